This design comes from an exercise in tuning for small area on the open sky130 flow, not from production work. Where RTL was checked, it was by simulation tests only, not by an equivalence proof against the original. Runs are listed by start time; runs that overlapped did not see each other's results, and the first one shown may already differ from the original design. Not every run is shown, and edits may drop behaviour that the tests do not exercise. Function not checked in runs 4 and 5: the RTL went through the layout flow alone. Power is estimated from default activity; no workload was simulated.

==> design.v <==
`timescale 1ns / 1ps
module router_fifo(
    input clock,resetn,write_enb,soft_reset,read_enb,lfd_state,
    input [7:0]data_in,
    output empty,full,
    output reg[7:0]data_out);
    reg [8:0] mem[15:0];
    reg [4:0] rd_ptr,wr_ptr;      
    reg[6:0] count;    
    reg temp;  
    always@(posedge clock) begin
        if(!resetn) temp<=0;
        else temp<=lfd_state;
    end
    integer i;
    always@(posedge clock)  begin
    if(!resetn) begin
        for(i=0;i<16;i=i+1) begin
            mem[i]<=0;
            wr_ptr<=0;
        end
    end
    else if(soft_reset) begin
        for(i=0;i<16;i=i+1) begin
                mem[i]<=0;
                wr_ptr<=0;
            end
        end
    else if(write_enb && !full)begin
        mem[wr_ptr[3:0]]<={temp,data_in};
        wr_ptr<=wr_ptr+1;
    end
    end
   always@(posedge clock) begin
   if(!resetn) begin
      data_out<=0;
      rd_ptr=0;
    end
    else if(soft_reset) begin
        data_out<=8'b0;
    end
    else if(count==0)
         data_out <= 8'b0;
    else if(read_enb && !empty) begin
          data_out <= mem[rd_ptr[3:0]][7:0];
          rd_ptr <= rd_ptr + 1'b1;
   end
   else
      data_out <= 8'b0;
    end
       always@(posedge clock) begin
         if(!resetn)
             count <= 7'b000_0000;
         else if(soft_reset)
             count <= 7'b000_0000;
         else if(mem[rd_ptr[3:0]][8] == 1'b1)
             count <= mem[rd_ptr[3:0]][7:2] + 1'b1;
         else if(read_enb && !empty)
             count <= count - 1'b1;
         else
             count <= count;
     end
     assign full = ((wr_ptr[4] != rd_ptr[4]) && (wr_ptr[3:0] == rd_ptr[3:0])) ? 1'b1 : 1'b0;
     assign empty = (wr_ptr == rd_ptr) ? 1'b1 : 1'b0;
endmodule
`timescale 1ns / 1ps
module router_fsm(
    input        clock,
    input        resetn,
    input        pkt_valid,
    input        parity_done,
    input  [1:0] data_in,
    input        soft_reset_0,
    input        soft_reset_1,
    input        soft_reset_2,
    input        fifo_full,
    input      low_pkt_valid,
    input fifo_empty_0,
    input fifo_empty_1,
    input fifo_empty_2, 
    output        busy,
    output       detect_add,
    output       ld_state,
    output       laf_state,
    output       full_state,
    output       write_enb_reg,
    output       rst_int_reg,
    output       lfd_state
  );
  reg [1:0] addr;
  reg [2:0] state,next_state;
  parameter DECODE_ADDRESS=         3'b000,
            LOAD_FIRST_DATA=        3'b001,
            LOAD_DATA=              3'b010,
            LOAD_PARITY=            3'b011,
            FIFO_FULL_STATE=        3'b100,
            LOAD_AFTER_FULL=        3'b101,
            WAIT_TILL_EMPTY=        3'b110,
            CHECK_PARITY_ERROR=     3'b111;
   always@(posedge clock) begin
   if(!resetn) state<=DECODE_ADDRESS;
   else if(soft_reset_0 | soft_reset_1 | soft_reset_2) state<=DECODE_ADDRESS;
   else state<=next_state;
   end
   always@(posedge clock) begin
   if(!resetn) addr<=0;
   else addr<=data_in;
   end
    always @(*) begin
          case (state)
              DECODE_ADDRESS: if((pkt_valid & (data_in[1:0]==0) & fifo_empty_0)|
                                 (pkt_valid & (data_in[1:0]==1) & fifo_empty_1)|
                                 (pkt_valid & (data_in[1:0]==2) & fifo_empty_2)) begin
                                      next_state = LOAD_FIRST_DATA;
                               end
                               else if((pkt_valid & (data_in[1:0]==0) & !fifo_empty_0)|
                                 (pkt_valid & (data_in[1:0]==1) & !fifo_empty_1)|
                                 (pkt_valid & (data_in[1:0]==2) & !fifo_empty_2)) begin
                                     next_state = WAIT_TILL_EMPTY;
                               end
                               else begin
                                  next_state = DECODE_ADDRESS;
                               end
              LOAD_FIRST_DATA: next_state = LOAD_DATA;
              LOAD_DATA: if(fifo_full) begin
                              next_state = FIFO_FULL_STATE;
                          end
                          else if(!fifo_full && !pkt_valid) begin
                              next_state = LOAD_PARITY;
                          end
                          else begin
                              next_state = LOAD_DATA;
                          end
           LOAD_PARITY: next_state = CHECK_PARITY_ERROR;
                           FIFO_FULL_STATE: if (!fifo_full) begin
                                               next_state = LOAD_AFTER_FULL;
                                            end
                                            else begin
                                               next_state = FIFO_FULL_STATE;
                                            end
                           LOAD_AFTER_FULL: if(parity_done) begin
                                               next_state = DECODE_ADDRESS;
                                            end
                                            else if (!parity_done && !low_pkt_valid) begin
                                               next_state = LOAD_DATA;
                                            end
                                            else if (!parity_done && low_pkt_valid) begin
                                               next_state = LOAD_PARITY;
                                            end
                                            else begin
                                               next_state = LOAD_AFTER_FULL;
                                            end
                           WAIT_TILL_EMPTY: if ((fifo_empty_0 && (addr == 0)) || (fifo_empty_1 && (addr == 1)) || (fifo_empty_2 &&(addr == 2))) begin
                                               next_state = LOAD_FIRST_DATA;
                                            end
                                            else begin
                                               next_state = WAIT_TILL_EMPTY;
                                            end
                           CHECK_PARITY_ERROR: 
                                            if (!fifo_full) begin
                                                next_state = DECODE_ADDRESS;
                                            end
                                            else if (fifo_full) begin
                                                next_state = FIFO_FULL_STATE;
                                             end
                                             else begin
                                                next_state = CHECK_PARITY_ERROR;
                                             end
                                       endcase
                                     end
                                      assign detect_add = (state == DECODE_ADDRESS) ? 1'b1 : 1'b0;
                                      assign lfd_state  = (state == LOAD_FIRST_DATA) ? 1'b1 : 1'b0;
                                      assign busy       = ((state == LOAD_FIRST_DATA)||(state == LOAD_PARITY)||(state == FIFO_FULL_STATE) || (state == LOAD_AFTER_FULL) ||(state == WAIT_TILL_EMPTY) || (state == CHECK_PARITY_ERROR)) ? 1'b1 : 1'b0;
                                      assign ld_state   = (state == LOAD_DATA) ? 1'b1 : 1'b0;
                                      assign write_enb_reg = ((state == LOAD_DATA) || (state == LOAD_PARITY) ||(state == LOAD_AFTER_FULL)) ? 1'b1 : 1'b0;
                                      assign full_state = (state == FIFO_FULL_STATE) ? 1'b1 : 1'b0;
                                      assign laf_state = (state == LOAD_AFTER_FULL) ? 1'b1 : 1'b0;
                                      assign rst_int_reg = (state == CHECK_PARITY_ERROR) ? 1'b1 : 1'b0;
endmodule
`timescale 1ns / 1ps
module router_reg(input clock,
                  input resetn,
                  input pkt_valid,
                  input[7:0] data_in,
                  input fifo_full,
                  input rst_int_reg,
                  input detect_add,
                  input ld_state,
                  input laf_state,
                  input full_state,
                  input lfd_state,
                  output reg parity_done,
                  output reg low_pkt_valid,
                  output reg err,
                  output reg[7:0] dout
                  );
    reg[7:0] fifo_full_state;
    reg[7:0] internal_parity;
    reg[7:0] header_byte;
    reg[7:0] packet_parity; 
    always@(posedge clock) begin
        if(!resetn)
            dout <= 0;
        else if(lfd_state)
            dout <= header_byte;
        else if(ld_state && !fifo_full)
            dout <= data_in;
        else if(laf_state)
            dout <= fifo_full_state;
        else
            dout <= dout;
    end
    always@(posedge clock) begin
        if(!resetn)
            parity_done <= 1'b0;
        else if(ld_state && !fifo_full && !pkt_valid)
            parity_done <= 1'b1;
        else if(laf_state && !parity_done && low_pkt_valid)
            parity_done <= 1'b1;
        else if(detect_add)
            parity_done <= 1'b0;
    end
    always@(posedge clock) begin
        if(!resetn) 
            low_pkt_valid <= 1'b0;
        else if(rst_int_reg)
            low_pkt_valid <= 1'b0;
        else if(~pkt_valid && ld_state)
            low_pkt_valid <= 1'b1;
    end
    always@(posedge clock) begin
        if(!resetn)
            err <= 1'b0;
        else if(parity_done == 1 && internal_parity != packet_parity)
            err <= 1'b1;
        else
            err <= 1'b0;
    end
    always@(posedge clock) begin
        if(!resetn)
            packet_parity <= 8'b0000_0000;
        else if((ld_state && !pkt_valid && !fifo_full)||(laf_state && low_pkt_valid && parity_done))
            packet_parity <= data_in;
        else if(!pkt_valid && rst_int_reg)
            packet_parity <= 8'b0000_0000;
        else if(detect_add)
            packet_parity <= 8'b0000_0000;
    end
       always@(posedge clock) begin
           if(!resetn)
               {header_byte, fifo_full_state} = 2'b00;
           else if(detect_add && pkt_valid && data_in[1:0]!=2'b11)
               header_byte <= data_in;
           else if(ld_state && fifo_full)
               fifo_full_state <= data_in;
       end
    always@(posedge clock) begin
        if(!resetn)
            internal_parity <= 8'b0000_0000;
        else if(detect_add)
            internal_parity <= 8'b0000_0000;
        else if(lfd_state)
            internal_parity <= header_byte;
        else if(ld_state && pkt_valid && !full_state)
            internal_parity <= internal_parity ^ data_in;
        else if(!pkt_valid && rst_int_reg)
            internal_parity <= 8'b0000_0000;
    end
endmodule
`timescale 1ns / 1ps
module router_sync(
    input [1:0]data_in,
    input detect_add, write_enb_reg,clock,resetn,read_enb_0,read_enb_1,read_enb_2,empty_0,empty_1,empty_2,full_0,full_1,full_2,
    output reg [2:0] write_enb,
    output vld_out_0,vld_out_1,vld_out_2,
    output reg fifo_full,soft_reset_0,soft_reset_1,soft_reset_2
);
    reg[1:0] temp;
    always@(posedge clock) begin
    if(!resetn) temp<=0;
    else if(detect_add)temp<=data_in;
    end
    always@(*) begin
    case(temp)
        2'b00:fifo_full=full_0;
        2'b01:fifo_full=full_1;
        2'b10:fifo_full=full_2;
        default:fifo_full=0;
     endcase
     end
     assign vld_out_0=~empty_0;
     assign vld_out_1=~empty_1;
     assign vld_out_2=~empty_2;
     always@(*) begin
       if(write_enb_reg) begin
         case(temp)
            2'b00: write_enb={2'b00,write_enb_reg};        
            2'b01: write_enb={1'b0,write_enb_reg,1'b0};    
            2'b10: write_enb={write_enb_reg,2'b00};        
            default:write_enb=3'b000;
         endcase
       end
       else write_enb=3'b000;
     end
     reg [4:0] count0;
     always@(posedge clock) begin
     if(!resetn) begin
        soft_reset_0<=0;
        count0<=5'b00000;
     end
     else if(vld_out_0 && !read_enb_0) begin
        if(count0==5'd29) begin
               soft_reset_0<=1;
               count0<=0;
        end
        else begin
                soft_reset_0<=0;
                count0<=count0+1'b1;
        end
     end
     else begin
        soft_reset_0<=0;
        count0<=0;
     end
     end
     reg [4:0] count1;
          always@(posedge clock) begin
          if(!resetn) begin
             soft_reset_1<=0;
             count1<=5'b00000;
          end
          else if(vld_out_1 && !read_enb_1) begin
             if(count1==5'd29) begin
                    soft_reset_1<=1;
                    count1<=0;
             end
             else begin
                     soft_reset_1<=0;
                     count1<=count1+1'b1;
             end
          end
          else begin
             soft_reset_1<=0;
             count1<=0;
          end
      end
      reg [4:0] count2;
           always@(posedge clock) begin
           if(!resetn) begin
              soft_reset_2<=0;
              count2<=5'b00000;
           end
           else if(vld_out_2 && !read_enb_2) begin
              if(count2==5'd29) begin
                     soft_reset_2<=1;
                     count2<=0;
              end
              else begin
                      soft_reset_2<=0;
                      count2<=count2+1'b1;
              end
           end
           else begin
              soft_reset_2<=0;
              count2<=0;
           end
           end
endmodule
module router_top(
    input        clock,
    input        resetn,
    input        read_enb_0,
    input        read_enb_1,
    input        read_enb_2,
    input  [7:0] data_in,
    input        pkt_valid,
    output [7:0] data_out_0,
    output [7:0] data_out_1,
    output [7:0] data_out_2,
    output       valid_out_0,
    output       valid_out_1,
    output       valid_out_2,
    output       error,
    output       busy
);
    wire [2:0] write_enb;
    wire [7:0] dout;
    wire empty_0, empty_1, empty_2, full_0, full_1, full_2;
    wire soft_reset_0, soft_reset_1, soft_reset_2;
    wire fifo_full, parity_done, low_pkt_valid;
    wire detect_add, ld_state, laf_state, full_state, write_enb_reg, rst_int_reg, lfd_state;
    router_fsm fsm(.clock(clock), .resetn(resetn), .pkt_valid(pkt_valid),
                   .parity_done(parity_done), .data_in(data_in[1:0]),
                   .soft_reset_0(soft_reset_0), .soft_reset_1(soft_reset_1), .soft_reset_2(soft_reset_2),
                   .fifo_full(fifo_full), .low_pkt_valid(low_pkt_valid),
                   .fifo_empty_0(empty_0), .fifo_empty_1(empty_1), .fifo_empty_2(empty_2),
                   .busy(busy), .detect_add(detect_add), .ld_state(ld_state), .laf_state(laf_state),
                   .full_state(full_state), .write_enb_reg(write_enb_reg), .rst_int_reg(rst_int_reg),
                   .lfd_state(lfd_state));
    router_sync sync(.data_in(data_in[1:0]), .detect_add(detect_add), .write_enb_reg(write_enb_reg),
                     .clock(clock), .resetn(resetn),
                     .read_enb_0(read_enb_0), .read_enb_1(read_enb_1), .read_enb_2(read_enb_2),
                     .empty_0(empty_0), .empty_1(empty_1), .empty_2(empty_2),
                     .full_0(full_0), .full_1(full_1), .full_2(full_2),
                     .write_enb(write_enb),
                     .vld_out_0(valid_out_0), .vld_out_1(valid_out_1), .vld_out_2(valid_out_2),
                     .fifo_full(fifo_full),
                     .soft_reset_0(soft_reset_0), .soft_reset_1(soft_reset_1), .soft_reset_2(soft_reset_2));
    router_reg regs(.clock(clock), .resetn(resetn), .pkt_valid(pkt_valid), .data_in(data_in),
                    .fifo_full(fifo_full), .rst_int_reg(rst_int_reg), .detect_add(detect_add),
                    .ld_state(ld_state), .laf_state(laf_state), .full_state(full_state),
                    .lfd_state(lfd_state), .parity_done(parity_done), .low_pkt_valid(low_pkt_valid),
                    .err(error), .dout(dout));
    router_fifo fifo_0(.clock(clock), .resetn(resetn), .write_enb(write_enb[0]), .soft_reset(soft_reset_0),
                       .read_enb(read_enb_0), .lfd_state(lfd_state), .data_in(dout),
                       .empty(empty_0), .full(full_0), .data_out(data_out_0));
    router_fifo fifo_1(.clock(clock), .resetn(resetn), .write_enb(write_enb[1]), .soft_reset(soft_reset_1),
                       .read_enb(read_enb_1), .lfd_state(lfd_state), .data_in(dout),
                       .empty(empty_1), .full(full_1), .data_out(data_out_1));
    router_fifo fifo_2(.clock(clock), .resetn(resetn), .write_enb(write_enb[2]), .soft_reset(soft_reset_2),
                       .read_enb(read_enb_2), .lfd_state(lfd_state), .data_in(dout),
                       .empty(empty_2), .full(full_2), .data_out(data_out_2));
endmodule
==> run.sh <==
#!/bin/bash
# synth_recipe.tcl (not shown) runs the flow's synth.tcl, then flattens the netlist and writes it again
# the make line also repeats each setting of config.mk as NAME=value (left out here)
make -C /OpenROAD-flow-scripts/flow DESIGN_CONFIG=/design/flow/config.mk WORK_HOME=/design/flow/orfs CLKGATE_MAP_FILE= SYNTH_SCRIPT=/design/flow/synth_recipe.tcl finish
==> config.mk <==
export PLATFORM = sky130hd
export DESIGN_NAME = router_top
export DESIGN_NICKNAME = router_top
export VERILOG_FILES = /design/flow/design.v
export SDC_FILE = /design/flow/constraint.sdc
export NUM_CORES = 4
export LEC_CHECK = 0
export CAP_MARGIN = 20
export CORE_MARGIN = 2
export CORE_UTILIZATION = 40
export SLEW_MARGIN = 20
==> constraint.sdc <==
create_clock -name core_clock -period 5.0 [get_ports {clock}]
set_input_delay 1.0000 -clock core_clock [delete_from_list [all_inputs] [get_ports {clock}]]
set_output_delay 1.0000 -clock core_clock [all_outputs]
set_load 0.01 [all_outputs]
==> summary.md, run 1 <==
| Metric | Value |
|---|---|
| Setup Skew | `0.02605 ns` |
| Initial DRC count | `1810` |
| Ant diodes | `0` |
| Postcts setup bufs | `0` |
| CP most frequent cell | `buf_4` |
| Post-CTS resize count | `0` |
| Slew margin rel. | `26.93%` |
| Cell Area, Placed | `27930 sq um` |
| Crit-path cells | `nor2b_1 > a21oi_1 > a2111oi_4 > nand3_1 > buf_4 > o21ai_0 > buf_4` |
| CTS Root Cell | `clkbuf_16` |
| Syn-to-layout area delta | `12.78%` |
| Die W | `261.9 um` |
| Total Routing Usage GR | `19.80%` |
| LEAKAGE | `0.01042 uW` |
| Setup violators final | `0` |
| DR pass1 iterations | `5` |
| Most frequent cells in the layout | `edfxtp_1, nor3_1, dfxtp_1` |
| H-tree levels | `2` |
| Async S/R FF share, synth | `0%` |
| WP data required | `5.33 ns` |
| Worst hold path class | `register to register` |
| Die H | `261.9 um` |
| Number of flops mapped to enable cells by yosys | `432` |
| Top Ports | `43` |
| Slowest stage cell, crit path | `a2111oi_4` |
| Max Fanout on Critical Path | `14` |
| Via density | `5.755` |
| Setup ws final | `1.130 ns` |
| DRC violation count after routing | `0` |
| CTS buffer count | `61` |
| Status | `no timing/DRC/antenna violations` |
| Synth Warn # | `4` |
| Final Cycle Share | `77.39%` |
| Antenna violations before repair | `0` |
| Fin. Hold Viols | `0` |
| RSZ-0062 raised after global routing | `false` |
| Final nets | `2100` |
| Clock sink total | `588` |
| CTS tree | `built` |
| Mapped cell area | `26610 sq um` |
| Post-synthesis sequential area ratio | `60.48%` |
| Cell count after synthesis | `2067` |
| Yosys cell types | `66` |
| Max cap viols | `0` |
| GP Congestion | `0.8395` |
| Syn Nets | `2111` |
| Reg clk slew, reported paths | `0.06 ns` |
| First-pass GRT wire length | `103600 um` |
| Die area | `68610 sq um` |
| Insertion delay to the later sink of the worst-skew pair | `0.64 ns` |
| Initial Util | `40.41%` |
| Slowest stage delay, CP | `0.71 ns` |
| Max VDD drop | `0.2919 mV` |
| Core Util, Final | `45.57%` |
| Critical path startpoint category | `register` |
| Vias | `17110` |
| Final worst path period need | `3.870 ns` |
| Largest net degree at the start of global routing | `46` |
| DR WL/cell | `22.69 um` |
| Top_reg_cell synth | `edfxtp_1` |
| Worst EP arrival | `4.20 ns` |
| HPWL after detailed placement | `43320 um` |
| Final slew viol count | `0` |
| IO buf count | `42` |
| CTS Hold Bufs | `0` |
| Final Cell Area | `30010 sq um` |
| CTS Buffer Depth | `3` |
| DRT antenna net count | `0` |
| WS Path Type | `register to register` |
| Number of global-route vias before repair | `16960` |
| Worst Tran Pin Value | `1.096 ns` |
| Most common cell after layout, fill and taps aside | `edfxtp_1` |
| Share of cells above drive strength 1 | `15.69%` |
| Place WS | `1.133 ns` |
| Fmax | `0.2584 GHz` |
| Crit. End Element | `register` |
| PwrDens | `416.6 nW/um^2` |
| Core area | `65860 sq um` |
| #FFs+latches synth | `588` |
| FP Rows | `94` |
| Post-Route Setup TNS | `0 ns` |
| GRT overflow | `0` |
| Avg Inst Size Synth | `12.88 sq um` |
| DRT Wirelength | `67440 um` |
[Yosys cell counts, types with 9 or more instances]
cell type  number  area (sq um)
edfxtp_1      432         12970
nor3_1        214          1071
dfxtp_1       156          3123
clkbuf_1      155         581.8
nor2_1        138         518.0
mux4_2        116          2613
and3_1        111         694.4
nand2_1        85         319.1
nor4_1         81         506.7
xor2_1         56         490.5
o21ai_0        50         250.2
nand3_1        41         205.2
a21oi_1        34         170.2
and2_1         33         206.5
ha_1           30         375.4
xnor2_1        29         254.0
a22oi_1        28         210.2
inv_1          24         90.09
mux2i_1        23         230.2
buf_2          22         110.1
a211oi_1       18         135.1
nor2b_1        17         106.4
nand2b_1       15         93.84
nand4_1        14         87.58
a221oi_1       11         96.34
a22o_1         11         96.34
buf_1          11         41.29
clkinv_1        9         33.78
o31ai_1         9         67.56
[worst max-delay path: cells and delay by family, from the launching register on]
kind,cells,cell delay (ns)
buffers and inverters,2,0.64
AOI/OAI and AO/OA,3,1.40
and+or+nand+nor,2,0.99
DFF,1,0.53
[final cells by class]
class | count | area, sq um
Clock buffer | 84 | 1758
Inverter | 35 | 131.4
Sequential cell | 588 | 16100
Tap cell | 864 | 1081
Clock inverter | 32 | 314.1
Multi-Input combinational cell | 1244 | 9565
Timing Repair Buffer | 126 | 1064
Fill cell | 5815 | 35850
[through the flow]
stage / total power, uW / instances / hold WS [ns]
final: 12500 / 2973 / 0.4602
after global routing: 12980 / 2973 / 0.4783
after CTS: 12580 / 2973 / 0.4614
after detailed placement: 7940 / 2857 / 0.4520
after global placement: 7902 / 2856 / 0.4437
after floorplan: 7165 / 2067 / 0.4334
[where the power goes]
| part | switching [uW] | internal [uW] |
|---|---|---|
| sequential | 344 | 5480 |
| clock | 1970 | 2680 |
| combinational | 1290 | 731 |
[path summary, 6_finish.rpt]
kind | from | end | slack [ns] | cells after the start
worst max register to register | fsm.state[0]$_SDFF_PP0_ | fifo_1.mem[9][5]$_SDFFCE_PN0P_ | 1.13 | 7
worst min register to register | regs.fifo_full_state[7]$_SDFFE_PN0P_ | regs.fifo_full_state[7]$_SDFFE_PN0P_ | 0.46 | 2
worst max-delay path | fsm.state[0]$_SDFF_PP0_ | fifo_1.mem[9][5]$_SDFFCE_PN0P_ | 1.13 | 7
worst min-delay path | regs.fifo_full_state[7]$_SDFFE_PN0P_ | regs.fifo_full_state[7]$_SDFFE_PN0P_ | 0.46 | 2
[cell families after synthesis]
| family | count (synthesis) | share of synthesized area (%) |
|---|---|---|
| AO/OA/AOI/OAI | 194 | 5.106 |
| XOR/XNOR | 85 | 2.797 |
| adder cells (fa/ha/maj) | 30 | 1.410 |
| buffers and inverters | 235 | 3.630 |
| flip-flops | 588 | 60.48 |
| multiplexers | 141 | 10.77 |
| AND/OR/NAND/NOR | 794 | 15.81 |
[state kept, by name (all words and copies together), names as in the netlist, 7 cells and up, named ones only]
name                  cells
fifo_0.mem              144
fifo_1.mem              144
fifo_2.mem              144
fifo_0.data_out           8
fifo_1.data_out           8
fifo_2.data_out           8
regs.dout                 8
regs.fifo_full_state      8
regs.header_byte          8
regs.internal_parity      8
regs.packet_parity        8
fifo_0.count              7
fifo_1.count              7
fifo_2.count              7
[metal layers]
metal  global-route usage [%]  share of wire [%]  up-vias  wire, um
met5                        0                  0        -         0
met4                    5.979                2.6        0      1720
met3                    2.932                6.4      109      4317
met2                    33.27                 49      635     32890
met1                    26.65                 42     8516     28520
li1                         -                  -     7850         -
==> run 2: changes to the inputs <==
==> design.v (replaced) <==
module router_fifo(
    input            clock,
    input            resetn,
    input            write_enb,
    input            soft_reset,
    input            read_enb,
    input            hdr_in,         
    input      [7:0] data_in,
    output           empty,
    output           full,
    output reg [7:0] data_out);
    reg  [7:0] mem [0:15];
    reg [15:0] hdr;
    reg        wrapped;              
    reg  [4:0] rd_ptr, wr_ptr;
    reg  [6:0] cnt_m1;               
    wire eq_lo = (rd_ptr[3:0] == wr_ptr[3:0]);
    assign empty = eq_lo & (rd_ptr[4] == wr_ptr[4]);
    assign full  = eq_lo & (rd_ptr[4] != wr_ptr[4]);
    wire clr = ~resetn | soft_reset;
    wire we  = write_enb & ~full;
    wire [15:0] wsel = 16'd1 << wr_ptr[3:0];
    wire [15:0] rsel = 16'd1 << rd_ptr[3:0];
    integer i;
    always @(posedge clock) begin
        for (i = 0; i < 16; i = i + 1)
            if (we & wsel[i]) mem[i] <= data_in;
    end
    always @(posedge clock) begin
        for (i = 0; i < 16; i = i + 1)
            if (we & wsel[i]) hdr[i] <= hdr_in;
    end
    always @(posedge clock) begin
        if (clr) begin
            wr_ptr  <= 5'd0;
            wrapped <= 1'b0;
        end else if (we) begin
            wr_ptr <= wr_ptr + 5'd1;
            if (&wr_ptr[3:0]) wrapped <= 1'b1;
        end
    end
    wire rvalid = wrapped | (rd_ptr[3:0] < wr_ptr[3:0]);
    reg [7:0] rdata;
    reg       rhdr;
    always @(*) begin
        rdata = 8'd0;
        rhdr  = 1'b0;
        for (i = 0; i < 16; i = i + 1) begin
            rdata = rdata | (mem[i] & {8{rsel[i]}});
            rhdr  = rhdr | (hdr[i] & rsel[i]);
        end
    end
    wire cnt_zero = &cnt_m1;
    wire rd_ok    = read_enb & ~empty;
    wire do_read  = rd_ok & ~cnt_zero & ~soft_reset;
    wire rd_data  = do_read & rvalid;
    always @(posedge clock) begin
        if (!resetn) begin
            data_out <= 8'd0;
            rd_ptr   <= 5'd0;
        end else begin
            data_out <= rd_data ? rdata : 8'd0;
            if (do_read) rd_ptr <= rd_ptr + 5'd1;
        end
    end
    always @(posedge clock) begin
        if (clr) cnt_m1 <= 7'h7f;
        else if (rhdr & rvalid) cnt_m1 <= {1'b0, rdata[7:2]};
        else if (rd_ok) cnt_m1 <= cnt_m1 - 7'd1;
    end
endmodule
module router_fsm(
    input        clock,
    input        resetn,
    input        pkt_valid,
    input        parity_done,
    input  [1:0] data_in,
    input        soft_reset,
    input        fifo_full,
    input        low_pkt_valid,
    input        fifo_empty_0,
    input        fifo_empty_1,
    input        fifo_empty_2,
    output       busy,
    output       detect_add,
    output       ld_state,
    output       laf_state,
    output       full_state,
    output       write_enb_reg,
    output       rst_int_reg,
    output       lfd_state);
    localparam DECODE_ADDRESS     = 3'b000,
               LOAD_FIRST_DATA    = 3'b001,
               LOAD_DATA          = 3'b010,
               LOAD_PARITY        = 3'b011,
               FIFO_FULL_STATE    = 3'b100,
               LOAD_AFTER_FULL    = 3'b101,
               WAIT_TILL_EMPTY    = 3'b110,
               CHECK_PARITY_ERROR = 3'b111;
    reg [2:0] state, next_state;
    reg [1:0] addr;
    always @(posedge clock) begin
        if (!resetn) addr <= 2'd0;
        else addr <= data_in;
    end
    always @(posedge clock) begin
        if (!resetn | soft_reset) state <= DECODE_ADDRESS;
        else state <= next_state;
    end
    reg empty_in, empty_addr;
    always @(*) begin
        case (data_in)
            2'd0: empty_in = fifo_empty_0;
            2'd1: empty_in = fifo_empty_1;
            default: empty_in = fifo_empty_2;
        endcase
        case (addr)
            2'd0: empty_addr = fifo_empty_0;
            2'd1: empty_addr = fifo_empty_1;
            2'd2: empty_addr = fifo_empty_2;
            default: empty_addr = 1'b0;
        endcase
    end
    wire take_hdr = pkt_valid & (data_in != 2'd3);
    always @(*) begin
        case (state)
            DECODE_ADDRESS:     next_state = !take_hdr ? DECODE_ADDRESS :
                                             empty_in ? LOAD_FIRST_DATA : WAIT_TILL_EMPTY;
            LOAD_FIRST_DATA:    next_state = LOAD_DATA;
            LOAD_DATA:          next_state = fifo_full ? FIFO_FULL_STATE :
                                             !pkt_valid ? LOAD_PARITY : LOAD_DATA;
            LOAD_PARITY:        next_state = CHECK_PARITY_ERROR;
            FIFO_FULL_STATE:    next_state = fifo_full ? FIFO_FULL_STATE : LOAD_AFTER_FULL;
            LOAD_AFTER_FULL:    next_state = parity_done ? DECODE_ADDRESS :
                                             low_pkt_valid ? LOAD_PARITY : LOAD_DATA;
            WAIT_TILL_EMPTY:    next_state = empty_addr ? LOAD_FIRST_DATA : WAIT_TILL_EMPTY;
            default:            next_state = fifo_full ? FIFO_FULL_STATE : DECODE_ADDRESS;
        endcase
    end
    assign detect_add    = (state == DECODE_ADDRESS);
    assign lfd_state     = (state == LOAD_FIRST_DATA);
    assign ld_state      = (state == LOAD_DATA);
    assign full_state    = (state == FIFO_FULL_STATE);
    assign laf_state     = (state == LOAD_AFTER_FULL);
    assign rst_int_reg   = (state == CHECK_PARITY_ERROR);
    assign busy          = ~(detect_add | ld_state);
    assign write_enb_reg = ld_state | (state == LOAD_PARITY) | laf_state;
endmodule
module router_reg(
    input            clock,
    input            resetn,
    input            pkt_valid,
    input      [7:0] data_in,
    input            fifo_full,
    input            rst_int_reg,
    input            detect_add,
    input            ld_state,
    input            laf_state,
    input            lfd_state,
    output reg       parity_done,
    output reg       low_pkt_valid,
    output reg       err,
    output reg [7:0] dout);
    reg [7:0] fifo_full_state;
    reg [7:0] internal_parity;
    reg [7:0] packet_parity;
    wire take_hdr = detect_add & pkt_valid & (data_in[1:0] != 2'b11);
    always @(posedge clock) begin
        if (!resetn) dout <= 8'd0;
        else if (take_hdr | (ld_state & ~fifo_full)) dout <= data_in;
        else if (laf_state) dout <= fifo_full_state;
    end
    always @(posedge clock) begin
        if (!resetn) fifo_full_state <= 8'd0;
        else if (ld_state & fifo_full) fifo_full_state <= data_in;
    end
    always @(posedge clock) begin
        if (!resetn) parity_done <= 1'b0;
        else if ((ld_state & ~fifo_full & ~pkt_valid) | (laf_state & low_pkt_valid)) parity_done <= 1'b1;
        else if (detect_add) parity_done <= 1'b0;
    end
    always @(posedge clock) begin
        if (!resetn | rst_int_reg) low_pkt_valid <= 1'b0;
        else if (~pkt_valid & ld_state) low_pkt_valid <= 1'b1;
    end
    always @(posedge clock) begin
        if (!resetn) err <= 1'b0;
        else err <= parity_done & (internal_parity != packet_parity);
    end
    always @(posedge clock) begin
        if (!resetn) packet_parity <= 8'd0;
        else if ((ld_state & ~pkt_valid & ~fifo_full) | (laf_state & low_pkt_valid & parity_done))
            packet_parity <= data_in;
        else if ((~pkt_valid & rst_int_reg) | detect_add)
            packet_parity <= 8'd0;
    end
    always @(posedge clock) begin
        if (!resetn) internal_parity <= 8'd0;
        else if (lfd_state) internal_parity <= dout;
        else if (ld_state & pkt_valid) internal_parity <= internal_parity ^ data_in;
        else if (~pkt_valid & rst_int_reg) internal_parity <= 8'd0;
    end
endmodule
module router_sync(
    input            clock,
    input            resetn,
    input      [1:0] data_in,
    input            detect_add,
    input            write_enb_reg,
    input            read_enb_0, read_enb_1, read_enb_2,
    input            empty_0, empty_1, empty_2,
    input            full_0, full_1, full_2,
    output     [2:0] write_enb,
    output reg       fifo_full,
    output reg       soft_reset_0, soft_reset_1, soft_reset_2);
    reg [1:0] sel;
    always @(posedge clock) begin
        if (!resetn) sel <= 2'd0;
        else if (detect_add) sel <= data_in;
    end
    always @(*) begin
        case (sel)
            2'd0: fifo_full = full_0;
            2'd1: fifo_full = full_1;
            2'd2: fifo_full = full_2;
            default: fifo_full = 1'b0;
        endcase
    end
    assign write_enb[0] = write_enb_reg & (sel == 2'd0);
    assign write_enb[1] = write_enb_reg & (sel == 2'd1);
    assign write_enb[2] = write_enb_reg & (sel == 2'd2);
    reg [4:0] count0, count1, count2;
    wire wait0 = ~empty_0 & ~read_enb_0;
    wire wait1 = ~empty_1 & ~read_enb_1;
    wire wait2 = ~empty_2 & ~read_enb_2;
    wire hit0 = (count0 == 5'd29);
    wire hit1 = (count1 == 5'd29);
    wire hit2 = (count2 == 5'd29);
    always @(posedge clock) begin
        if (!resetn | ~wait0 | hit0) count0 <= 5'd0;
        else count0 <= count0 + 5'd1;
        soft_reset_0 <= resetn & wait0 & hit0;
    end
    always @(posedge clock) begin
        if (!resetn | ~wait1 | hit1) count1 <= 5'd0;
        else count1 <= count1 + 5'd1;
        soft_reset_1 <= resetn & wait1 & hit1;
    end
    always @(posedge clock) begin
        if (!resetn | ~wait2 | hit2) count2 <= 5'd0;
        else count2 <= count2 + 5'd1;
        soft_reset_2 <= resetn & wait2 & hit2;
    end
endmodule
module router_top(
    input        clock,
    input        resetn,
    input        read_enb_0,
    input        read_enb_1,
    input        read_enb_2,
    input  [7:0] data_in,
    input        pkt_valid,
    output [7:0] data_out_0,
    output [7:0] data_out_1,
    output [7:0] data_out_2,
    output       valid_out_0,
    output       valid_out_1,
    output       valid_out_2,
    output       error,
    output       busy
);
    wire [2:0] write_enb;
    wire [7:0] dout;
    wire empty_0, empty_1, empty_2, full_0, full_1, full_2;
    wire soft_reset_0, soft_reset_1, soft_reset_2;
    wire fifo_full, parity_done, low_pkt_valid;
    wire detect_add, ld_state, laf_state, full_state, write_enb_reg, rst_int_reg, lfd_state;
    reg hdr_next;
    always @(posedge clock) begin
        if (!resetn) hdr_next <= 1'b0;
        else hdr_next <= lfd_state;
    end
    router_fsm fsm(.clock(clock), .resetn(resetn), .pkt_valid(pkt_valid),
                   .parity_done(parity_done), .data_in(data_in[1:0]),
                   .soft_reset(soft_reset_0 | soft_reset_1 | soft_reset_2),
                   .fifo_full(fifo_full), .low_pkt_valid(low_pkt_valid),
                   .fifo_empty_0(empty_0), .fifo_empty_1(empty_1), .fifo_empty_2(empty_2),
                   .busy(busy), .detect_add(detect_add), .ld_state(ld_state), .laf_state(laf_state),
                   .full_state(full_state), .write_enb_reg(write_enb_reg), .rst_int_reg(rst_int_reg),
                   .lfd_state(lfd_state));
    router_sync sync(.clock(clock), .resetn(resetn), .data_in(data_in[1:0]),
                     .detect_add(detect_add), .write_enb_reg(write_enb_reg),
                     .read_enb_0(read_enb_0), .read_enb_1(read_enb_1), .read_enb_2(read_enb_2),
                     .empty_0(empty_0), .empty_1(empty_1), .empty_2(empty_2),
                     .full_0(full_0), .full_1(full_1), .full_2(full_2),
                     .write_enb(write_enb), .fifo_full(fifo_full),
                     .soft_reset_0(soft_reset_0), .soft_reset_1(soft_reset_1), .soft_reset_2(soft_reset_2));
    router_reg regs(.clock(clock), .resetn(resetn), .pkt_valid(pkt_valid), .data_in(data_in),
                    .fifo_full(fifo_full), .rst_int_reg(rst_int_reg), .detect_add(detect_add),
                    .ld_state(ld_state), .laf_state(laf_state), .lfd_state(lfd_state),
                    .parity_done(parity_done), .low_pkt_valid(low_pkt_valid),
                    .err(error), .dout(dout));
    router_fifo fifo_0(.clock(clock), .resetn(resetn), .write_enb(write_enb[0]), .soft_reset(soft_reset_0),
                       .read_enb(read_enb_0), .hdr_in(hdr_next), .data_in(dout),
                       .empty(empty_0), .full(full_0), .data_out(data_out_0));
    router_fifo fifo_1(.clock(clock), .resetn(resetn), .write_enb(write_enb[1]), .soft_reset(soft_reset_1),
                       .read_enb(read_enb_1), .hdr_in(hdr_next), .data_in(dout),
                       .empty(empty_1), .full(full_1), .data_out(data_out_1));
    router_fifo fifo_2(.clock(clock), .resetn(resetn), .write_enb(write_enb[2]), .soft_reset(soft_reset_2),
                       .read_enb(read_enb_2), .hdr_in(hdr_next), .data_in(dout),
                       .empty(empty_2), .full(full_2), .data_out(data_out_2));
    assign valid_out_0 = ~empty_0;
    assign valid_out_1 = ~empty_1;
    assign valid_out_2 = ~empty_2;
endmodule
==> summary.md, run 2 <==
| Metric | Value |
|---|---|
| Async S/R FF share, synth | `0%` |
| Largest cells by area after synthesis | `edfxtp_1, dfxtp_1, ha_1` |
| Worst Tran Pin Value | `1.087 ns` |
| Setup Skew | `0.01507 ns` |
| DR pass1 iterations | `6` |
| Vias | `14790` |
| CTS tree | `built` |
| DRT antenna net count | `0` |
| Clock power share | `35.4%` |
| Final slew viol count | `0` |
| Biggest regs | `fifo_0.mem: 128 flops, fifo_1.mem: 128 flops, fifo_2.mem: 128 flops` |
| Final Cycle Share | `75.72%` |
| Cell count after synthesis | `1724` |
| Number of global-route vias before repair | `14590` |
| CTS Buffer Depth | `3` |
| Mapped cell area | `23360 sq um` |
| Antenna violations before repair | `0` |
| Post-synthesis sequential area ratio | `67.45%` |
| Slew margin rel. | `27.52%` |
| Max cap viols | `0` |
| Delay-heaviest family, CP | `buffers and inverters` |
| RSZ-0062 raised after global routing | `false` |
| Worst EP arrival | `2.79 ns` |
| Post-synth top area share | `55.54%` |
| Insertion delay to the later sink of the worst-skew pair | `0.61 ns` |
| Final nets | `1833` |
| Most common cell after layout, fill and taps aside | `edfxtp_1` |
| Clock sink total | `571` |
| WS Path Type | `register to output port` |
| Synth area leader | `edfxtp_1` |
| Slowest stage delay, CP | `0.51 ns` |
| Reg clk slew, reported paths | `0.06 ns` |
| Share of cells above drive strength 1 | `10.29%` |
| CTS Hold Bufs | `0` |
| Top-count cell post-synth | `edfxtp_1` |
| Die area | `60350 sq um` |
| Core area | `57700 sq um` |
| Yosys cell types | `71` |
| Power Internal | `8895 uW` |
| HPWL after detailed placement | `35900 um` |
| First-pass GRT wire length | `90470 um` |
| GRT overflow | `0` |
| DR WL/cell | `22.76 um` |
| Syn Nets | `1798` |
| Top Ports | `43` |
| Status | `no timing/DRC/antenna violations` |
| Place WS | `1.567 ns` |
| CTS buffer count | `58` |
| Net Sw Power | `3572 uW` |
| Synth Warn # | `6` |
| Ant diodes | `0` |
| Worst hold path class | `register to register` |
| Initial Util | `40.49%` |
| Post-CTS resize count | `0` |
| Initial DRC count | `1551` |
| IO buf count | `42` |
| Power Total | `12470 uW` |
| Setup ws final | `1.214 ns` |
| DRC violation count after routing | `0` |
| Via density | `5.746` |
| Crit. End Element | `output port` |
| Slowest stage cell, crit path | `dfxtp_1` |
| CP Buf/Inv Count | `2` |
| R2R setup slack | `1.55 ns` |
| Switching part of the total power | `28.65%` |
| Top_reg_cell synth | `edfxtp_1` |
| PwrDens | `469.6 nW/um^2` |
| #FFs+latches synth | `571` |
| Seq pwr share | `48.6%` |
| Max Fanout on Critical Path | `12` |
| LEAKAGE | `0.009026 uW` |
| Setup violators final | `0` |
| CTS Root Cell | `clkbuf_16` |
| WP data required | `4.00 ns` |
| Most frequent cells in the layout | `edfxtp_1, dfxtp_1, nand2_1` |
| Post-Route Setup TNS | `0 ns` |
| Die W | `245.7 um` |
| H-tree levels | `2` |
| DRT Wirelength | `58560 um` |
| Largest net degree at the start of global routing | `56` |
| Avg Inst Size Synth | `13.55 sq um` |
| GP Congestion | `0.8601` |
| Die H | `245.7 um` |
| Comb pwr share | `16.1%` |
| Post-synth top cells | `edfxtp_1, dfxtp_1, nand2_1, nor2_1, nand3_1` |
| Number of flops mapped to enable cells by yosys | `432` |
| Max VDD drop | `0.3966 mV` |
| Fin. Hold Viols | `0` |
| Total Routing Usage GR | `19.53%` |
| Critical path startpoint category | `register` |
| FP Rows | `88` |
| Final worst path period need | `3.786 ns` |
| Fmax | `0.2641 GHz` |
| Postcts setup bufs | `0` |
| Syn-to-layout area delta | `13.65%` |
| Crit-path cells | `inv_1 > ha_1 > nand4_1 > or2_2 > clkdlybuf4s50_1` |
==> run 2: cell count changes after synthesis, sizes merged, moves of 22 or more <==
cell    before  now
nor3       215   28
mux4       116    6
clkbuf     158   56
and3       115   27
nor4        84   10
nand2       85  125
ha          30   60
a22oi       28   57
a222oi       0   28
xor2        56   28
nor2       139  113
nand3       41   64
a221oi      11   33
==> run 2: power groups by stage <==
| stage | clock network, uW | registers [uW] | logic, uW |
|---|---|---|---|
| 6_report | 4410 | 6050 | 2000 |
| 5_1_grt | 4690 | 6100 | 2200 |
| 4_1_cts | 4480 | 6050 | 2010 |
| 3_5_place_dp | 0 | 6150 | 2000 |
| 3_3_place_gp | 0 | 6130 | 1970 |
| 2_1_floorplan | 0 | 5990 | 1260 |
==> run 2: logic make-up after synthesis <==
family	count (synthesis)	synth area share, %
xor+xnor	57	2.137
compound gates	370	12.05
fa+ha+maj	60	3.214
flops	571	67.45
mux	57	2.876
simple gates	472	9.883
buf+inv	137	2.394
==> run 2: final cells by class <==
cell class                      instances  area (sq um)
Clock inverter                         35         315.3
Inverter                               38         142.6
Tap cell                              765         957.2
Sequential cell                       571         15780
Clock buffer                           74          1637
Fill cell                            5121         31150
Timing Repair Buffer                   74         655.6
Multi-Input combinational cell       1016          7062
==> run 2: final timing paths <==
path,endpoint,startpoint,cells after the start
worst max-delay path,valid_out_1,fifo_1.wr_ptr[2]$_SDFFE_PP0P_,5
worst min register to register,fifo_0.wrapped$_SDFFE_PP0P_,fifo_0.wrapped$_SDFFE_PP0P_,2
worst max register to register,fifo_2.mem[6][3]$_DFFE_PP_,fsm.state[2]$_SDFF_PP0_,5
worst min-delay path,fifo_0.wrapped$_SDFFE_PP0P_,fifo_0.wrapped$_SDFFE_PP0P_,2
==> run 2: tightest hold or removal path, cell delays in order (launching register included) <==
cell and delay, ns:
dfxtp_1 0.32, a31oi_1 0.04, nor2_1 0.07
==> run 2: layer usage <==
metal  up-vias  global-route usage (%)  share of wire [%]
met4         0                   4.082                1.6
met1      7464                   27.85                 44
met3        64                   3.350                6.7
met5         -                       0                  0
met2       527                   31.38                 47
li1       6730                       -                  -
==> run 2: per-stage QoR <==
step	hold slack, ns	std cells	instance area [sq um]	utilization [%]
after detailed placement	0.4606	2464	24580	42.60
after global routing	0.4926	2573	26550	46.01
final	0.4691	2573	26550	46.01
after floorplan	0.4311	1724	23360	-
after global placement	0.4460	2464	24570	42.59
after CTS	0.4750	2573	26530	45.98
==> run 3: changes to the inputs <==
--- a/config.mk
+++ b/config.mk
@@ -8,4 +8,7 @@
 export CAP_MARGIN = 20
 export CORE_MARGIN = 2
 export CORE_UTILIZATION = 40
+export CTS_BUF_LIST = sky130_fd_sc_hd__clkbuf_4
+export CTS_CLUSTER_SIZE = 20
+export GPL_TIMING_DRIVEN = 0
 export SLEW_MARGIN = 20
==> summary.md, run 3 <==
| Metric | Value |
|---|---|
| Synth area leader | `edfxtp_1` |
| R2R Path End | `fifo_0.hdr[8]$_DFFE_PP_` |
| Mapped cell area | `23360 sq um` |
| DRT Wirelength | `62860 um` |
| CP Buf/Inv Count | `3` |
| Post-synth top cells | `edfxtp_1, dfxtp_1, nand2_1, nor2_1, nand3_1` |
| Post-synth top area share | `55.54%` |
| Number of global-route vias before repair | `16150` |
| Slowest stage delay, CP | `0.50 ns` |
| Crit-path cells | `clkbuf_1 > inv_1 > ha_1 > nand4_1 > or2_2 > clkdlybuf4s50_1` |
| Stages on worst setup path | `6` |
| Total Routing Usage GR | `21.05%` |
| Post-Route Setup TNS | `0 ns` |
| CTS tree | `built` |
| Biggest regs | `fifo_0.mem: 128 flops, fifo_1.mem: 128 flops, fifo_2.mem: 128 flops` |
| Critical path startpoint category | `register` |
| Number of flops mapped to enable cells by yosys | `432` |
| Most common cell after layout, fill and taps aside | `edfxtp_1` |
| Worst hold path class | `input port to register` |
| Slew margin rel. | `12.20%` |
| Worst Tran Pin Value | `1.284 ns` |
| First-pass GRT wire length | `94900 um` |
| IO buf count | `39` |
| Core area | `57700 sq um` |
| Reg2Reg Depth | `9` |
| Yosys cell types | `71` |
| Slowest stage cell, crit path | `clkdlybuf4s50_1` |
| WP data required | `4.00 ns` |
| Vias | `15900` |
| Max Fanout on Critical Path | `10` |
| Initial DRC count | `1582` |
| Core Util, Final | `46.74%` |
| Avg Inst Size Synth | `13.55 sq um` |
| Syn-to-layout area delta | `15.44%` |
| CTS Hold Bufs | `0` |
| GP Congestion | `0.8320` |
| Final Cycle Share | `88.08%` |
| Die H | `245.7 um` |
| DR pass1 iterations | `6` |
| Largest net degree at the start of global routing | `44` |
| Initial Util | `40.49%` |
| DRC violation count after routing | `0` |
| Cell count after synthesis | `1724` |
| CTS buffer count | `151` |
| Final nets | `2008` |
| Top-count cell post-synth | `edfxtp_1` |
| LEAKAGE | `0.009420 uW` |
| Reg-to-Reg Start | `fifo_0.wr_ptr[3]$_SDFFE_PP0P_` |
| Top_reg_cell synth | `edfxtp_1` |
| Async S/R FF share, synth | `0%` |
| Top Ports | `43` |
| Setup Skew | `0.05337 ns` |
| PwrDens | `455.7 nW/um^2` |
| WS Path Type | `register to output port` |
| GRT overflow | `0` |
| Post-synthesis sequential area ratio | `67.45%` |
| Status | `no timing/DRC/antenna violations` |
| Insertion delay to the later sink of the worst-skew pair | `0.96 ns` |
| Antenna violations before repair | `1` |
| Max cap viols | `0` |
| Via density | `5.671` |
| Largest cells by area after synthesis | `edfxtp_1, dfxtp_1, ha_1` |
| Crit. End Element | `output port` |
| Setup violators final | `0` |
| Fin. Hold Viols | `0` |
| CP startpoint | `fifo_0.wr_ptr[3]$_SDFFE_PP0P_` |
| R2R setup slack | `0.81 ns` |
| RSZ-0062 raised after global routing | `false` |
| DR WL/cell | `22.42 um` |
| Setup crit end | `valid_out_0` |
| Fmax | `0.2271 GHz` |
| Delay-heaviest family, CP | `buffers and inverters` |
| Syn Nets | `1798` |
| CTS Root Cell | `clkbuf_4` |
| Postcts setup bufs | `0` |
| Synth Warn # | `6` |
| Clock sink total | `571` |
| CTS Buffer Depth | `3` |
| Reg clk slew, reported paths | `0.07 ns` |
| Die area | `60350 sq um` |
| DRT antenna net count | `0` |
| #FFs+latches synth | `571` |
| Post-CTS resize count | `0` |
| HPWL after detailed placement | `41100 um` |
| Final worst path period need | `4.404 ns` |
| FP Rows | `88` |
| Worst EP arrival | `3.40 ns` |
| Most frequent cells in the layout | `edfxtp_1, clkbuf_4, dfxtp_1` |
| Max VDD drop | `0.2352 mV` |
| H-tree levels | `4` |
| Die W | `245.7 um` |
| Share of cells above drive strength 1 | `17.32%` |
| Final slew viol count | `0` |
## run 3: changes by cell type in the layout (fill, tap and decap cells not counted), sizes merged
cell and delta:
buf +28, clkbuf +208, bufinv -2, clkinvlp -3, clkdlybuf4s50 -2, inv +2
clkinv -1, diode +1
## run 3: worst min path at each step
stage                                           start                     endpoint  slack (ns)  depth (start not counted)
after floorplan           fifo_0.wrapped$_SDFFE_PP0P_  fifo_0.wrapped$_SDFFE_PP0P_        0.43                          2
after detailed placement    sync.count1[0]$_SDFF_PP0_    sync.count1[0]$_SDFF_PP0_        0.46                          1
after CTS                                  data_in[0]     sync.sel[0]$_SDFFE_PN0P_        0.33                          3
final                                      data_in[0]     sync.sel[0]$_SDFFE_PN0P_        0.43                          3
after global placement      sync.count1[0]$_SDFF_PP0_    sync.count1[0]$_SDFF_PP0_        0.45                          1
after global routing                       data_in[0]     sync.sel[0]$_SDFFE_PN0P_        0.34                          3
## run 3: area by class of cell
class	count	area, sq um
fillers	5236	30730
clock inverters	31	217.7
plain buffers	99	416.7
multi-input cells	1016	7104
well taps	765	957.2
clock buffers	226	1697
diodes	1	2.502
inverters	38	142.6
repair buffers	57	661.9
flip-flops and latches	571	15770
## run 3: worst register-to-register path, cell delays in order (launching register included)
cell and delay, ns:
dfxtp_1 0.31, clkbuf_1 0.38, inv_1 0.22, ha_1 0.36, nand4_1 0.26, nor2b_1 0.13
nor4_2 0.62, clkbuf_1 0.41, nand2_1 0.22, nor2_1 0.89
## run 3: power by group
| part | leakage, uW | total [uW] | switching (uW) | internal (uW) |
|---|---|---|---|---|
| combinational | 0.00317 | 2260 | 1470 | 784 |
| sequential | 0.00511 | 5940 | 323 | 5610 |
| clock | 0.00114 | 4090 | 1890 | 2210 |
| total | 0.00942 | 12300 | 3680 | 8600 |
## run 3: metal layers
layer / wire (um) / GRT usage, % / part of all wire (%)
met2: 29240 / 33.13 / 47
met5: 0 / 0 / 0
met3: 4993 / 5.653 / 7.9
met4: 1647 / 7.986 / 2.6
met1: 26980 / 27.83 / 43
## run 3: logic make-up after synthesis
group / count (synthesis) / synth area share [%]
multiplexers: 57 / 2.876
XOR/XNOR: 57 / 2.137
buffers and inverters: 137 / 2.394
AND/OR/NAND/NOR: 472 / 9.883
adder cells (fa/ha/maj): 60 / 3.214
flip-flops: 571 / 67.45
AO/OA/AOI/OAI: 370 / 12.05
## run 3: stage by stage
step,setup slack [ns],power [uW],instances,area [sq um],hold slack [ns]
5_1_grt,0.3724,12850,2804,26970,0.3408
2_1_floorplan,1.962,7255,1724,23360,0.4311
3_5_place_dp,0.8649,8257,2545,25030,0.4589
3_3_place_gp,0.4254,8093,2528,24710,0.4451
6_report,0.5961,12290,2804,26970,0.4307
4_1_cts,0.5199,12350,2802,26940,0.3331
==> run 4: changes to the inputs <==
--- a/design.v
+++ b/design.v
@@ -40,16 +40,29 @@
         end
     end
     wire rvalid = wrapped | (rd_ptr[3:0] < wr_ptr[3:0]);
-    reg [7:0] rdata;
-    reg       rhdr;
-    always @(*) begin
-        rdata = 8'd0;
-        rhdr  = 1'b0;
-        for (i = 0; i < 16; i = i + 1) begin
-            rdata = rdata | (mem[i] & {8{rsel[i]}});
-            rhdr  = rhdr | (hdr[i] & rsel[i]);
+    wire [8:0] rword [0:15];
+    wire [8:0] rbit;
+    genvar b, k;
+    generate
+        for (k = 0; k < 16; k = k + 1) begin : g_word
+            assign rword[k] = {hdr[k], mem[k]};
         end
-    end
+        for (b = 0; b < 9; b = b + 1) begin : g_bit
+            wire [5:0] t;
+            for (k = 0; k < 5; k = k + 1) begin : g_grp
+                router_aoi222 u_aoi(.a(rword[3*k][b]), .sa(rsel[3*k]),
+                                    .b(rword[3*k+1][b]), .sb(rsel[3*k+1]),
+                                    .c(rword[3*k+2][b]), .sc(rsel[3*k+2]), .y(t[k]));
+            end
+            assign t[5] = ~(rword[15][b] & rsel[15]);
+            wire h0, h1;
+            router_nand3 u_n0(.a(t[0]), .b(t[1]), .c(t[2]), .y(h0));
+            router_nand3 u_n1(.a(t[3]), .b(t[4]), .c(t[5]), .y(h1));
+            assign rbit[b] = h0 | h1;
+        end
+    endgenerate
+    wire [7:0] rdata = rbit[7:0];
+    wire       rhdr  = rbit[8];
     wire cnt_zero = &cnt_m1;
     wire rd_ok    = read_enb & ~empty;
     wire do_read  = rd_ok & ~cnt_zero & ~soft_reset;
@@ -69,6 +82,12 @@
         else if (rd_ok) cnt_m1 <= cnt_m1 - 7'd1;
     end
 endmodule
+module router_aoi222(input a, input sa, input b, input sb, input c, input sc, output y);
+    assign y = ~((a & sa) | (b & sb) | (c & sc));
+endmodule
+module router_nand3(input a, input b, input c, output y);
+    assign y = ~(a & b & c);
+endmodule
 module router_fsm(
     input        clock,
     input        resetn,
--- a/config.mk
+++ b/config.mk
@@ -8,7 +8,6 @@
 export CAP_MARGIN = 20
 export CORE_MARGIN = 2
 export CORE_UTILIZATION = 40
-export CTS_BUF_LIST = sky130_fd_sc_hd__clkbuf_4
-export CTS_CLUSTER_SIZE = 20
-export GPL_TIMING_DRIVEN = 0
 export SLEW_MARGIN = 20
+export SYNTH_HIERARCHICAL = 1
+export SYNTH_MINIMUM_KEEP_SIZE = 0
==> summary.md, run 4 <==
| Metric | Value |
|---|---|
| DR pass1 iterations | `12` |
| GRT overflow | `0` |
| Core area | `55200 sq um` |
| Synth Warn # | `13` |
| CTS Root Cell | `clkbuf_16` |
| Vias | `13740` |
| Antenna violations before repair | `0` |
| IO buf count | `42` |
| Syn-to-layout area delta | `13.95%` |
| Clock sink total | `571` |
| CTS buffer count | `57` |
| Worst Tran Pin Value | `1.078 ns` |
| Crit-path cells | `inv_1 > ha_1 > and4_1 > nand2_1 > inv_1 > inv_1 > clkdlybuf4s50_1` |
| Worst hold path class | `register to register` |
| First-pass GRT wire length | `79630 um` |
| Syn Nets | `1665` |
| GP Congestion | `0.8363` |
| Initial DRC count | `1369` |
| H-tree levels | `2` |
| Reg clk slew, reported paths | `0.06 ns` |
| Max cap viols | `0` |
| R2R setup slack | `1.87 ns` |
| Final worst path period need | `3.821 ns` |
| RSZ-0062 raised after global routing | `false` |
| Top Ports | `43` |
| DRT antenna net count | `0` |
| R2R Path End | `fifo_0.mem[6][0]$_DFFE_PP_` |
| Slowest stage cell, crit path | `dfxtp_1` |
| WS Path Type | `register to output port` |
| LEAKAGE | `0.008747 uW` |
| Via density | `5.585` |
| FP Rows | `86` |
| Max VDD drop | `0.3083 mV` |
| CTS Hold Bufs | `0` |
| Reg2Reg Depth | `7` |
| CP startpoint | `fifo_1.wr_ptr[3]$_SDFFE_PP0P_` |
| Most frequent cells in the layout | `edfxtp_1, nor2_1, a222oi_1` |
| Die W | `240.6 um` |
| CP Buf/Inv Count | `4` |
| Cell count after synthesis | `1591` |
| Die H | `240.6 um` |
| Biggest regs | `fifo_0.mem: 128 flops, fifo_1.mem: 128 flops, fifo_2.mem: 128 flops` |
| Initial Util | `40.58%` |
| Max Fanout on Critical Path | `9` |
| HPWL after detailed placement | `33020 um` |
| Cell Area, Placed | `23630 sq um` |
| PwrDens | `468.9 nW/um^2` |
| Die area | `57910 sq um` |
| Number of global-route vias before repair | `13530` |
| Final Cell Area | `25520 sq um` |
| WP data required | `4.00 ns` |
| Share of cells above drive strength 1 | `7.593%` |
| DR WL/cell | `21.27 um` |
| Delay-heaviest family, CP | `buffers and inverters` |
| Worst EP arrival | `2.82 ns` |
| CP most frequent cell | `inv_1` |
| Insertion delay to the later sink of the worst-skew pair | `0.61 ns` |
| Post-CTS resize count | `0` |
| Fin. Hold Viols | `0` |
| Total Routing Usage GR | `18.08%` |
| CTS tree | `built` |
| Setup crit end | `valid_out_1` |
| Most common cell after layout, fill and taps aside | `edfxtp_1` |
| Post-Route Setup TNS | `0 ns` |
| Final nets | `1738` |
| Status | `no timing/DRC/antenna violations` |
| Final slew viol count | `0` |
| Mapped cell area | `22400 sq um` |
| DRT Wirelength | `52320 um` |
| Reg-to-Reg Start | `fsm.state[0]$_SDFF_PP0_` |
| Final Cycle Share | `76.41%` |
| Setup violators final | `0` |
| Crit. End Element | `output port` |
| Postcts setup bufs | `0` |
| Critical path startpoint category | `register` |
| Ant diodes | `0` |
| Slew margin rel. | `27.57%` |
| DRC violation count after routing | `0` |
| CTS Buffer Depth | `3` |
| Stages on worst setup path | `7` |
| Largest net degree at the start of global routing | `52` |
| Avg Inst Size Synth | `14.08 sq um` |
| Fmax | `0.2617 GHz` |
| Setup Skew | `0.02827 ns` |
| Slowest stage delay, CP | `0.48 ns` |
==> run 4: layer usage <==
metal	track usage, %	vias to the layer above	routed length (um)
met1	24.60	6860	22920
met3	2.745	86	2979
met4	6.870	0	1603
li1	-	6359	-
met2	29.32	434	24810
met5	0	-	0
==> run 4: worst min path at each step <==
stage,start,end,slack (ns),depth (start not counted)
after floorplan,sync.count0[0]$_SDFF_PP0_,sync.count0[0]$_SDFF_PP0_,0.43,1
after global placement,sync.count0[0]$_SDFF_PP0_,sync.count0[0]$_SDFF_PP0_,0.45,1
final,sync.count2[0]$_SDFF_PP0_,sync.count2[0]$_SDFF_PP0_,0.46,1
after global routing,sync.count2[0]$_SDFF_PP0_,sync.count2[0]$_SDFF_PP0_,0.48,1
after CTS,regs.fifo_full_state[7]$_SDFFE_PN0P_,regs.fifo_full_state[7]$_SDFFE_PN0P_,0.46,2
after detailed placement,regs.fifo_full_state[7]$_SDFFE_PN0P_,regs.fifo_full_state[7]$_SDFFE_PN0P_,0.46,2
==> run 4: area by class of cell <==
class | count | area, sq um
clock inverter | 36 | 340.3
sequential | 571 | 15780
multi-input combinational | 930 | 6231
clock buffer | 71 | 1541
timing repair buffer | 55 | 513.0
inverter | 49 | 183.9
tap | 748 | 935.9
fill | 4844 | 29680
==> run 4: per-stage QoR <==
step / util (%) / power, uW / hold WS, ns / std cells / setup slack [ns]
final: 46.24 / 11970 / 0.4627 / 2460 / 1.179
after global routing: 46.24 / 12480 / 0.4823 / 2460 / 1.040
after CTS: 46.22 / 12070 / 0.4645 / 2460 / 1.176
after detailed placement: 42.81 / 7815 / 0.4563 / 2353 / 1.836
after global placement: 42.80 / 7759 / 0.4478 / 2353 / 1.917
after floorplan: - / 7098 / 0.4334 / 1591 / 2.250
==> run 4: power by group <==
group,switching [uW],leakage (uW),total [uW],internal (uW)
clock,1780,0.000925,4270,2500
combinational,833,0.00273,1350,514
sequential,640,0.00509,6350,5710
==> run 5: changes to the inputs <==
==> flow/run.sh (new file) <==
#!/bin/bash
# The standard ORFS layout (standard.sh) with two steps given their own arguments:
# - clock tree: mid-size clock buffers (clkbuf_8) in clusters of up to 17 sinks
#   and no dummy loads, instead of clkbuf_16 with dummy loads;
# - port buffers: every input and output port still gets a buffer, a buf_1.
# All output goes to standard.log here; ORFS's per-step logs are under orfs/logs.
set -euo pipefail
export CTS_ARGS="-sink_clustering_enable -repair_clock_nets -dont_use_dummy_load -buf_list sky130_fd_sc_hd__clkbuf_8 -sink_clustering_size 17 -sink_clustering_max_diameter 80"
export BUFFER_PORTS_ARGS="-buffer_cell sky130_fd_sc_hd__buf_1"
bash standard.sh > standard.log 2>&1
==> standard.sh (new file) <==
#!/bin/bash
# synth_recipe.tcl (not shown) runs the flow's synth.tcl, then flattens the netlist and writes it again
# the make line also repeats each setting of config.mk as NAME=value (left out here)
make -C /OpenROAD-flow-scripts/flow DESIGN_CONFIG=/design/flow/config.mk WORK_HOME=/design/flow/orfs CLKGATE_MAP_FILE= SYNTH_SCRIPT=/design/flow/synth_recipe.tcl "${@:-finish}"
--- a/config.mk
+++ b/config.mk
@@ -7,7 +7,8 @@
 export LEC_CHECK = 0
 export CAP_MARGIN = 20
 export CORE_MARGIN = 2
-export CORE_UTILIZATION = 40
+export CORE_UTILIZATION = 60
+export PLACE_DENSITY = 0.75
 export SLEW_MARGIN = 20
 export SYNTH_HIERARCHICAL = 1
 export SYNTH_MINIMUM_KEEP_SIZE = 0
removed: run.sh
==> summary.md, run 5 <==
| Metric | Value |
|---|---|
| Final slew viol count | `0` |
| Setup violators final | `0` |
| Ant diodes | `0` |
| Status | `no timing/DRC/antenna violations` |
| Max VDD drop | `0.3547 mV` |
| Crit-path cells | `inv_1 > ha_1 > and4_1 > nand2_1 > inv_1 > inv_1 > buf_1` |
| CTS tree | `built` |
| Insertion delay to the later sink of the worst-skew pair | `0.62 ns` |
| Biggest regs | `fifo_0.mem: 128 flops, fifo_1.mem: 128 flops, fifo_2.mem: 128 flops` |
| WS Path Type | `register to output port` |
| Vias | `13740` |
| Final Cycle Share | `70.07%` |
| Mapped cell area | `22400 sq um` |
| DRT Wirelength | `48970 um` |
| DRC violation count after routing | `0` |
| Post-CTS resize count | `0` |
| Initial Util | `61.04%` |
| Syn Nets | `1665` |
| FP Rows | `70` |
| Place WS | `1.647 ns` |
| HPWL after detailed placement | `31110 um` |
| Cell count after synthesis | `1591` |
| Synth Warn # | `13` |
| Via density | `6.509` |
| Syn-to-layout area delta | `5.324%` |
| Top Ports | `43` |
| Final worst path period need | `3.504 ns` |
| LEAKAGE | `0.008009 uW` |
| Die W | `197.2 um` |
| R2R setup slack | `1.58 ns` |
| Share of cells above drive strength 1 | `5.113%` |
| Slew margin rel. | `26.66%` |
| WHS Path Cells | `2` |
| Worst EP arrival | `2.50 ns` |
| Slowest stage delay, CP | `0.49 ns` |
| Met1 WL | `20580 um` |
| Most frequent cells in the layout | `edfxtp_1, nor2_1, a222oi_1` |
| Setup ws final | `1.496 ns` |
| Avg Inst Size Synth | `14.08 sq um` |
| CTS Root Cell | `clkbuf_8` |
| RSZ-0062 raised after global routing | `false` |
| Final nets | `1719` |
| Most common cell after layout, fill and taps aside | `edfxtp_1` |
| Crit. End Element | `output port` |
| Core area | `36700 sq um` |
| CTS Buffer Depth | `3` |
| CTS Hold Bufs | `0` |
| DRT antenna net count | `0` |
| Reg clk slew, reported paths | `0.12 ns` |
| WP data required | `4.00 ns` |
| Max Fanout on Critical Path | `9` |
| Slowest stage cell, crit path | `dfxtp_1` |
| DR pass1 iterations | `9` |
| Postcts setup bufs | `0` |
| CTS buffer count | `39` |
| IO buf count | `42` |
| Initial DRC count | `1872` |
| GRT overflow | `0` |
| WL met3 | `3287 um` |
| Reg2Reg Depth | `8` |
| PwrDens | `413.1 nW/um^2` |
| Total Routing Usage GR | `25.51%` |
| Die H | `197.2 um` |
| Highest routed metal layer | `met4` |
| First-pass GRT wire length | `76260 um` |
| Antenna violations before repair | `0` |
| Clock sink total | `571` |
| Critical path startpoint category | `register` |
| GP Congestion | `0.9034` |
| Fmax | `0.2854 GHz` |
| Worst hold path class | `register to register` |
| H-tree levels | `2` |
| Setup Skew | `0.04117 ns` |
| Number of global-route vias before repair | `13450` |
| Met2 Routed Length | `23790 um` |
| DR WL/cell | `23.20 um` |
| CP most frequent cell | `inv_1` |
| Post-Route Setup TNS | `0 ns` |
| Max cap viols | `0` |
| Die area | `38890 sq um` |
| Fin. Hold Viols | `0` |
| Worst-case hold slack | `0.4761 ns` |
| Worst Tran Pin Value | `1.100 ns` |
| Largest net degree at the start of global routing | `55` |
-- run 5: power breakdown --
part	total [uW]	internal [uW]	leakage (uW)	switching, uW
Sequential	6320	5700	0.00509	622
Combinational	1360	495	0.00264	867
Clock	2060	706	0.000280	1360
Total	9750	6900	0.00801	2850
-- run 5: path summary, 6_finish.rpt --
check | start | endpoint
max reg2reg | fsm.state[0]$_SDFF_PP0_ | fifo_0.mem[9][7]$_DFFE_PP_
min | regs.fifo_full_state[4]$_SDFFE_PN0P_ | regs.fifo_full_state[4]$_SDFFE_PN0P_
max | fifo_0.wr_ptr[3]$_SDFFE_PP0P_ | valid_out_0
min reg2reg | regs.fifo_full_state[4]$_SDFFE_PN0P_ | regs.fifo_full_state[4]$_SDFFE_PN0P_
-- run 5: cell type report --
type | instances | area [sq um]
multi-input combinational | 930 | 6240
clock buffer | 39 | 536.8
inverter | 49 | 183.9
timing repair buffer | 54 | 269.0
tap | 468 | 585.6
fill | 2683 | 13110
sequential | 571 | 15780
-- run 5: metrics by stage --
| stage | cells | utilization (%) | cell area, sq um | power (uW) |
|---|---|---|---|---|
| after CTS | 2110 | 64.15 | 23540 | 9769 |
| after global placement | 2071 | 62.69 | 23010 | 7690 |
| after detailed placement | 2071 | 62.69 | 23010 | 7771 |
| after global routing | 2111 | 64.29 | 23590 | 10150 |
| after floorplan | 1591 | - | 22400 | 7098 |
| final | 2111 | 64.29 | 23590 | 9747 |
-- run 5: metal layers --
metal  up-vias  GRT usage (%)
met5         -              0
met4         0          7.825
met3        87          3.432
met2       565          42.20
met1      6830          35.60
li1       6259              -
-- run 5: worst max-delay path: cells and delay by family, from the launching register on --
family / cells / cell delay [ns]
flops: 1 / 0.49
simple gates: 2 / 0.39
buf+inv: 4 / 0.65
fa+ha+maj: 1 / 0.37
==> run 6: changes to the inputs <==
==> design.v (replaced) <==
module router_fifo(
    input            clock,
    input            resetn,
    input            write_enb,
    input            soft_reset,
    input            read_enb,
    input            hdr_in,         
    input      [7:0] data_in,
    output           empty,
    output           full,
    output reg [7:0] data_out);
    reg  [7:0] mem [0:15];
    reg [15:0] hdr;
    reg        wrapped;              
    reg  [4:0] rd_ptr, wr_ptr;
    reg  [6:0] cnt_m1;               
    wire eq_lo = (rd_ptr[3:0] == wr_ptr[3:0]);
    assign empty = eq_lo & (rd_ptr[4] == wr_ptr[4]);
    assign full  = eq_lo & (rd_ptr[4] != wr_ptr[4]);
    wire clr = ~resetn | soft_reset;
    wire we  = write_enb & ~full;
    wire [15:0] wsel = 16'd1 << wr_ptr[3:0];
    wire [15:0] rsel = 16'd1 << rd_ptr[3:0];
    integer i;
    always @(posedge clock) begin
        for (i = 0; i < 16; i = i + 1)
            if (we & wsel[i]) mem[i] <= data_in;
    end
    always @(posedge clock) begin
        for (i = 0; i < 16; i = i + 1)
            if (we & wsel[i]) hdr[i] <= hdr_in;
    end
    always @(posedge clock) begin
        if (clr) begin
            wr_ptr  <= 5'd0;
            wrapped <= 1'b0;
        end else if (we) begin
            wr_ptr <= wr_ptr + 5'd1;
            if (&wr_ptr[3:0]) wrapped <= 1'b1;
        end
    end
    wire rvalid = wrapped | (rd_ptr[3:0] < wr_ptr[3:0]);
    wire [8:0] rword [0:15];
    wire [8:0] rbit;
    genvar b, k;
    generate
        for (k = 0; k < 16; k = k + 1) begin : g_word
            assign rword[k] = {hdr[k], mem[k]};
        end
        for (b = 0; b < 9; b = b + 1) begin : g_bit
            wire [5:0] t;
            for (k = 0; k < 5; k = k + 1) begin : g_grp
                router_aoi222 u_aoi(.a(rword[3*k][b]), .sa(rsel[3*k]),
                                    .b(rword[3*k+1][b]), .sb(rsel[3*k+1]),
                                    .c(rword[3*k+2][b]), .sc(rsel[3*k+2]), .y(t[k]));
            end
            assign t[5] = ~(rword[15][b] & rsel[15]);
            wire h0, h1;
            router_nand3 u_n0(.a(t[0]), .b(t[1]), .c(t[2]), .y(h0));
            router_nand3 u_n1(.a(t[3]), .b(t[4]), .c(t[5]), .y(h1));
            assign rbit[b] = h0 | h1;
        end
    endgenerate
    wire [7:0] rdata = rbit[7:0];
    wire       rhdr  = rbit[8];
    wire cnt_zero = &cnt_m1;
    wire rd_ok    = read_enb & ~empty;
    wire do_read  = rd_ok & ~cnt_zero & ~soft_reset;
    wire rd_data  = do_read & rvalid;
    always @(posedge clock) begin
        if (!resetn) begin
            data_out <= 8'd0;
            rd_ptr   <= 5'd0;
        end else begin
            data_out <= rd_data ? rdata : 8'd0;
            if (do_read) rd_ptr <= rd_ptr + 5'd1;
        end
    end
    always @(posedge clock) begin
        if (clr) cnt_m1 <= 7'h7f;
        else if (rhdr & rvalid) cnt_m1 <= {1'b0, rdata[7:2]};
        else if (rd_ok) cnt_m1 <= cnt_m1 - 7'd1;
    end
endmodule
module router_aoi222(input a, input sa, input b, input sb, input c, input sc, output y);
    assign y = ~((a & sa) | (b & sb) | (c & sc));
endmodule
module router_nand3(input a, input b, input c, output y);
    assign y = ~(a & b & c);
endmodule
module router_fsm(
    input            clock,
    input            resetn,
    input            pkt_valid,
    input      [7:0] data_in,
    input            soft_reset,        
    input            empty_0, empty_1, empty_2,
    input            full_0, full_1, full_2,
    output           busy,
    output reg       err,
    output reg [7:0] dout,              
    output     [2:0] write_enb,
    output reg       hdr_next);         
    localparam [2:0] DECODE_ADDRESS     = 3'b000,
                     LOAD_FIRST_DATA    = 3'b001,
                     LOAD_DATA          = 3'b010,
                     LOAD_PARITY        = 3'b011,
                     FIFO_FULL_STATE    = 3'b100,
                     LOAD_AFTER_FULL    = 3'b101,
                     WAIT_TILL_EMPTY    = 3'b110,
                     CHECK_PARITY_ERROR = 3'b111;
    reg [2:0] state, next_state;
    reg [1:0] addr;                     
    reg [1:0] sel;                      
    reg       parity_done, low_pkt_valid;
    reg [7:0] fifo_full_state, internal_parity, packet_parity;
    wire detect_add = (state == DECODE_ADDRESS);
    wire lfd_state  = (state == LOAD_FIRST_DATA);
    wire ld_state   = (state == LOAD_DATA);
    wire laf_state  = (state == LOAD_AFTER_FULL);
    wire cpe_state  = (state == CHECK_PARITY_ERROR);
    wire write_enb_reg = ld_state | (state == LOAD_PARITY) | laf_state;
    assign busy = ~(detect_add | ld_state);
    reg fifo_full, empty_in, empty_addr;
    always @(*) begin
        case (sel)
            2'd0: fifo_full = full_0;
            2'd1: fifo_full = full_1;
            2'd2: fifo_full = full_2;
            default: fifo_full = 1'b0;
        endcase
        case (data_in[1:0])
            2'd0: empty_in = empty_0;
            2'd1: empty_in = empty_1;
            default: empty_in = empty_2;
        endcase
        case (addr)
            2'd0: empty_addr = empty_0;
            2'd1: empty_addr = empty_1;
            2'd2: empty_addr = empty_2;
            default: empty_addr = 1'b0;
        endcase
    end
    assign write_enb[0] = write_enb_reg & (sel == 2'd0);
    assign write_enb[1] = write_enb_reg & (sel == 2'd1);
    assign write_enb[2] = write_enb_reg & (sel == 2'd2);
    wire take_hdr = pkt_valid & (data_in[1:0] != 2'd3);
    always @(*) begin
        case (state)
            DECODE_ADDRESS:     next_state = !take_hdr ? DECODE_ADDRESS :
                                             empty_in ? LOAD_FIRST_DATA : WAIT_TILL_EMPTY;
            LOAD_FIRST_DATA:    next_state = LOAD_DATA;
            LOAD_DATA:          next_state = fifo_full ? FIFO_FULL_STATE :
                                             !pkt_valid ? LOAD_PARITY : LOAD_DATA;
            LOAD_PARITY:        next_state = CHECK_PARITY_ERROR;
            FIFO_FULL_STATE:    next_state = fifo_full ? FIFO_FULL_STATE : LOAD_AFTER_FULL;
            LOAD_AFTER_FULL:    next_state = parity_done ? DECODE_ADDRESS :
                                             low_pkt_valid ? LOAD_PARITY : LOAD_DATA;
            WAIT_TILL_EMPTY:    next_state = empty_addr ? LOAD_FIRST_DATA : WAIT_TILL_EMPTY;
            default:            next_state = fifo_full ? FIFO_FULL_STATE : DECODE_ADDRESS;
        endcase
    end
    always @(posedge clock) begin
        if (!resetn | soft_reset) state <= DECODE_ADDRESS;
        else state <= next_state;
    end
    always @(posedge clock) begin
        addr <= data_in[1:0];
        if (detect_add) sel <= data_in[1:0];
        hdr_next <= lfd_state;
    end
    always @(posedge clock) begin
        if (detect_add | (ld_state & ~fifo_full)) dout <= data_in;
        else if (laf_state) dout <= fifo_full_state;
    end
    always @(posedge clock) begin
        if (!resetn) fifo_full_state <= 8'd0;
        else if (ld_state & fifo_full) fifo_full_state <= data_in;
    end
    always @(posedge clock) begin
        if (!resetn) parity_done <= 1'b0;
        else if ((ld_state & ~fifo_full & ~pkt_valid) | (laf_state & low_pkt_valid)) parity_done <= 1'b1;
        else if (detect_add) parity_done <= 1'b0;
    end
    always @(posedge clock) begin
        if (!resetn | cpe_state) low_pkt_valid <= 1'b0;
        else if (~pkt_valid & ld_state) low_pkt_valid <= 1'b1;
    end
    always @(posedge clock) begin
        if (!resetn) err <= 1'b0;
        else err <= parity_done & (internal_parity != packet_parity);
    end
    always @(posedge clock) begin
        if ((ld_state & ~pkt_valid & ~fifo_full) | (laf_state & low_pkt_valid & parity_done))
            packet_parity <= data_in;
        else if ((~pkt_valid & cpe_state) | detect_add)
            packet_parity <= 8'd0;
    end
    always @(posedge clock) begin
        if (lfd_state) internal_parity <= dout;
        else if (ld_state & pkt_valid) internal_parity <= internal_parity ^ data_in;
        else if (~pkt_valid & cpe_state) internal_parity <= 8'd0;
    end
endmodule
module router_sync(
    input      clock,
    input      resetn,
    input      wait_rd,             
    output reg soft_reset);
    reg [4:0] lfsr;
    wire hit = (lfsr == 5'b11000);
    always @(posedge clock) begin
        if (~wait_rd | hit) lfsr <= 5'd0;
        else lfsr <= {lfsr[3:0], ~(lfsr[4] ^ lfsr[2])};
        soft_reset <= resetn & wait_rd & hit;
    end
endmodule
module router_top(
    input        clock,
    input        resetn,
    input        read_enb_0,
    input        read_enb_1,
    input        read_enb_2,
    input  [7:0] data_in,
    input        pkt_valid,
    output [7:0] data_out_0,
    output [7:0] data_out_1,
    output [7:0] data_out_2,
    output       valid_out_0,
    output       valid_out_1,
    output       valid_out_2,
    output       error,
    output       busy
);
    wire [2:0] write_enb;
    wire [7:0] dout;
    wire hdr_next;
    wire empty_0, empty_1, empty_2, full_0, full_1, full_2;
    wire soft_reset_0, soft_reset_1, soft_reset_2;
    router_fsm ctrl(.clock(clock), .resetn(resetn), .pkt_valid(pkt_valid), .data_in(data_in),
                    .soft_reset(soft_reset_0 | soft_reset_1 | soft_reset_2),
                    .empty_0(empty_0), .empty_1(empty_1), .empty_2(empty_2),
                    .full_0(full_0), .full_1(full_1), .full_2(full_2),
                    .busy(busy), .err(error), .dout(dout), .write_enb(write_enb),
                    .hdr_next(hdr_next));
    router_sync wd_0(.clock(clock), .resetn(resetn), .wait_rd(~empty_0 & ~read_enb_0), .soft_reset(soft_reset_0));
    router_sync wd_1(.clock(clock), .resetn(resetn), .wait_rd(~empty_1 & ~read_enb_1), .soft_reset(soft_reset_1));
    router_sync wd_2(.clock(clock), .resetn(resetn), .wait_rd(~empty_2 & ~read_enb_2), .soft_reset(soft_reset_2));
    router_fifo fifo_0(.clock(clock), .resetn(resetn), .write_enb(write_enb[0]), .soft_reset(soft_reset_0),
                       .read_enb(read_enb_0), .hdr_in(hdr_next), .data_in(dout),
                       .empty(empty_0), .full(full_0), .data_out(data_out_0));
    router_fifo fifo_1(.clock(clock), .resetn(resetn), .write_enb(write_enb[1]), .soft_reset(soft_reset_1),
                       .read_enb(read_enb_1), .hdr_in(hdr_next), .data_in(dout),
                       .empty(empty_1), .full(full_1), .data_out(data_out_1));
    router_fifo fifo_2(.clock(clock), .resetn(resetn), .write_enb(write_enb[2]), .soft_reset(soft_reset_2),
                       .read_enb(read_enb_2), .hdr_in(hdr_next), .data_in(dout),
                       .empty(empty_2), .full(full_2), .data_out(data_out_2));
    assign valid_out_0 = ~empty_0;
    assign valid_out_1 = ~empty_1;
    assign valid_out_2 = ~empty_2;
endmodule
==> flow/run.sh (replaced) <==
#!/bin/bash
# The standard ORFS layout (standard.sh) with two steps given their own arguments:
# - clock tree: mid-size clock buffers (clkbuf_8) in clusters of up to 15 sinks
#   and no dummy loads, instead of clkbuf_16 with dummy loads;
# - port buffers: every input and output port still gets a buffer, a buf_1.
# All output goes to standard.log here; ORFS's per-step logs are under orfs/logs.
set -euo pipefail
export CTS_ARGS="-sink_clustering_enable -repair_clock_nets -dont_use_dummy_load -buf_list sky130_fd_sc_hd__clkbuf_8 -sink_clustering_size 15 -sink_clustering_max_diameter 80"
export BUFFER_PORTS_ARGS="-buffer_cell sky130_fd_sc_hd__buf_1"
bash standard.sh > standard.log 2>&1
==> summary.md, run 6 <==
| Metric | Value |
|---|---|
| Status | `no timing/DRC/antenna violations` |
| WS Path Type | `register to output port` |
| Number of flops mapped to enable cells by yosys | `458` |
| Post-CTS resize count | `0` |
| Initial DRC count | `1563` |
| Final worst path period need | `3.492 ns` |
| Mapped cell area | `22200 sq um` |
| Reg clk slew, reported paths | `0.10 ns` |
| HPWL after detailed placement | `30850 um` |
| Register area | `16020 sq um` |
| Fmax | `0.2864 GHz` |
| Biggest regs | `fifo_0.mem: 128 flops, fifo_1.mem: 128 flops, fifo_2.mem: 128 flops` |
| Final slew viol count | `0` |
| Gr busiest metal | `met2` |
| Most frequent cells in the layout | `edfxtp_1, nor2_1, a222oi_1` |
| IO buf count | `42` |
| Final nets | `1620` |
| Post-synthesis sequential area ratio | `72.14%` |
| Share of cells above drive strength 1 | `6.968%` |
| Yosys cell types | `55` |
| Delay-heaviest family, CP | `buffers and inverters` |
| Syn Nets | `1554` |
| Max cap viols | `0` |
| WP data required | `4.00 ns` |
| Post-synth top cells | `edfxtp_1, nor2_1, a222oi_1, dfxtp_1, nand2_1` |
| Total Routing Usage GR | `24.63%` |
| GP Congestion | `0.8486` |
| Core Util, Final | `64.30%` |
| Max Fanout on Critical Path | `9` |
| GR Util met2 | `40.85%` |
| RSZ-0062 raised after global routing | `false` |
| Antenna violations before repair | `1` |
| Async S/R FF share, synth | `0%` |
| Top Ports | `43` |
| LEAKAGE | `0.007989 uW` |
| Die W | `196.4 um` |
| Place WS | `1.648 ns` |
| DR WL/cell | `23.59 um` |
| H-tree levels | `2` |
| Max VDD drop | `0.3068 mV` |
| Met1 GRT Util | `34.67%` |
| Synth Warn # | `11` |
| Slowest stage cell, crit path | `dfxtp_1` |
| Worst hold path class | `register to register` |
| CP most frequent cell | `inv_1` |
| CTS tree | `built` |
| Via density | `6.466` |
| Post-Route Setup TNS | `0 ns` |
| Fin. Hold Viols | `0` |
| Fill cell count | `2644` |
| Setup ws final | `1.508 ns` |
| FP Rows | `70` |
| Postcts setup bufs | `0` |
| M3 GR Usage | `2.943%` |
| #FFs+latches synth | `571` |
| Final Cycle Share | `69.84%` |
| Crit-path cells | `inv_1 > ha_1 > and4_1 > nand2_1 > inv_1 > inv_1 > buf_1` |
| PwrDens | `425.5 nW/um^2` |
| Top_reg_cell synth | `edfxtp_1` |
| Largest net degree at the start of global routing | `50` |
| Slowest stage delay, CP | `0.56 ns` |
| Core area | `36520 sq um` |
| Syn-to-layout area delta | `5.783%` |
| Final non-filler cell total | `2019` |
| DRT Wirelength | `47630 um` |
| DRC violation count after routing | `0` |
| Insertion delay to the later sink of the worst-skew pair | `0.57 ns` |
| Clock sink total | `571` |
| Slew margin rel. | `29.55%` |
| Multi-input logic area | `5872 sq um` |
| Largest cells by area after synthesis | `edfxtp_1, dfxtp_1, a222oi_1` |
| Setup Skew | `0.07199 ns` |
| Initial Util | `60.78%` |
| Worst EP arrival | `2.49 ns` |
| Cell count after synthesis | `1486` |
| CP Buf/Inv Count | `4` |
| CTS Root Cell | `clkbuf_8` |
| Synth area leader | `edfxtp_1` |
| CTS buffer count | `44` |
| Setup violators final | `0` |
| Avg Inst Size Synth | `14.94 sq um` |
| GRT overflow | `0` |
| Placed Cells | `1974` |
| Die area | `38560 sq um` |
| Critical path startpoint category | `register` |
| Crit. End Element | `output port` |
| CTS Hold Bufs | `0` |
| CTS Buffer Depth | `3` |
| Number of global-route vias before repair | `12790` |
| Worst Tran Pin Value | `1.053 ns` |
| Post-synth top area share | `61.95%` |
| Die H | `196.4 um` |
| Most common cell after layout, fill and taps aside | `edfxtp_1` |
| DR pass1 iterations | `10` |
| Vias | `13060` |
| Top-count cell post-synth | `edfxtp_1` |
| First-pass GRT wire length | `72230 um` |
| DRT antenna net count | `0` |
## run 6: changes by cell type in the layout (fill, tap and decap cells not counted), moves of 14 or more
| cell | before | now |
|---|---|---|
| edfxtp_1 | 432 | 458 |
| dfxtp_1 | 130 | 112 |
| nand2_1 | 111 | 78 |
| nand3_1 | 103 | 70 |
| a21boi_0 | 15 | 1 |
| nor2_1 | 170 | 142 |
## run 6: per-module statistics from Yosys, one instance, submodules excluded
module,flip-flops and latches,times used,cells inside,cell area (sq um)
router_sync,6,3,15,186.4
router_fifo,170,3,357,5964
router_fsm,43,1,174,2097
router_top,0,1,7,28.78
router_aoi222,0,135,1,10.01
router_nand3,0,54,1,5.005
## run 6: cell type report
type | instances | area share (%)
Clock buffer | 44 | 2.579
Multi-Input combinational cell | 839 | 25.00
Inverter | 43 | 0.6873
Sequential cell | 571 | 68.20
Timing Repair Buffer | 53 | 1.023
Antenna cell | 1 | 0.01066
Tap cell | 468 | 2.493
## run 6: worst paths after layout
kind | from | end | cells past startpoint | slack, ns
max | fifo_2.wr_ptr[3]$_SDFFE_PP0P_ | valid_out_2 | 7 | 1.51
min | wd_0.lfsr[3]$_SDFF_PP0_ | wd_0.lfsr[4]$_SDFF_PP0_ | 2 | 0.43
max reg2reg | ctrl.state[2]$_SDFF_PP0_ | fifo_1.hdr[6]$_DFFE_PP_ | 6 | 1.74
min reg2reg | wd_0.lfsr[3]$_SDFF_PP0_ | wd_0.lfsr[4]$_SDFF_PP0_ | 2 | 0.43
## run 6: logic make-up after synthesis
group / count (synthesis) / synth area share [%]
AO/OA/AOI/OAI: 237 / 9.412
flip-flops: 571 / 72.14
adder cells (fa/ha/maj): 54 / 3.043
XOR/XNOR: 55 / 2.170
multiplexers: 18 / 0.8567
buffers and inverters: 76 / 1.612
AND/OR/NAND/NOR: 475 / 10.76
## run 6: metal layers
layer | part of all wire (%) | wire length [um]
met4 | 2.8 | 1335
met5 | 0 | 0
met1 | 42 | 19810
met2 | 48 | 22880
met3 | 7.6 | 3609
## run 6: tightest hold or removal path, delay by kind of cell (launching register included)
kind             cells  cell delay [ns]
flip-flops           1             0.33
AND/OR/NAND/NOR      2             0.09
## run 6: per-stage QoR
step | hold WS [ns] | power (uW) | area, sq um
3_3_place_gp | 0.4192 | 7889 | 22830
2_1_floorplan | 0.4128 | 7249 | 22200
4_1_cts | 0.4314 | 10030 | 23440
3_5_place_dp | 0.4362 | 7953 | 22830
6_report | 0.4322 | 9993 | 23480
5_1_grt | 0.4505 | 10390 | 23480
## run 6: report_power, final
part / switching [uW] / total, uW / internal (uW)
registers: 235 / 6100 / 5870
clock network: 1350 / 2130 / 790
logic: 1270 / 1750 / 486
total: 2850 / 9990 / 7150
==> run 7: changes to the inputs <==
--- a/design.v
+++ b/design.v
@@ -19,16 +19,29 @@
     assign full  = eq_lo & (rd_ptr[4] != wr_ptr[4]);
     wire clr = ~resetn | soft_reset;
     wire we  = write_enb & ~full;
-    wire [15:0] wsel = 16'd1 << wr_ptr[3:0];
-    wire [15:0] rsel = 16'd1 << rd_ptr[3:0];
+    wire [3:0] wlo_n, whi_n, rlo_n, rhi_n;
+    wire [15:0] wsel, rsel;
+    genvar j;
+    generate
+        for (j = 0; j < 4; j = j + 1) begin : g_pre
+            assign wlo_n[j] = ~(we & (wr_ptr[1:0] == j));
+            assign whi_n[j] = ~(wr_ptr[3:2] == j);
+            assign rlo_n[j] = ~(rd_ptr[1:0] == j);
+            assign rhi_n[j] = ~(rd_ptr[3:2] == j);
+        end
+        for (j = 0; j < 16; j = j + 1) begin : g_sel
+            router_nor2 u_w(.a(wlo_n[j % 4]), .b(whi_n[j / 4]), .y(wsel[j]));
+            router_nor2 u_r(.a(rlo_n[j % 4]), .b(rhi_n[j / 4]), .y(rsel[j]));
+        end
+    endgenerate
     integer i;
     always @(posedge clock) begin
         for (i = 0; i < 16; i = i + 1)
-            if (we & wsel[i]) mem[i] <= data_in;
+            if (wsel[i]) mem[i] <= data_in;
     end
     always @(posedge clock) begin
         for (i = 0; i < 16; i = i + 1)
-            if (we & wsel[i]) hdr[i] <= hdr_in;
+            if (wsel[i]) hdr[i] <= hdr_in;
     end
     always @(posedge clock) begin
         if (clr) begin
@@ -87,6 +100,9 @@
 endmodule
 module router_nand3(input a, input b, input c, output y);
     assign y = ~(a & b & c);
+endmodule
+module router_nor2(input a, input b, output y);
+    assign y = ~(a | b);
 endmodule
 module router_fsm(
     input            clock,
==> summary.md, run 7 <==
| Metric | Value |
|---|---|
| Synth Area in Simple Gates | `10.25%` |
| DRT Wirelength | `48700 um` |
| Initial Util | `60.64%` |
| Most common cell after layout, fill and taps aside | `edfxtp_1` |
| Die W | `196.1 um` |
| CTS buffer count | `44` |
| WP data required | `4.00 ns` |
| Post-CTS resize count | `0` |
| Ant diodes | `0` |
| Reg-to-Reg Start | `ctrl.state[1]$_SDFF_PP0_` |
| Worst hold path class | `register to register` |
| Async S/R FF share, synth | `0%` |
| Final nets | `1622` |
| Hold Path Sink | `wd_1.lfsr[4]$_SDFF_PP0_` |
| Total Routing Usage GR | `25.62%` |
| DR WL/cell | `23.97 um` |
| First-pass GRT wire length | `75350 um` |
| WS Path Type | `register to output port` |
| Antenna violations before repair | `1` |
| Slowest stage delay, CP | `0.44 ns` |
| Mapped cell area | `22150 sq um` |
| CP most frequent cell | `inv_1` |
| CTS Buffer Depth | `3` |
| Placed Cells | `1987` |
| Final slew viol count | `0` |
| Status | `no timing/DRC/antenna violations` |
| GP Congestion | `0.8759` |
| R2R setup slack | `1.98 ns` |
| Avg Inst Size Synth | `14.90 sq um` |
| HPWL after detailed placement | `31780 um` |
| Reg2Reg Depth | `6` |
| Post-synthesis mux area share | `1.418%` |
| Most frequent cells in the layout | `edfxtp_1, nor2_1, a222oi_1` |
| Share of cells above drive strength 1 | `7.481%` |
| Post-synth top cells | `edfxtp_1, nor2_1, a222oi_1, dfxtp_1, nand2_1` |
| Number of flops mapped to enable cells by yosys | `458` |
| Number of global-route vias before repair | `13140` |
| Initial DRC count | `2092` |
| DRT antenna net count | `0` |
| Post-synthesis sequential area ratio | `72.31%` |
| Vias | `13370` |
| Post-Route Setup TNS | `0 ns` |
| Cell count after synthesis | `1486` |
| Max VDD drop | `0.3307 mV` |
| LEAKAGE | `0.007731 uW` |
| Core Util, Final | `64.25%` |
| Slowest stage cell, crit path | `nor2_1` |
| Worst hold start | `wd_1.lfsr[3]$_SDFF_PP0_` |
| Worst-case hold slack | `0.3941 ns` |
| Synth Warn # | `11` |
| Top_reg_cell synth | `edfxtp_1` |
| Fill cell count | `2618` |
| Adder-Cell Fraction of Synth Area | `2.373%` |
| Fmax | `0.2899 GHz` |
| Worst EP arrival | `2.45 ns` |
| Power Total | `9739 uW` |
| Crit-path cells | `inv_1 > ha_1 > nand4_2 > nor2_1 > inv_1 > buf_1` |
| Synth Area in Compound Gates | `10.33%` |
| Clock sink total | `571` |
| Largest net degree at the start of global routing | `50` |
| DR pass1 iterations | `10` |
| Max Fanout on Critical Path | `9` |
| #FFs+latches synth | `571` |
| CTS Root Cell | `clkbuf_8` |
| PwrDens | `415.0 nW/um^2` |
| Post-synth top area share | `62.10%` |
| Biggest regs | `fifo_0.mem: 128 flops, fifo_1.mem: 128 flops, fifo_2.mem: 128 flops` |
| Reg clk slew, reported paths | `0.10 ns` |
| Setup violators final | `0` |
| Core area | `36520 sq um` |
| Yosys cell types | `63` |
| CTS Hold Bufs | `0` |
| Max cap viols | `0` |
| Final worst path period need | `3.449 ns` |
| Setup Skew | `0.05743 ns` |
| Die area | `38470 sq um` |
| Main combinational cell family by area after synthesis | `compound AO/OA/AOI/OAI gates` |
| Final Cycle Share | `68.99%` |
| Critical path startpoint category | `register` |
| IO buf count | `42` |
| Fin. Hold Viols | `0` |
| GRT overflow | `0` |
| Slew margin rel. | `30.82%` |
| R2R Path End | `fifo_0.mem[6][4]$_DFFE_PP_` |
| H-tree levels | `2` |
| Synth area leader | `edfxtp_1` |
| Postcts setup bufs | `0` |
| Syn-to-layout area delta | `5.960%` |
| DRC violation count after routing | `0` |
| Crit. End Element | `output port` |
| Largest cells by area after synthesis | `edfxtp_1, dfxtp_1, a222oi_1` |
| Syn Nets | `1542` |
| Worst Tran Pin Value | `1.038 ns` |
| Top-count cell post-synth | `edfxtp_1` |
| RSZ-0062 raised after global routing | `false` |
| WHS Path Cells | `2` |
| FP Rows | `70` |
| Via density | `6.582` |
| Synth Area in XOR/XNOR | `1.921%` |
| Insertion delay to the later sink of the worst-skew pair | `0.57 ns` |
| Die H | `196.1 um` |
| Top Ports | `43` |
| CTS tree | `built` |
| Final non-filler cell total | `2032` |
## run 7: report_power, final
group | total, uW | switching (uW) | internal, uW
registers | 6110 | 217 | 5890
logic | 1510 | 1140 | 375
clock network | 2120 | 1330 | 790
total | 9740 | 2680 | 7050
## run 7: cells by family (layout without fill, tap and decap cells)
group / after synthesis / after routing
flops: 571 / 571
simple gates: 463 / 463
compound gates: 264 / 264
buf+inv: 70 / 148
xor+xnor: 46 / 46
fa+ha+maj: 42 / 42
mux: 30 / 30
## run 7: worst max-delay path, delay by kind of cell, from the launching register on
family | cells | cell delay, ns
buffers and inverters | 3 | 0.46
AND/OR/NAND/NOR | 2 | 0.68
flip-flops | 1 | 0.41
adder cells (fa/ha/maj) | 1 | 0.31
## run 7: routing by layer
layer  part of all wire (%)  vias up  global-route usage, %
li1                       -     6037                      -
met1                     41     6595                  36.50
met2                     48      642                  42.09
met3                    8.7       98                  3.868
met4                    2.3        2                  6.369
met5                  0.027        -                      0
## run 7: modules after synthesis (local to each module, per instance)
module,cell area (sq um),times used,flops+latches,cells inside
router_sync,186.4,3,6,15
router_fsm,2097,1,43,174
router_nor2,3.754,96,0,1
router_top,28.78,1,0,7
router_fifo,5827,3,170,325
router_nand3,5.005,54,0,1
router_aoi222,10.01,135,0,1
## run 7: metrics by stage
stage / instance area [sq um] / setup WS [ns]
finish: 23470 / 1.551
floorplan: 22150 / 2.450
CTS: 23450 / 1.522
global route: 23470 / 1.345
detailed placement: 22850 / 2.056
global placement: 22850 / 2.141
## run 7: worst max path at each step
| stage | end | slack, ns | start |
|---|---|---|---|
| after floorplan | ctrl.packet_parity[0]$_SDFFCE_PN0P_ | 2.45 | fifo_2.rd_ptr[0]$_SDFFE_PN0P_ |
| after global placement | ctrl.packet_parity[3]$_SDFFCE_PN0P_ | 2.14 | fifo_2.wr_ptr[3]$_SDFFE_PP0P_ |
| after detailed placement | fifo_0.mem[9][6]$_DFFE_PP_ | 2.06 | ctrl.state[1]$_SDFF_PP0_ |
| after CTS | valid_out_1 | 1.52 | fifo_1.rd_ptr[0]$_SDFFE_PN0P_ |
| after global routing | valid_out_1 | 1.35 | fifo_1.rd_ptr[0]$_SDFFE_PN0P_ |
| final | valid_out_1 | 1.55 | fifo_1.rd_ptr[0]$_SDFFE_PN0P_ |
## run 7: cell type report
type	instances	area [sq um]	area share (%)
inverter	52	195.2	0.8317
clock buffer	44	605.6	2.581
timing repair buffer	52	241.5	1.029
sequential	571	16020	68.25
tap	468	585.6	2.495
multi-input combinational	845	5823	24.81
==> run 8: changes to the inputs <==
--- a/config.mk
+++ b/config.mk
@@ -8,6 +8,7 @@
 export CAP_MARGIN = 20
 export CORE_MARGIN = 2
 export CORE_UTILIZATION = 60
+export GPL_TIMING_DRIVEN = 0
 export PLACE_DENSITY = 0.75
 export SLEW_MARGIN = 20
 export SYNTH_HIERARCHICAL = 1
==> summary.md, run 8 <==
| Metric | Value |
|---|---|
| Initial Util | `60.64%` |
| Net Sw Power | `2686 uW` |
| Yosys cell types | `63` |
| Mapped cell area | `22150 sq um` |
| First-pass GRT wire length | `74290 um` |
| Initial DRC count | `1804` |
| RSZ-0062 raised after global routing | `false` |
| Fmax | `0.2682 GHz` |
| Cell count after synthesis | `1486` |
| Delay-heaviest family, CP | `simple AND/OR/NAND/NOR gates` |
| Number of flops mapped to enable cells by yosys | `458` |
| WP data required | `4.00 ns` |
| Vias | `13490` |
| Synth area leader | `edfxtp_1` |
| R2R setup slack | `1.73 ns` |
| CTS Buffer Depth | `3` |
| Via density | `6.552` |
| Final nets | `1648` |
| Critical path startpoint category | `register` |
| Largest cells by area after synthesis | `edfxtp_1, dfxtp_1, a222oi_1` |
| #FFs+latches synth | `571` |
| WS Path Type | `register to output port` |
| Switching part of the total power | `27.12%` |
| R2R Path End | `fifo_0.mem[10][0]$_DFFE_PP_` |
| Power Internal | `7218 uW` |
| Cell Area, Placed | `23180 sq um` |
| CTS Root Cell | `clkbuf_8` |
| Slowest stage delay, CP | `0.62 ns` |
| Post-CTS resize count | `0` |
| Post-synth top area share | `62.10%` |
| Reg clk slew, reported paths | `0.09 ns` |
| Insertion delay to the later sink of the worst-skew pair | `0.59 ns` |
| DRC violation count after routing | `0` |
| Largest net degree at the start of global routing | `36` |
| Share of cells above drive strength 1 | `8.302%` |
| Core Util, Final | `65.12%` |
| Max cap viols | `0` |
| Worst hold path class | `register to register` |
| Final slew viol count | `0` |
| Slew margin rel. | `35.63%` |
| Top_reg_cell synth | `edfxtp_1` |
| Final worst path period need | `3.729 ns` |
| Postcts setup bufs | `0` |
| Setup Skew | `0.03394 ns` |
| DR pass1 iterations | `8` |
| Setup violators final | `0` |
| Syn-to-layout area delta | `7.390%` |
| WHS Path Cells | `2` |
| HPWL after detailed placement | `32850 um` |
| CTS tree | `built` |
| Stages on worst setup path | `6` |
| Most frequent cells in the layout | `edfxtp_1, nor2_1, a222oi_1` |
| CP Buf/Inv Count | `3` |
| Die area | `38470 sq um` |
| Hold Path Sink | `wd_2.lfsr[4]$_SDFF_PP0_` |
| Top Ports | `43` |
| Antenna violations before repair | `0` |
| Seq pwr share | `62.4%` |
| GRT overflow | `0` |
| DRT Wirelength | `48010 um` |
| Crit. End Element | `output port` |
| Crit-path cells | `inv_1 > ha_1 > nand4_2 > nor2_1 > inv_1 > buf_1` |
| Reg-to-Reg Start | `ctrl.state[2]$_SDFF_PP0_` |
| PwrDens | `416.4 nW/um^2` |
| Syn Nets | `1542` |
| Setup ws final | `1.271 ns` |
| Post-synthesis sequential area ratio | `72.31%` |
| Most common cell after layout, fill and taps aside | `edfxtp_1` |
| Total Routing Usage GR | `25.21%` |
| Worst Tran Pin Value | `0.9621 ns` |
| Clock sink total | `571` |
| Die W | `196.1 um` |
| Post-Route Setup TNS | `0 ns` |
| Reg2Reg Depth | `7` |
| Power Total | `9905 uW` |
| Slowest stage cell, crit path | `nor2_1` |
| LEAKAGE | `0.007870 uW` |
| Top-count cell post-synth | `edfxtp_1` |
| DRT antenna net count | `0` |
| Clock power share | `21.6%` |
| Number of global-route vias before repair | `13320` |
| Fin. Hold Viols | `0` |
| Core area | `36520 sq um` |
| Avg Inst Size Synth | `14.90 sq um` |
| Status | `no timing/DRC/antenna violations` |
| DR WL/cell | `23.32 um` |
| Biggest regs | `fifo_0.mem: 128 flops, fifo_1.mem: 128 flops, fifo_2.mem: 128 flops` |
| IO buf count | `42` |
| Die H | `196.1 um` |
| Max VDD drop | `0.2916 mV` |
| Post-synth top cells | `edfxtp_1, nor2_1, a222oi_1, dfxtp_1, nand2_1` |
| H-tree levels | `2` |
| FP Rows | `70` |
| CTS buffer count | `44` |
| Max Fanout on Critical Path | `9` |
| CTS Hold Bufs | `0` |
| Worst hold start | `wd_2.lfsr[3]$_SDFF_PP0_` |
| Place WS | `1.856 ns` |
| Async S/R FF share, synth | `0%` |
| Final Cell Area | `23780 sq um` |
| Comb pwr share | `16.0%` |
| Final Cycle Share | `74.58%` |
| Worst EP arrival | `2.73 ns` |
| CP most frequent cell | `inv_1` |
| GP Congestion | `0.8221` |
| Synth Warn # | `11` |
[run 8: cell counts after synthesis]
No cell type changed its count.
[run 8: per-module statistics from Yosys (local to each module, per instance)]
module | flops+latches | area, sq um
router_nand3 | 0 | 5.005
router_fifo | 170 | 5827
router_top | 0 | 28.78
router_fsm | 43 | 2097
router_nor2 | 0 | 3.754
router_sync | 6 | 186.4
router_aoi222 | 0 | 10.01
[run 8: worst register-to-register path: stages (launching register included)]
cell and delay, ns:
dfxtp_1 0.36, buf_2 0.22, nand2_1 0.13, o21ai_0 0.34
nor3b_1 0.58, nor2b_1 0.31, nand2_1 0.19, nor2_1 0.75
[run 8: worst max path at each step]
stage	from	end	slack (ns)
6_report	fifo_1.rd_ptr[0]$_SDFFE_PN0P_	valid_out_1	1.27
2_1_floorplan	fifo_2.rd_ptr[0]$_SDFFE_PN0P_	ctrl.packet_parity[0]$_SDFFCE_PN0P_	2.45
5_1_grt	fifo_1.rd_ptr[0]$_SDFFE_PN0P_	valid_out_1	1.13
3_5_place_dp	fifo_2.rd_ptr[0]$_SDFFE_PN0P_	ctrl.packet_parity[5]$_SDFFCE_PN0P_	1.86
3_3_place_gp	resetn	fifo_2.cnt_m1[2]$_SDFFE_PP1P_	1.79
4_1_cts	fifo_1.rd_ptr[0]$_SDFFE_PN0P_	valid_out_1	1.24
[run 8: logic make-up after synthesis]
group / share of synthesized area (%)
fa+ha+maj: 2.373
simple gates: 10.25
compound gates: 10.33
buf+inv: 1.395
flops: 72.31
xor+xnor: 1.921
mux: 1.418
[run 8: layer usage]
metal  GRT usage, %  share of wire [%]  vias to the layer above
li1               -                  -                     6084
met1          35.16                 41                     6660
met2          40.98                 48                      638
met3          3.644                8.2                      108
met4          9.175                3.0                        0
met5              0                  0                        -
[run 8: final cells by class]
class | count | area [sq um]
Buffer | 18 | 113.9
Clock buffer | 44 | 605.6
Inverter | 52 | 195.2
Sequential cell | 571 | 16020
Multi-Input combinational cell | 845 | 5823
Timing Repair Buffer | 60 | 441.7
Antenna cell | 1 | 2.502
Fill cell | 2610 | 12740
Tap cell | 468 | 585.6
[run 8: stage by stage]
stage | hold WS, ns | instances
global route | 0.4672 | 2058
floorplan | 0.4128 | 1486
detailed placement | 0.4326 | 2014
CTS | 0.4440 | 2058
finish | 0.4419 | 2059
global placement | 0.4227 | 1996
[run 8: power by group through the flow]
stage | logic [uW] | registers [uW] | clock network, uW
2_1_floorplan | 696 | 6340 | 0
3_3_place_gp | 913 | 6670 | 0
3_5_place_dp | 1570 | 6290 | 0
4_1_cts | 1580 | 6180 | 2180
5_1_grt | 1720 | 6220 | 2330
6_report | 1580 | 6180 | 2140
==> run 9: changes to the inputs <==
--- a/design.v
+++ b/design.v
@@ -76,7 +76,7 @@
     endgenerate
     wire [7:0] rdata = rbit[7:0];
     wire       rhdr  = rbit[8];
-    wire cnt_zero = &cnt_m1;
+    wire cnt_zero = ~|cnt_m1;
     wire rd_ok    = read_enb & ~empty;
     wire do_read  = rd_ok & ~cnt_zero & ~soft_reset;
     wire rd_data  = do_read & rvalid;
@@ -90,9 +90,9 @@
         end
     end
     always @(posedge clock) begin
-        if (clr) cnt_m1 <= 7'h7f;
-        else if (rhdr & rvalid) cnt_m1 <= {1'b0, rdata[7:2]};
-        else if (rd_ok) cnt_m1 <= cnt_m1 - 7'd1;
+        if (clr) cnt_m1 <= 7'h00;
+        else if (rhdr & rvalid) cnt_m1 <= {1'b1, ~rdata[7:2]};
+        else if (rd_ok) cnt_m1 <= cnt_m1 + 7'd1;
     end
 endmodule
 module router_aoi222(input a, input sa, input b, input sb, input c, input sc, output y);
--- a/config.mk
+++ b/config.mk
@@ -8,7 +8,6 @@
 export CAP_MARGIN = 20
 export CORE_MARGIN = 2
 export CORE_UTILIZATION = 60
-export GPL_TIMING_DRIVEN = 0
 export PLACE_DENSITY = 0.75
 export SLEW_MARGIN = 20
 export SYNTH_HIERARCHICAL = 1
==> summary.md, run 9 <==
| Metric | Value |
|---|---|
| Status | `no timing/DRC/antenna violations` |
| Max Fanout on Critical Path | `11` |
| Final Cell Area | `23330 sq um` |
| Reg2Reg Depth | `6` |
| Top_reg_cell synth | `edfxtp_1` |
| Die W | `195.3 um` |
| WP data required | `5.23 ns` |
| Total Routing Usage GR | `26.20%` |
| DRT Wirelength | `50010 um` |
| Fmax | `0.2934 GHz` |
| Most frequent cells in the layout | `edfxtp_1, nor2_1, a222oi_1` |
| Crit. End Element | `register` |
| Post-synth top area share | `62.65%` |
| Worst Tran Pin Value | `1.070 ns` |
| Post-synthesis sequential area ratio | `72.96%` |
| CTS Buffer Depth | `3` |
| Synth Area in Compound Gates | `8.988%` |
| Final slew viol count | `0` |
| DR WL/cell | `24.88 um` |
| Worst hold path class | `register to register` |
| Reg clk slew, reported paths | `0.11 ns` |
| WS Path Type | `register to register` |
| GP Congestion | `0.8747` |
| Post-Route Setup TNS | `0 ns` |
| CTS tree | `built` |
| Final Cycle Share | `68.18%` |
| Hold Path Sink | `wd_1.lfsr[4]$_SDFF_PP0_` |
| Setup Skew | `0.05898 ns` |
| CTS Hold Bufs | `0` |
| Cell Area, Placed | `22720 sq um` |
| Adder-Cell Fraction of Synth Area | `2.394%` |
| Initial DRC count | `2142` |
| Setup violators final | `0` |
| Clock sink total | `571` |
| LEAKAGE | `0.007861 uW` |
| Number of global-route vias before repair | `13040` |
| Post-CTS resize count | `0` |
| Worst hold start | `wd_1.lfsr[3]$_SDFF_PP0_` |
| Max VDD drop | `0.2877 mV` |
| Final nets | `1599` |
| Syn Nets | `1515` |
| PwrDens | `422.4 nW/um^2` |
| Cell count after synthesis | `1459` |
| Via density | `6.613` |
| Initial Util | `60.40%` |
| DRT antenna net count | `0` |
| First-pass GRT wire length | `75240 um` |
| Main combinational cell family by area after synthesis | `simple AND/OR/NAND/NOR gates` |
| Syn-to-layout area delta | `6.275%` |
| Post-synthesis mux area share | `1.431%` |
| Most common cell after layout, fill and taps aside | `edfxtp_1` |
| Final worst path period need | `3.409 ns` |
| Die area | `38130 sq um` |
| WHS Path Cells | `2` |
| Antenna violations before repair | `1` |
| Fin. Hold Viols | `0` |
| DRC violation count after routing | `0` |
| GRT overflow | `0` |
| R2R setup slack | `1.59 ns` |
| Postcts setup bufs | `0` |
| Core Util, Final | `64.19%` |
| Yosys cell types | `58` |
| FP Rows | `70` |
| Insertion delay to the later sink of the worst-skew pair | `0.61 ns` |
| Critical path startpoint category | `register` |
| Top-count cell post-synth | `edfxtp_1` |
| RSZ-0062 raised after global routing | `false` |
| Slew margin rel. | `28.65%` |
| Share of cells above drive strength 1 | `7.398%` |
| Post-synth top cells | `edfxtp_1, nor2_1, a222oi_1, dfxtp_1, nand2_1` |
| DR pass1 iterations | `10` |
| Synth Area in Simple Gates | `10.36%` |
| Die H | `195.3 um` |
| Avg Inst Size Synth | `15.05 sq um` |
| Synth area leader | `edfxtp_1` |
| H-tree levels | `2` |
| #FFs+latches synth | `571` |
| Synth Warn # | `11` |
| Biggest regs | `fifo_0.mem: 128 flops, fifo_1.mem: 128 flops, fifo_2.mem: 128 flops` |
| Largest net degree at the start of global routing | `50` |
| CTS buffer count | `44` |
| CTS Root Cell | `clkbuf_8` |
| Synth Area in XOR/XNOR | `2.656%` |
| R2R Path End | `fifo_1.mem[6][1]$_DFFE_PP_` |
| Number of flops mapped to enable cells by yosys | `458` |
| Worst EP arrival | `3.64 ns` |
| Core area | `36350 sq um` |
| Vias | `13290` |
| Max cap viols | `0` |
| Top Ports | `43` |
| HPWL after detailed placement | `32470 um` |
| Mapped cell area | `21950 sq um` |
| IO buf count | `42` |
| Largest cells by area after synthesis | `edfxtp_1, dfxtp_1, a222oi_1` |
| Async S/R FF share, synth | `0%` |
| Reg-to-Reg Start | `ctrl.state[2]$_SDFF_PP0_` |
run 9: cell count changes after synthesis, sizes merged, moves of 9 or more:
| cell | before | now |
|---|---|---|
| nor3 | 43 | 10 |
| nor2 | 162 | 189 |
| a22oi | 12 | 0 |
| xnor2 | 15 | 27 |
| nand4 | 7 | 16 |
| o31ai | 9 | 0 |
| or2 | 15 | 6 |
| or4 | 9 | 0 |
run 9: critical path: stages (launching register included):
cell	delay [ns]
dfxtp_1	0.55
nand2_1	0.17
o21ai_0	0.41
and3b_2	0.29
a21boi_1	0.56
nand2_1	0.34
nor2_1	0.71
run 9: worst max-delay path by stage:
stage | slack, ns | depth (start not counted) | from | end
2_1_floorplan | 2.54 | 9 | fifo_2.rd_ptr[0]$_SDFFE_PN0P_ | ctrl.packet_parity[0]$_SDFFCE_PN0P_
3_5_place_dp | 1.62 | 6 | ctrl.state[2]$_SDFF_PP0_ | fifo_1.mem[3][5]$_DFFE_PP_
3_3_place_gp | 1.71 | 6 | ctrl.state[2]$_SDFF_PP0_ | fifo_1.mem[3][1]$_DFFE_PP_
4_1_cts | 1.59 | 6 | ctrl.state[2]$_SDFF_PP0_ | fifo_1.mem[3][4]$_DFFE_PP_
6_report | 1.59 | 6 | ctrl.state[2]$_SDFF_PP0_ | fifo_1.mem[6][1]$_DFFE_PP_
5_1_grt | 1.34 | 6 | ctrl.state[2]$_SDFF_PP0_ | fifo_1.mem[3][4]$_DFFE_PP_
run 9: final cells by class:
type	instances	area, sq um
multi-input cells	824	5669
flip-flops and latches	571	16020
well taps	468	585.6
fillers	2589	13020
repair buffers	56	277.8
clock buffers	44	605.6
diodes	1	2.502
inverters	46	172.7
run 9: kinds of logic after synthesis:
family	after synthesis
compound gates	222
xor+xnor	64
fa+ha+maj	42
buf+inv	64
flops	571
mux	30
simple gates	466
run 9: report_power, final:
group / internal, uW / switching [uW] / total [uW]
sequential: 5890 / 267 / 6160
clock: 789 / 1350 / 2140
combinational: 403 / 1150 / 1560
run 9: metal layers:
metal	global-route usage, %	vias to the layer above	routed length (um)
met5	0	-	0
met4	9.302	0	1620
met3	3.696	115	4823
met2	42.49	809	23680
met1	36.84	6514	19880
li1	-	5854	-
run 9: per-stage QoR:
stage	total power, uW	hold slack (ns)	instances	setup slack (ns)
floorplan	7023	0.4128	1459	2.538
global placement	7760	0.4218	1963	1.707
detailed placement	7825	0.4228	1965	1.623
CTS	9890	0.4150	2009	1.591
global route	10210	0.4238	2010	1.336
finish	9854	0.4132	2010	1.591
run 9: Yosys stat by module (local to each module, per instance):
| module | area, sq um | times used |
|---|---|---|
| router_fsm | 2097 | 1 |
| router_sync | 186.4 | 3 |
| router_fifo | 5762 | 3 |
| router_top | 28.78 | 1 |
| router_nor2 | 3.754 | 96 |
| router_nand3 | 5.005 | 54 |
| router_aoi222 | 10.01 | 135 |
==> run 10: changes to the inputs <==
==> flow/run.sh (replaced) <==
#!/bin/bash
# The standard ORFS layout (standard.sh) with two steps given their own arguments:
# - clock tree: mid-size clock buffers (clkbuf_8) in clusters of up to 16 sinks
#   and no dummy loads, instead of clkbuf_16 with dummy loads;
# - port buffers: every input and output port still gets a buffer, a buf_1.
# All output goes to standard.log here; ORFS's per-step logs are under orfs/logs.
set -euo pipefail
export CTS_ARGS="-sink_clustering_enable -repair_clock_nets -dont_use_dummy_load -buf_list sky130_fd_sc_hd__clkbuf_8 -sink_clustering_size 16 -sink_clustering_max_diameter 80"
export BUFFER_PORTS_ARGS="-buffer_cell sky130_fd_sc_hd__buf_1"
bash standard.sh > standard.log 2>&1
==> summary.md, run 10 <==
| Metric | Value |
|---|---|
| Status | `no timing/DRC/antenna violations` |
| Setup Skew | `0.05543 ns` |
| Highest routed metal layer | `met4` |
| Mapped cell area | `21950 sq um` |
| IO buf count | `42` |
| Crit-path cells | `nand2_1 > o21ai_0 > and3b_2 > a21boi_1 > nand2_1 > nor2_1` |
| DRT Wirelength | `49940 um` |
| CP startpoint | `ctrl.state[2]$_SDFF_PP0_` |
| Via density | `6.628` |
| Share of cells above drive strength 1 | `7.217%` |
| PwrDens | `420.3 nW/um^2` |
| Worst hold path class | `register to register` |
| Post-Route Setup TNS | `0 ns` |
| Crit. End Element | `register` |
| GRT overflow | `0` |
| Number of global-route vias before repair | `13100` |
| Cell count after synthesis | `1459` |
| Register area | `16020 sq um` |
| Worst EP arrival | `3.62 ns` |
| Die W | `195.3 um` |
| Met2 Routed Length | `23770 um` |
| Insertion delay to the later sink of the worst-skew pair | `0.59 ns` |
| Max VDD drop | `0.3088 mV` |
| Syn-to-layout area delta | `6.087%` |
| GP Congestion | `0.8747` |
| Clock sink total | `571` |
| First-pass GRT wire length | `75300 um` |
| Slowest stage delay, CP | `0.70 ns` |
| CTS buffer count | `41` |
| Number of flops mapped to enable cells by yosys | `458` |
| Largest cells by area after synthesis | `edfxtp_1, dfxtp_1, a222oi_1` |
| Max cap viols | `0` |
| Fmax | `0.2928 GHz` |
| Yosys cell types | `58` |
| CTS tree | `built` |
| R2R setup slack | `1.58 ns` |
| CTS Buffer Depth | `3` |
| CTS Root Cell | `clkbuf_8` |
| Largest net degree at the start of global routing | `50` |
| Met1 WL | `20050 um` |
| Worst hold start | `wd_2.lfsr[3]$_SDFF_PP0_` |
| Async S/R FF share, synth | `0%` |
| Post-synth top area share | `62.65%` |
| Fin. Hold Viols | `0` |
| #FFs+latches synth | `571` |
| Total Routing Usage GR | `26.13%` |
| Core area | `36350 sq um` |
| DRC violation count after routing | `0` |
| Setup violators final | `0` |
| Synth area leader | `edfxtp_1` |
| Top_reg_cell synth | `edfxtp_1` |
| Reg-to-Reg Start | `ctrl.state[2]$_SDFF_PP0_` |
| Synth Warn # | `11` |
| Post-synth top cells | `edfxtp_1, nor2_1, a222oi_1, dfxtp_1, nand2_1` |
| Avg Inst Size Synth | `15.05 sq um` |
| Slew margin rel. | `29.35%` |
| Fill cell count | `2605` |
| Most frequent cells in the layout | `edfxtp_1, nor2_1, a222oi_1` |
| Biggest regs | `fifo_0.mem: 128 flops, fifo_1.mem: 128 flops, fifo_2.mem: 128 flops` |
| Max Fanout on Critical Path | `11` |
| FP Rows | `70` |
| Syn Nets | `1515` |
| Antenna violations before repair | `1` |
| WL met3 | `4467 um` |
| LEAKAGE | `0.007839 uW` |
| Final worst path period need | `3.416 ns` |
| HPWL after detailed placement | `32470 um` |
| CTS Hold Bufs | `0` |
| RSZ-0062 raised after global routing | `false` |
| Final nets | `1596` |
| Worst Tran Pin Value | `1.060 ns` |
| Die area | `38130 sq um` |
| Critical path startpoint category | `register` |
| CP most frequent cell | `nand2_1` |
| Post-CTS resize count | `0` |
| Reg clk slew, reported paths | `0.11 ns` |
| DR pass1 iterations | `14` |
| Initial Util | `60.40%` |
| Power Total | `9788 uW` |
| WP data required | `5.21 ns` |
| Vias | `13300` |
| Top Ports | `43` |
| Initial DRC count | `2153` |
| DRT antenna net count | `0` |
| Postcts setup bufs | `0` |
| WS Path Type | `register to register` |
| Post-synthesis sequential area ratio | `72.96%` |
| Setup ws final | `1.584 ns` |
| Final slew viol count | `0` |
| Die H | `195.3 um` |
| Place WS | `1.623 ns` |
| Slowest stage cell, crit path | `nor2_1` |
| Top-count cell post-synth | `edfxtp_1` |
| DR WL/cell | `24.88 um` |
| H-tree levels | `2` |
| Most common cell after layout, fill and taps aside | `edfxtp_1` |
| Final Cycle Share | `68.31%` |
| Multi-input logic area | `5669 sq um` |
-- run 10: cell counts after synthesis --
No cell type changed its count.
-- run 10: critical path, delay by kind of cell (launching register included) --
kind | cells | cell delay, ns
DFF | 1 | 0.55
AOI/OAI and AO/OA | 2 | 1.00
and+or+nand+nor | 4 | 1.53
-- run 10: final timing paths --
kind | to | depth (start not counted)
worst max-delay path | fifo_1.hdr[6]$_DFFE_PP_ | 6
worst min register to register | wd_2.lfsr[4]$_SDFF_PP0_ | 2
worst min-delay path | wd_2.lfsr[4]$_SDFF_PP0_ | 2
worst max register to register | fifo_1.hdr[6]$_DFFE_PP_ | 6
-- run 10: modules after synthesis (local to each module, per instance) --
module	cell area, sq um	flip-flops and latches
router_aoi222	10.01	0
router_fifo	5762	170
router_top	28.78	0
router_fsm	2097	43
router_nor2	3.754	0
router_nand3	5.005	0
router_sync	186.4	6
-- run 10: area by class of cell --
class | count | share of cell area (%)
Sequential cell | 571 | 68.77
Multi-Input combinational cell | 824 | 24.34
Tap cell | 468 | 2.514
Clock buffer | 41 | 2.423
Timing Repair Buffer | 56 | 1.193
Inverter | 46 | 0.7414
Antenna cell | 1 | 0.01075
-- run 10: through the flow --
stage / cell area, sq um / utilization (%) / cells / hold WS, ns
2_1_floorplan: 21950 / - / 1459 / 0.4128
3_3_place_gp: 22690 / 62.43 / 1963 / 0.4218
3_5_place_dp: 22720 / 62.51 / 1965 / 0.4228
4_1_cts: 23290 / 64.07 / 2006 / 0.4369
5_1_grt: 23290 / 64.07 / 2007 / 0.4480
6_report: 23290 / 64.07 / 2007 / 0.4347
-- run 10: kinds of logic after synthesis --
family / Yosys count / share of synthesized area [%]
XOR/XNOR: 64 / 2.656
buffers and inverters: 64 / 1.220
adder cells (fa/ha/maj): 42 / 2.394
multiplexers: 30 / 1.431
AND/OR/NAND/NOR: 466 / 10.36
flip-flops: 571 / 72.96
AO/OA/AOI/OAI: 222 / 8.988
-- run 10: per-layer routing --
metal / GRT usage [%] / up-vias
met5: 0 / -
met4: 9.189 / 0
met3: 3.765 / 117
met2: 42.43 / 782
met1: 36.66 / 6558
li1: - / 5845
-- run 10: power by group --
group	switching [uW]	total, uW	leakage [uW]	internal [uW]
logic	1150	1560	0.00244	403
clock network	1330	2070	0.000295	738
registers	268	6160	0.00510	5890
total	2750	9790	0.00784	7040
==> run 11: changes to the inputs <==
--- a/config.mk
+++ b/config.mk
@@ -7,8 +7,8 @@
 export LEC_CHECK = 0
 export CAP_MARGIN = 20
 export CORE_MARGIN = 2
-export CORE_UTILIZATION = 60
-export PLACE_DENSITY = 0.75
+export CORE_UTILIZATION = 70
+export PLACE_DENSITY = 0.85
 export SLEW_MARGIN = 20
 export SYNTH_HIERARCHICAL = 1
 export SYNTH_MINIMUM_KEEP_SIZE = 0
==> summary.md, run 11 <==
| Metric | Value |
|---|---|
| Status | `no timing/DRC/antenna violations` |
| Reg clk slew, reported paths | `0.10 ns` |
| Final Cycle Share | `68.96%` |
| Total Routing Usage GR | `30.74%` |
| IO buf count | `42` |
| Insertion delay to the later sink of the worst-skew pair | `0.58 ns` |
| Slew margin rel. | `22.03%` |
| Crit. End Element | `register` |
| Delay-heaviest family, CP | `simple AND/OR/NAND/NOR gates` |
| Largest cells by area after synthesis | `edfxtp_1, dfxtp_1, a222oi_1` |
| Core area | `30750 sq um` |
| Cell count after synthesis | `1459` |
| Final worst path period need | `3.448 ns` |
| Top Ports | `43` |
| Via density | `7.004` |
| Max cap viols | `0` |
| Worst Tran Pin Value | `1.170 ns` |
| DRT antenna net count | `0` |
| Biggest regs | `fifo_0.mem: 128 flops, fifo_1.mem: 128 flops, fifo_2.mem: 128 flops` |
| CP most frequent cell | `nand2_1` |
| Switching part of the total power | `28.06%` |
| Setup Skew | `0.03996 ns` |
| DRC violation count after routing | `0` |
| Fin. Hold Viols | `0` |
| Worst EP arrival | `3.64 ns` |
| Final non-filler cell total | `1934` |
| Top_reg_cell synth | `edfxtp_1` |
| Async S/R FF share, synth | `0%` |
| Top-count cell post-synth | `edfxtp_1` |
| CP startpoint | `ctrl.state[2]$_SDFF_PP0_` |
| Clock power share | `20.9%` |
| Number of flops mapped to enable cells by yosys | `458` |
| Synth Warn # | `11` |
| CTS buffer count | `41` |
| Yosys cell types | `58` |
| Post-synth top cells | `edfxtp_1, nor2_1, a222oi_1, dfxtp_1, nand2_1` |
| R2R Path End | `fifo_1.mem[4][5]$_DFFE_PP_` |
| CTS Hold Bufs | `0` |
| Place WS | `1.635 ns` |
| Vias | `13550` |
| Worst-case hold slack | `0.4422 ns` |
| RSZ-0062 raised after global routing | `false` |
| Initial Util | `71.39%` |
| #FFs+latches synth | `571` |
| FP Rows | `64` |
| Antenna violations before repair | `1` |
| CTS Root Cell | `clkbuf_8` |
| Largest net degree at the start of global routing | `50` |
| WS Path Type | `register to register` |
| R2R setup slack | `1.55 ns` |
| Initial DRC count | `2402` |
| Setup violators final | `0` |
| Critical path startpoint category | `register` |
| Crit-path cells | `nand2_1 > o21ai_0 > and3b_2 > a21boi_1 > nand2_1 > nor2_1` |
| Mapped cell area | `21950 sq um` |
| Most frequent cells in the layout | `edfxtp_1, nor2_1, a222oi_1` |
| CP Buf/Inv Count | `0` |
| Number of global-route vias before repair | `13470` |
| CTS Buffer Depth | `3` |
| PwrDens | `422.1 nW/um^2` |
| Die area | `32790 sq um` |
| Max VDD drop | `0.3881 mV` |
| Stages on worst setup path | `6` |
| GRT overflow | `0` |
| GP Congestion | `0.9638` |
| Final slew viol count | `0` |
| Comb pwr share | `15.1%` |
| Post-Route Setup TNS | `0 ns` |
| Setup ws final | `1.552 ns` |
| Fill cell count | `1852` |
| Max Fanout on Critical Path | `11` |
| Worst hold path class | `register to register` |
| Post-synth top area share | `62.65%` |
| Die W | `181.1 um` |
| HPWL after detailed placement | `33350 um` |
| Reg-to-Reg Start | `ctrl.state[2]$_SDFF_PP0_` |
| Slowest stage cell, crit path | `nor2_1` |
| Share of cells above drive strength 1 | `7.222%` |
| Power Total | `9793 uW` |
| First-pass GRT wire length | `75930 um` |
| Syn Nets | `1515` |
| Postcts setup bufs | `0` |
| Post-synthesis sequential area ratio | `72.96%` |
| Power Internal | `7045 uW` |
| DRT Wirelength | `50360 um` |
| H-tree levels | `2` |
| Post-CTS resize count | `0` |
| Net Sw Power | `2748 uW` |
| Placed Cells | `1892` |
| Fmax | `0.2900 GHz` |
| CTS tree | `built` |
| Synth area leader | `edfxtp_1` |
| Reg2Reg Depth | `6` |
| WP data required | `5.19 ns` |
| Setup crit end | `fifo_1.mem[4][5]$_DFFE_PP_` |
| Die H | `181.1 um` |
| Seq pwr share | `64.0%` |
| Clock sink total | `571` |
| Syn-to-layout area delta | `5.694%` |
| Final nets | `1595` |
| LEAKAGE | `0.007840 uW` |
| Slowest stage delay, CP | `0.71 ns` |
| Avg Inst Size Synth | `15.05 sq um` |
| Most common cell after layout, fill and taps aside | `edfxtp_1` |
| DR pass1 iterations | `15` |
| DR WL/cell | `26.04 um` |
-- run 11: cell counts after synthesis --
No cell type changed its count.
-- run 11: modules after synthesis, one instance, submodules excluded --
module / flip-flops and latches / copies in the design / cells inside
router_aoi222: 0 / 135 / 1
router_fifo: 170 / 3 / 316
router_fsm: 43 / 1 / 174
router_nand3: 0 / 54 / 1
router_nor2: 0 / 96 / 1
router_sync: 6 / 3 / 15
router_top: 0 / 1 / 7
-- run 11: kinds of logic (layout without fill, tap and decap cells) --
kind of cell,after synthesis,after routing,share of synthesized area [%]
buffers and inverters,64,142,1.220
XOR/XNOR,64,64,2.656
multiplexers,30,30,1.431
AO/OA/AOI/OAI,222,222,8.988
AND/OR/NAND/NOR,466,466,10.36
other,0,1,0
adder cells (fa/ha/maj),42,42,2.394
flip-flops,571,571,72.96
-- run 11: layout make-up --
cell class                      count  area [sq um]  area share (%)
Antenna cell                        1         2.502         0.01079
Clock buffer                       41         564.3           2.432
Inverter                           46         172.7          0.7442
Multi-Input combinational cell    824          5669           24.43
Sequential cell                   571         16020           69.04
Tap cell                          396         495.5           2.135
Timing Repair Buffer               55         279.0           1.203
-- run 11: worst min-delay path, delay by kind of cell, from the launching register on --
kind	cells	cell delay, ns
AND/OR/NAND/NOR	2	0.09
flip-flops	1	0.32
-- run 11: how the worst min path moves through the flow --
stage | endpoint | slack, ns | start | cells after the start
finish | wd_2.lfsr[4]$_SDFF_PP0_ | 0.44 | wd_2.lfsr[3]$_SDFF_PP0_ | 2
CTS | wd_2.lfsr[4]$_SDFF_PP0_ | 0.44 | wd_2.lfsr[3]$_SDFF_PP0_ | 2
global placement | wd_1.lfsr[4]$_SDFF_PP0_ | 0.42 | wd_1.lfsr[3]$_SDFF_PP0_ | 2
global route | wd_1.lfsr[4]$_SDFF_PP0_ | 0.47 | wd_1.lfsr[3]$_SDFF_PP0_ | 2
floorplan | wd_0.lfsr[4]$_SDFF_PP0_ | 0.41 | wd_0.lfsr[3]$_SDFF_PP0_ | 2
detailed placement | wd_2.lfsr[4]$_SDFF_PP0_ | 0.43 | wd_2.lfsr[3]$_SDFF_PP0_ | 2
-- run 11: per-layer routing --
layer | share of wire (%) | up-vias | global-route usage (%) | wire [um]
met2 | 47 | 995 | 50.62 | 23870
met3 | 11 | 151 | 6.370 | 5777
met4 | 4.1 | 0 | 12.13 | 2074
li1 | - | 5837 | - | -
met5 | 0 | - | 0 | 0
met1 | 37 | 6563 | 40.78 | 18640
-- run 11: metrics by stage --
stage,cell area (sq um),util (%)
3_3_place_gp,22590,73.46
4_1_cts,23200,75.44
2_1_floorplan,21950,-
6_report,23200,75.46
5_1_grt,23200,75.45
3_5_place_dp,22630,73.60
-- run 11: power groups by stage --
| stage | Sequential (uW) | Combinational, uW | Clock, uW |
|---|---|---|---|
| 6_report | 6270 | 1480 | 2050 |
| 3_5_place_dp | 6370 | 1460 | 0 |
| 4_1_cts | 6260 | 1450 | 2070 |
| 2_1_floorplan | 6350 | 677 | 0 |
| 3_3_place_gp | 6420 | 1320 | 0 |
| 5_1_grt | 6300 | 1570 | 2220 |

[port drivers added, routing unchanged]
The results above use ideal ports. As a check the final layouts listed here were re-extracted and re-timed, cells and wires unchanged.
Step 1 assumes that a clkbuf_16 drives the clock port and a buf_2 every other input.
Step 2 times the ports against the registers' clock, not the clock port: input delays grow and output delays shrink by t, the midpoint of the rising clock arrivals with the driver on.
Slacks: ideal ports / drivers / drivers and shift; pairs: ideal ports / drivers.
run	t, ns	setup slack, ns	pins driven straight from the clock port
run 1	0.693	1.130 / 1.130 / 1.130	1
run 2	0.666	1.214 / 1.155 / 1.545	1
run 3	1.000	0.596 / 0.537 / 0.808	1
run 4	0.652	1.179 / 1.125 / 1.777	1
run 5	0.643	1.496 / 1.449 / 1.583	1
run 6	0.594	1.508 / 1.456 / 1.737	1
run 7	0.600	1.551 / 1.504 / 1.983	1
run 8	0.622	1.271 / 1.222 / 1.727	1
run 9	0.642	1.591 / 1.591 / 1.591	1
run 10	0.615	1.584 / 1.584 / 1.584	1
run 11	0.611	1.552 / 1.552 / 1.552	1
After both steps setup and hold are still met in every run listed.
